This is an optimization exercise on Yosys and OpenROAD, whose aim is small area, not a production implementation. Where RTL was checked, it was by simulation tests only, not by an equivalence proof against the original. The runs stand in the order in which they began. Some may have run side by side, so a run need not build on the results above it, and the first need not be the original design. Not every run is shown, and edits may drop behaviour that the tests do not exercise. The RTL of run 4 was laid out without a check of its function. Power figures rest on the tool's default switching activity, not on a simulated workload.

==> flow/design.v <==
`timescale 1ns / 1ps
module encoder16 (
    input   wire [15:0]  in,
    output  reg  [3 :0]  out
);
    always @(*) begin
        case (in)
        16'b0000_0000_0000_0000: out = 4'd0; 
        16'b0000_0000_0000_0010: out = 4'd1; 
        16'b0000_0000_0000_0100: out = 4'd2; 
        16'b0000_0000_0000_1000: out = 4'd3; 
        16'b0000_0000_0001_0000: out = 4'd4; 
        16'b0000_0000_0010_0000: out = 4'd5; 
        16'b0000_0000_0100_0000: out = 4'd6; 
        16'b0000_0000_1000_0000: out = 4'd7; 
        16'b0000_0001_0000_0000: out = 4'd8; 
        16'b0000_0010_0000_0000: out = 4'd9; 
        16'b0000_0100_0000_0000: out = 4'd10; 
        16'b0000_1000_0000_0000: out = 4'd11; 
        16'b0001_0000_0000_0000: out = 4'd12; 
        16'b0010_0000_0000_0000: out = 4'd13; 
        16'b0100_0000_0000_0000: out = 4'd14; 
        16'b1000_0000_0000_0000: out = 4'd15; 
        default: out = 4'd0;     
        endcase
    end
endmodule
`timescale 1ns / 1ps
module tlb #(
    parameter TLBNUM = 16
    ) (
    input   wire                        clk,
    input   wire [              18:0]   s_vpn_1,
    input   wire                        s_odd_1,
    input   wire [              7 :0]   s_asid_1,
    output  wire                        s_found_1,
    output  wire [$clog2(TLBNUM)-1:0]   s_index_1,
    output  wire [              19:0]   s_pfn_1,
    output  wire [              2 :0]   s_c_1,
    output  wire                        s_d_1,
    output  wire                        s_v_1,
    input   wire [              18:0]   s_vpn_2,
    input   wire                        s_odd_2,
    input   wire [              7 :0]   s_asid_2,
    output  wire                        s_found_2,
    output  wire [$clog2(TLBNUM)-1:0]   s_index_2,
    output  wire [              19:0]   s_pfn_2,
    output  wire [              2 :0]   s_c_2,
    output  wire                        s_d_2,
    output  wire                        s_v_2,
    input   wire                        we,
    input   wire [$clog2(TLBNUM)-1:0]   w_index,
    input   wire [              18:0]   w_vpn,
    input   wire [              7 :0]   w_asid,
    input   wire                        w_g,
    input   wire [              19:0]   w_pfn0,
    input   wire [              2 :0]   w_c0,
    input   wire                        w_d0,
    input   wire                        w_v0,
    input   wire [              19:0]   w_pfn1,
    input   wire [              2 :0]   w_c1,
    input   wire                        w_d1,
    input   wire                        w_v1,
    input   wire [$clog2(TLBNUM)-1:0]   r_index,
    output  wire [              18:0]   r_vpn,
    output  wire [              7 :0]   r_asid,
    output  wire                        r_g,
    output  wire [              19:0]   r_pfn0,
    output  wire [              2 :0]   r_c0,
    output  wire                        r_d0,
    output  wire                        r_v0,
    output  wire [              19:0]   r_pfn1,
    output  wire [              2 :0]   r_c1,
    output  wire                        r_d1,
    output  wire                        r_v1
);
    reg     [               18:0]   tlb_vpn     [TLBNUM-1:0];
    reg     [               7 :0]   tlb_asid    [TLBNUM-1:0];
    reg                             tlb_g       [TLBNUM-1:0];
    reg     [               19:0]   tlb_pfn0    [TLBNUM-1:0];
    reg     [               2 :0]   tlb_c0      [TLBNUM-1:0];
    reg                             tlb_d0      [TLBNUM-1:0];
    reg                             tlb_v0      [TLBNUM-1:0];
    reg     [               19:0]   tlb_pfn1    [TLBNUM-1:0];
    reg     [               2 :0]   tlb_c1      [TLBNUM-1:0];
    reg                             tlb_d1      [TLBNUM-1:0];
    reg                             tlb_v1      [TLBNUM-1:0];
    always @(posedge clk) begin
        if (we) begin
            tlb_vpn  [w_index]  <= w_vpn;
            tlb_asid [w_index]  <= w_asid;    
            tlb_g    [w_index]  <= w_g;
            tlb_pfn0 [w_index]  <= w_pfn0;    
            tlb_c0   [w_index]  <= w_c0;
            tlb_d0   [w_index]  <= w_d0;
            tlb_v0   [w_index]  <= w_v0;
            tlb_pfn1 [w_index]  <= w_pfn1;    
            tlb_c1   [w_index]  <= w_c1;
            tlb_d1   [w_index]  <= w_d1;
            tlb_v1   [w_index]  <= w_v1;
        end
    end
    assign r_vpn  = tlb_vpn  [r_index];
    assign r_asid = tlb_asid [r_index];
    assign r_g    = tlb_g    [r_index];
    assign r_pfn0 = tlb_pfn0 [r_index];
    assign r_c0   = tlb_c0   [r_index];
    assign r_d0   = tlb_d0   [r_index];
    assign r_v0   = tlb_v0   [r_index];
    assign r_pfn1 = tlb_pfn1 [r_index];
    assign r_c1   = tlb_c1   [r_index];
    assign r_d1   = tlb_d1   [r_index];
    assign r_v1   = tlb_v1   [r_index];
    wire    [TLBNUM-1:0]   tlb_match_1;
    assign tlb_match_1[ 0] = (s_vpn_1 == tlb_vpn[ 0]) && ((s_asid_1 == tlb_asid[ 0]) || tlb_g[ 0]);
    assign tlb_match_1[ 1] = (s_vpn_1 == tlb_vpn[ 1]) && ((s_asid_1 == tlb_asid[ 1]) || tlb_g[ 1]);
    assign tlb_match_1[ 2] = (s_vpn_1 == tlb_vpn[ 2]) && ((s_asid_1 == tlb_asid[ 2]) || tlb_g[ 2]);
    assign tlb_match_1[ 3] = (s_vpn_1 == tlb_vpn[ 3]) && ((s_asid_1 == tlb_asid[ 3]) || tlb_g[ 3]);
    assign tlb_match_1[ 4] = (s_vpn_1 == tlb_vpn[ 4]) && ((s_asid_1 == tlb_asid[ 4]) || tlb_g[ 4]);
    assign tlb_match_1[ 5] = (s_vpn_1 == tlb_vpn[ 5]) && ((s_asid_1 == tlb_asid[ 5]) || tlb_g[ 5]);
    assign tlb_match_1[ 6] = (s_vpn_1 == tlb_vpn[ 6]) && ((s_asid_1 == tlb_asid[ 6]) || tlb_g[ 6]);
    assign tlb_match_1[ 7] = (s_vpn_1 == tlb_vpn[ 7]) && ((s_asid_1 == tlb_asid[ 7]) || tlb_g[ 7]);
    assign tlb_match_1[ 8] = (s_vpn_1 == tlb_vpn[ 8]) && ((s_asid_1 == tlb_asid[ 8]) || tlb_g[ 8]);
    assign tlb_match_1[ 9] = (s_vpn_1 == tlb_vpn[ 9]) && ((s_asid_1 == tlb_asid[ 9]) || tlb_g[ 9]);
    assign tlb_match_1[10] = (s_vpn_1 == tlb_vpn[10]) && ((s_asid_1 == tlb_asid[10]) || tlb_g[10]);
    assign tlb_match_1[11] = (s_vpn_1 == tlb_vpn[11]) && ((s_asid_1 == tlb_asid[11]) || tlb_g[11]);
    assign tlb_match_1[12] = (s_vpn_1 == tlb_vpn[12]) && ((s_asid_1 == tlb_asid[12]) || tlb_g[12]);
    assign tlb_match_1[13] = (s_vpn_1 == tlb_vpn[13]) && ((s_asid_1 == tlb_asid[13]) || tlb_g[13]);
    assign tlb_match_1[14] = (s_vpn_1 == tlb_vpn[14]) && ((s_asid_1 == tlb_asid[14]) || tlb_g[14]);
    assign tlb_match_1[15] = (s_vpn_1 == tlb_vpn[15]) && ((s_asid_1 == tlb_asid[15]) || tlb_g[15]);
    assign s_found_1     = |tlb_match_1;
    encoder16 en0 (
        .in     (tlb_match_1),
        .out    (s_index_1)
    );
    assign s_pfn_1       = 
        {20{tlb_match_1[ 0] & ~s_odd_1}} & tlb_pfn0[ 0] |
        {20{tlb_match_1[ 0] &  s_odd_1}} & tlb_pfn1[ 0] |
        {20{tlb_match_1[ 1] & ~s_odd_1}} & tlb_pfn0[ 1] |
        {20{tlb_match_1[ 1] &  s_odd_1}} & tlb_pfn1[ 1] |
        {20{tlb_match_1[ 2] & ~s_odd_1}} & tlb_pfn0[ 2] |
        {20{tlb_match_1[ 2] &  s_odd_1}} & tlb_pfn1[ 2] |
        {20{tlb_match_1[ 3] & ~s_odd_1}} & tlb_pfn0[ 3] |
        {20{tlb_match_1[ 3] &  s_odd_1}} & tlb_pfn1[ 3] |
        {20{tlb_match_1[ 4] & ~s_odd_1}} & tlb_pfn0[ 4] |
        {20{tlb_match_1[ 4] &  s_odd_1}} & tlb_pfn1[ 4] |
        {20{tlb_match_1[ 5] & ~s_odd_1}} & tlb_pfn0[ 5] |
        {20{tlb_match_1[ 5] &  s_odd_1}} & tlb_pfn1[ 5] |
        {20{tlb_match_1[ 6] & ~s_odd_1}} & tlb_pfn0[ 6] |
        {20{tlb_match_1[ 6] &  s_odd_1}} & tlb_pfn1[ 6] |
        {20{tlb_match_1[ 7] & ~s_odd_1}} & tlb_pfn0[ 7] |
        {20{tlb_match_1[ 7] &  s_odd_1}} & tlb_pfn1[ 7] |
        {20{tlb_match_1[ 8] & ~s_odd_1}} & tlb_pfn0[ 8] |
        {20{tlb_match_1[ 8] &  s_odd_1}} & tlb_pfn1[ 8] |
        {20{tlb_match_1[ 9] & ~s_odd_1}} & tlb_pfn0[ 9] |
        {20{tlb_match_1[ 9] &  s_odd_1}} & tlb_pfn1[ 9] |
        {20{tlb_match_1[10] & ~s_odd_1}} & tlb_pfn0[10] |
        {20{tlb_match_1[10] &  s_odd_1}} & tlb_pfn1[10] |
        {20{tlb_match_1[11] & ~s_odd_1}} & tlb_pfn0[11] |
        {20{tlb_match_1[11] &  s_odd_1}} & tlb_pfn1[11] |
        {20{tlb_match_1[12] & ~s_odd_1}} & tlb_pfn0[12] |
        {20{tlb_match_1[12] &  s_odd_1}} & tlb_pfn1[12] |
        {20{tlb_match_1[13] & ~s_odd_1}} & tlb_pfn0[13] |
        {20{tlb_match_1[13] &  s_odd_1}} & tlb_pfn1[13] |
        {20{tlb_match_1[14] & ~s_odd_1}} & tlb_pfn0[14] |
        {20{tlb_match_1[14] &  s_odd_1}} & tlb_pfn1[14] |
        {20{tlb_match_1[15] & ~s_odd_1}} & tlb_pfn0[15] |
        {20{tlb_match_1[15] &  s_odd_1}} & tlb_pfn1[15] ;
    assign s_c_1         =
        {20{tlb_match_1[ 0] & ~s_odd_1}} & tlb_c0[ 0]   |
        {20{tlb_match_1[ 0] &  s_odd_1}} & tlb_c1[ 0]   |
        {20{tlb_match_1[ 1] & ~s_odd_1}} & tlb_c0[ 1]   |
        {20{tlb_match_1[ 1] &  s_odd_1}} & tlb_c1[ 1]   |
        {20{tlb_match_1[ 2] & ~s_odd_1}} & tlb_c0[ 2]   |
        {20{tlb_match_1[ 2] &  s_odd_1}} & tlb_c1[ 2]   |
        {20{tlb_match_1[ 3] & ~s_odd_1}} & tlb_c0[ 3]   |
        {20{tlb_match_1[ 3] &  s_odd_1}} & tlb_c1[ 3]   |
        {20{tlb_match_1[ 4] & ~s_odd_1}} & tlb_c0[ 4]   |
        {20{tlb_match_1[ 4] &  s_odd_1}} & tlb_c1[ 4]   |
        {20{tlb_match_1[ 5] & ~s_odd_1}} & tlb_c0[ 5]   |
        {20{tlb_match_1[ 5] &  s_odd_1}} & tlb_c1[ 5]   |
        {20{tlb_match_1[ 6] & ~s_odd_1}} & tlb_c0[ 6]   |
        {20{tlb_match_1[ 6] &  s_odd_1}} & tlb_c1[ 6]   |
        {20{tlb_match_1[ 7] & ~s_odd_1}} & tlb_c0[ 7]   |
        {20{tlb_match_1[ 7] &  s_odd_1}} & tlb_c1[ 7]   |
        {20{tlb_match_1[ 8] & ~s_odd_1}} & tlb_c0[ 8]   |
        {20{tlb_match_1[ 8] &  s_odd_1}} & tlb_c1[ 8]   |
        {20{tlb_match_1[ 9] & ~s_odd_1}} & tlb_c0[ 9]   |
        {20{tlb_match_1[ 9] &  s_odd_1}} & tlb_c1[ 9]   |
        {20{tlb_match_1[10] & ~s_odd_1}} & tlb_c0[10]   |
        {20{tlb_match_1[10] &  s_odd_1}} & tlb_c1[10]   |
        {20{tlb_match_1[11] & ~s_odd_1}} & tlb_c0[11]   |
        {20{tlb_match_1[11] &  s_odd_1}} & tlb_c1[11]   |
        {20{tlb_match_1[12] & ~s_odd_1}} & tlb_c0[12]   |
        {20{tlb_match_1[12] &  s_odd_1}} & tlb_c1[12]   |
        {20{tlb_match_1[13] & ~s_odd_1}} & tlb_c0[13]   |
        {20{tlb_match_1[13] &  s_odd_1}} & tlb_c1[13]   |
        {20{tlb_match_1[14] & ~s_odd_1}} & tlb_c0[14]   |
        {20{tlb_match_1[14] &  s_odd_1}} & tlb_c1[14]   |
        {20{tlb_match_1[15] & ~s_odd_1}} & tlb_c0[15]   |
        {20{tlb_match_1[15] &  s_odd_1}} & tlb_c1[15]   ;
    assign s_d_1         =
        {20{tlb_match_1[ 0] & ~s_odd_1}} & tlb_d0[ 0]   |
        {20{tlb_match_1[ 0] &  s_odd_1}} & tlb_d1[ 0]   |
        {20{tlb_match_1[ 1] & ~s_odd_1}} & tlb_d0[ 1]   |
        {20{tlb_match_1[ 1] &  s_odd_1}} & tlb_d1[ 1]   |
        {20{tlb_match_1[ 2] & ~s_odd_1}} & tlb_d0[ 2]   |
        {20{tlb_match_1[ 2] &  s_odd_1}} & tlb_d1[ 2]   |
        {20{tlb_match_1[ 3] & ~s_odd_1}} & tlb_d0[ 3]   |
        {20{tlb_match_1[ 3] &  s_odd_1}} & tlb_d1[ 3]   |
        {20{tlb_match_1[ 4] & ~s_odd_1}} & tlb_d0[ 4]   |
        {20{tlb_match_1[ 4] &  s_odd_1}} & tlb_d1[ 4]   |
        {20{tlb_match_1[ 5] & ~s_odd_1}} & tlb_d0[ 5]   |
        {20{tlb_match_1[ 5] &  s_odd_1}} & tlb_d1[ 5]   |
        {20{tlb_match_1[ 6] & ~s_odd_1}} & tlb_d0[ 6]   |
        {20{tlb_match_1[ 6] &  s_odd_1}} & tlb_d1[ 6]   |
        {20{tlb_match_1[ 7] & ~s_odd_1}} & tlb_d0[ 7]   |
        {20{tlb_match_1[ 7] &  s_odd_1}} & tlb_d1[ 7]   |
        {20{tlb_match_1[ 8] & ~s_odd_1}} & tlb_d0[ 8]   |
        {20{tlb_match_1[ 8] &  s_odd_1}} & tlb_d1[ 8]   |
        {20{tlb_match_1[ 9] & ~s_odd_1}} & tlb_d0[ 9]   |
        {20{tlb_match_1[ 9] &  s_odd_1}} & tlb_d1[ 9]   |
        {20{tlb_match_1[10] & ~s_odd_1}} & tlb_d0[10]   |
        {20{tlb_match_1[10] &  s_odd_1}} & tlb_d1[10]   |
        {20{tlb_match_1[11] & ~s_odd_1}} & tlb_d0[11]   |
        {20{tlb_match_1[11] &  s_odd_1}} & tlb_d1[11]   |
        {20{tlb_match_1[12] & ~s_odd_1}} & tlb_d0[12]   |
        {20{tlb_match_1[12] &  s_odd_1}} & tlb_d1[12]   |
        {20{tlb_match_1[13] & ~s_odd_1}} & tlb_d0[13]   |
        {20{tlb_match_1[13] &  s_odd_1}} & tlb_d1[13]   |
        {20{tlb_match_1[14] & ~s_odd_1}} & tlb_d0[14]   |
        {20{tlb_match_1[14] &  s_odd_1}} & tlb_d1[14]   |
        {20{tlb_match_1[15] & ~s_odd_1}} & tlb_d0[15]   |
        {20{tlb_match_1[15] &  s_odd_1}} & tlb_d1[15]   ;
    assign s_v_1         =
        {20{tlb_match_1[ 0] & ~s_odd_1}} & tlb_v0[ 0]   |
        {20{tlb_match_1[ 0] &  s_odd_1}} & tlb_v1[ 0]   |
        {20{tlb_match_1[ 1] & ~s_odd_1}} & tlb_v0[ 1]   |
        {20{tlb_match_1[ 1] &  s_odd_1}} & tlb_v1[ 1]   |
        {20{tlb_match_1[ 2] & ~s_odd_1}} & tlb_v0[ 2]   |
        {20{tlb_match_1[ 2] &  s_odd_1}} & tlb_v1[ 2]   |
        {20{tlb_match_1[ 3] & ~s_odd_1}} & tlb_v0[ 3]   |
        {20{tlb_match_1[ 3] &  s_odd_1}} & tlb_v1[ 3]   |
        {20{tlb_match_1[ 4] & ~s_odd_1}} & tlb_v0[ 4]   |
        {20{tlb_match_1[ 4] &  s_odd_1}} & tlb_v1[ 4]   |
        {20{tlb_match_1[ 5] & ~s_odd_1}} & tlb_v0[ 5]   |
        {20{tlb_match_1[ 5] &  s_odd_1}} & tlb_v1[ 5]   |
        {20{tlb_match_1[ 6] & ~s_odd_1}} & tlb_v0[ 6]   |
        {20{tlb_match_1[ 6] &  s_odd_1}} & tlb_v1[ 6]   |
        {20{tlb_match_1[ 7] & ~s_odd_1}} & tlb_v0[ 7]   |
        {20{tlb_match_1[ 7] &  s_odd_1}} & tlb_v1[ 7]   |
        {20{tlb_match_1[ 8] & ~s_odd_1}} & tlb_v0[ 8]   |
        {20{tlb_match_1[ 8] &  s_odd_1}} & tlb_v1[ 8]   |
        {20{tlb_match_1[ 9] & ~s_odd_1}} & tlb_v0[ 9]   |
        {20{tlb_match_1[ 9] &  s_odd_1}} & tlb_v1[ 9]   |
        {20{tlb_match_1[10] & ~s_odd_1}} & tlb_v0[10]   |
        {20{tlb_match_1[10] &  s_odd_1}} & tlb_v1[10]   |
        {20{tlb_match_1[11] & ~s_odd_1}} & tlb_v0[11]   |
        {20{tlb_match_1[11] &  s_odd_1}} & tlb_v1[11]   |
        {20{tlb_match_1[12] & ~s_odd_1}} & tlb_v0[12]   |
        {20{tlb_match_1[12] &  s_odd_1}} & tlb_v1[12]   |
        {20{tlb_match_1[13] & ~s_odd_1}} & tlb_v0[13]   |
        {20{tlb_match_1[13] &  s_odd_1}} & tlb_v1[13]   |
        {20{tlb_match_1[14] & ~s_odd_1}} & tlb_v0[14]   |
        {20{tlb_match_1[14] &  s_odd_1}} & tlb_v1[14]   |
        {20{tlb_match_1[15] & ~s_odd_1}} & tlb_v0[15]   |
        {20{tlb_match_1[15] &  s_odd_1}} & tlb_v1[15]   ;
    wire    [TLBNUM-1:0]   tlb_match_2;
    assign tlb_match_2[ 0] = (s_vpn_2 == tlb_vpn[ 0]) && ((s_asid_2 == tlb_asid[ 0]) || tlb_g[ 0]);
    assign tlb_match_2[ 1] = (s_vpn_2 == tlb_vpn[ 1]) && ((s_asid_2 == tlb_asid[ 1]) || tlb_g[ 1]);
    assign tlb_match_2[ 2] = (s_vpn_2 == tlb_vpn[ 2]) && ((s_asid_2 == tlb_asid[ 2]) || tlb_g[ 2]);
    assign tlb_match_2[ 3] = (s_vpn_2 == tlb_vpn[ 3]) && ((s_asid_2 == tlb_asid[ 3]) || tlb_g[ 3]);
    assign tlb_match_2[ 4] = (s_vpn_2 == tlb_vpn[ 4]) && ((s_asid_2 == tlb_asid[ 4]) || tlb_g[ 4]);
    assign tlb_match_2[ 5] = (s_vpn_2 == tlb_vpn[ 5]) && ((s_asid_2 == tlb_asid[ 5]) || tlb_g[ 5]);
    assign tlb_match_2[ 6] = (s_vpn_2 == tlb_vpn[ 6]) && ((s_asid_2 == tlb_asid[ 6]) || tlb_g[ 6]);
    assign tlb_match_2[ 7] = (s_vpn_2 == tlb_vpn[ 7]) && ((s_asid_2 == tlb_asid[ 7]) || tlb_g[ 7]);
    assign tlb_match_2[ 8] = (s_vpn_2 == tlb_vpn[ 8]) && ((s_asid_2 == tlb_asid[ 8]) || tlb_g[ 8]);
    assign tlb_match_2[ 9] = (s_vpn_2 == tlb_vpn[ 9]) && ((s_asid_2 == tlb_asid[ 9]) || tlb_g[ 9]);
    assign tlb_match_2[10] = (s_vpn_2 == tlb_vpn[10]) && ((s_asid_2 == tlb_asid[10]) || tlb_g[10]);
    assign tlb_match_2[11] = (s_vpn_2 == tlb_vpn[11]) && ((s_asid_2 == tlb_asid[11]) || tlb_g[11]);
    assign tlb_match_2[12] = (s_vpn_2 == tlb_vpn[12]) && ((s_asid_2 == tlb_asid[12]) || tlb_g[12]);
    assign tlb_match_2[13] = (s_vpn_2 == tlb_vpn[13]) && ((s_asid_2 == tlb_asid[13]) || tlb_g[13]);
    assign tlb_match_2[14] = (s_vpn_2 == tlb_vpn[14]) && ((s_asid_2 == tlb_asid[14]) || tlb_g[14]);
    assign tlb_match_2[15] = (s_vpn_2 == tlb_vpn[15]) && ((s_asid_2 == tlb_asid[15]) || tlb_g[15]);
    assign s_found_2     = |tlb_match_2;
    encoder16 en1 (
        .in     (tlb_match_2),
        .out    (s_index_2)
    );
    assign s_pfn_2       = 
        {20{tlb_match_2[ 0] & ~s_odd_2}} & tlb_pfn0[ 0] |
        {20{tlb_match_2[ 0] &  s_odd_2}} & tlb_pfn1[ 0] |
        {20{tlb_match_2[ 1] & ~s_odd_2}} & tlb_pfn0[ 1] |
        {20{tlb_match_2[ 1] &  s_odd_2}} & tlb_pfn1[ 1] |
        {20{tlb_match_2[ 2] & ~s_odd_2}} & tlb_pfn0[ 2] |
        {20{tlb_match_2[ 2] &  s_odd_2}} & tlb_pfn1[ 2] |
        {20{tlb_match_2[ 3] & ~s_odd_2}} & tlb_pfn0[ 3] |
        {20{tlb_match_2[ 3] &  s_odd_2}} & tlb_pfn1[ 3] |
        {20{tlb_match_2[ 4] & ~s_odd_2}} & tlb_pfn0[ 4] |
        {20{tlb_match_2[ 4] &  s_odd_2}} & tlb_pfn1[ 4] |
        {20{tlb_match_2[ 5] & ~s_odd_2}} & tlb_pfn0[ 5] |
        {20{tlb_match_2[ 5] &  s_odd_2}} & tlb_pfn1[ 5] |
        {20{tlb_match_2[ 6] & ~s_odd_2}} & tlb_pfn0[ 6] |
        {20{tlb_match_2[ 6] &  s_odd_2}} & tlb_pfn1[ 6] |
        {20{tlb_match_2[ 7] & ~s_odd_2}} & tlb_pfn0[ 7] |
        {20{tlb_match_2[ 7] &  s_odd_2}} & tlb_pfn1[ 7] |
        {20{tlb_match_2[ 8] & ~s_odd_2}} & tlb_pfn0[ 8] |
        {20{tlb_match_2[ 8] &  s_odd_2}} & tlb_pfn1[ 8] |
        {20{tlb_match_2[ 9] & ~s_odd_2}} & tlb_pfn0[ 9] |
        {20{tlb_match_2[ 9] &  s_odd_2}} & tlb_pfn1[ 9] |
        {20{tlb_match_2[10] & ~s_odd_2}} & tlb_pfn0[10] |
        {20{tlb_match_2[10] &  s_odd_2}} & tlb_pfn1[10] |
        {20{tlb_match_2[11] & ~s_odd_2}} & tlb_pfn0[11] |
        {20{tlb_match_2[11] &  s_odd_2}} & tlb_pfn1[11] |
        {20{tlb_match_2[12] & ~s_odd_2}} & tlb_pfn0[12] |
        {20{tlb_match_2[12] &  s_odd_2}} & tlb_pfn1[12] |
        {20{tlb_match_2[13] & ~s_odd_2}} & tlb_pfn0[13] |
        {20{tlb_match_2[13] &  s_odd_2}} & tlb_pfn1[13] |
        {20{tlb_match_2[14] & ~s_odd_2}} & tlb_pfn0[14] |
        {20{tlb_match_2[14] &  s_odd_2}} & tlb_pfn1[14] |
        {20{tlb_match_2[15] & ~s_odd_2}} & tlb_pfn0[15] |
        {20{tlb_match_2[15] &  s_odd_2}} & tlb_pfn1[15] ;
    assign s_c_2         =
        {20{tlb_match_2[ 0] & ~s_odd_2}} & tlb_c0[ 0]   |
        {20{tlb_match_2[ 0] &  s_odd_2}} & tlb_c1[ 0]   |
        {20{tlb_match_2[ 1] & ~s_odd_2}} & tlb_c0[ 1]   |
        {20{tlb_match_2[ 1] &  s_odd_2}} & tlb_c1[ 1]   |
        {20{tlb_match_2[ 2] & ~s_odd_2}} & tlb_c0[ 2]   |
        {20{tlb_match_2[ 2] &  s_odd_2}} & tlb_c1[ 2]   |
        {20{tlb_match_2[ 3] & ~s_odd_2}} & tlb_c0[ 3]   |
        {20{tlb_match_2[ 3] &  s_odd_2}} & tlb_c1[ 3]   |
        {20{tlb_match_2[ 4] & ~s_odd_2}} & tlb_c0[ 4]   |
        {20{tlb_match_2[ 4] &  s_odd_2}} & tlb_c1[ 4]   |
        {20{tlb_match_2[ 5] & ~s_odd_2}} & tlb_c0[ 5]   |
        {20{tlb_match_2[ 5] &  s_odd_2}} & tlb_c1[ 5]   |
        {20{tlb_match_2[ 6] & ~s_odd_2}} & tlb_c0[ 6]   |
        {20{tlb_match_2[ 6] &  s_odd_2}} & tlb_c1[ 6]   |
        {20{tlb_match_2[ 7] & ~s_odd_2}} & tlb_c0[ 7]   |
        {20{tlb_match_2[ 7] &  s_odd_2}} & tlb_c1[ 7]   |
        {20{tlb_match_2[ 8] & ~s_odd_2}} & tlb_c0[ 8]   |
        {20{tlb_match_2[ 8] &  s_odd_2}} & tlb_c1[ 8]   |
        {20{tlb_match_2[ 9] & ~s_odd_2}} & tlb_c0[ 9]   |
        {20{tlb_match_2[ 9] &  s_odd_2}} & tlb_c1[ 9]   |
        {20{tlb_match_2[10] & ~s_odd_2}} & tlb_c0[10]   |
        {20{tlb_match_2[10] &  s_odd_2}} & tlb_c1[10]   |
        {20{tlb_match_2[11] & ~s_odd_2}} & tlb_c0[11]   |
        {20{tlb_match_2[11] &  s_odd_2}} & tlb_c1[11]   |
        {20{tlb_match_2[12] & ~s_odd_2}} & tlb_c0[12]   |
        {20{tlb_match_2[12] &  s_odd_2}} & tlb_c1[12]   |
        {20{tlb_match_2[13] & ~s_odd_2}} & tlb_c0[13]   |
        {20{tlb_match_2[13] &  s_odd_2}} & tlb_c1[13]   |
        {20{tlb_match_2[14] & ~s_odd_2}} & tlb_c0[14]   |
        {20{tlb_match_2[14] &  s_odd_2}} & tlb_c1[14]   |
        {20{tlb_match_2[15] & ~s_odd_2}} & tlb_c0[15]   |
        {20{tlb_match_2[15] &  s_odd_2}} & tlb_c1[15]   ;
    assign s_d_2         =
        {20{tlb_match_2[ 0] & ~s_odd_2}} & tlb_d0[ 0]   |
        {20{tlb_match_2[ 0] &  s_odd_2}} & tlb_d1[ 0]   |
        {20{tlb_match_2[ 1] & ~s_odd_2}} & tlb_d0[ 1]   |
        {20{tlb_match_2[ 1] &  s_odd_2}} & tlb_d1[ 1]   |
        {20{tlb_match_2[ 2] & ~s_odd_2}} & tlb_d0[ 2]   |
        {20{tlb_match_2[ 2] &  s_odd_2}} & tlb_d1[ 2]   |
        {20{tlb_match_2[ 3] & ~s_odd_2}} & tlb_d0[ 3]   |
        {20{tlb_match_2[ 3] &  s_odd_2}} & tlb_d1[ 3]   |
        {20{tlb_match_2[ 4] & ~s_odd_2}} & tlb_d0[ 4]   |
        {20{tlb_match_2[ 4] &  s_odd_2}} & tlb_d1[ 4]   |
        {20{tlb_match_2[ 5] & ~s_odd_2}} & tlb_d0[ 5]   |
        {20{tlb_match_2[ 5] &  s_odd_2}} & tlb_d1[ 5]   |
        {20{tlb_match_2[ 6] & ~s_odd_2}} & tlb_d0[ 6]   |
        {20{tlb_match_2[ 6] &  s_odd_2}} & tlb_d1[ 6]   |
        {20{tlb_match_2[ 7] & ~s_odd_2}} & tlb_d0[ 7]   |
        {20{tlb_match_2[ 7] &  s_odd_2}} & tlb_d1[ 7]   |
        {20{tlb_match_2[ 8] & ~s_odd_2}} & tlb_d0[ 8]   |
        {20{tlb_match_2[ 8] &  s_odd_2}} & tlb_d1[ 8]   |
        {20{tlb_match_2[ 9] & ~s_odd_2}} & tlb_d0[ 9]   |
        {20{tlb_match_2[ 9] &  s_odd_2}} & tlb_d1[ 9]   |
        {20{tlb_match_2[10] & ~s_odd_2}} & tlb_d0[10]   |
        {20{tlb_match_2[10] &  s_odd_2}} & tlb_d1[10]   |
        {20{tlb_match_2[11] & ~s_odd_2}} & tlb_d0[11]   |
        {20{tlb_match_2[11] &  s_odd_2}} & tlb_d1[11]   |
        {20{tlb_match_2[12] & ~s_odd_2}} & tlb_d0[12]   |
        {20{tlb_match_2[12] &  s_odd_2}} & tlb_d1[12]   |
        {20{tlb_match_2[13] & ~s_odd_2}} & tlb_d0[13]   |
        {20{tlb_match_2[13] &  s_odd_2}} & tlb_d1[13]   |
        {20{tlb_match_2[14] & ~s_odd_2}} & tlb_d0[14]   |
        {20{tlb_match_2[14] &  s_odd_2}} & tlb_d1[14]   |
        {20{tlb_match_2[15] & ~s_odd_2}} & tlb_d0[15]   |
        {20{tlb_match_2[15] &  s_odd_2}} & tlb_d1[15]   ;
    assign s_v_2         =
        {20{tlb_match_2[ 0] & ~s_odd_2}} & tlb_v0[ 0]   |
        {20{tlb_match_2[ 0] &  s_odd_2}} & tlb_v1[ 0]   |
        {20{tlb_match_2[ 1] & ~s_odd_2}} & tlb_v0[ 1]   |
        {20{tlb_match_2[ 1] &  s_odd_2}} & tlb_v1[ 1]   |
        {20{tlb_match_2[ 2] & ~s_odd_2}} & tlb_v0[ 2]   |
        {20{tlb_match_2[ 2] &  s_odd_2}} & tlb_v1[ 2]   |
        {20{tlb_match_2[ 3] & ~s_odd_2}} & tlb_v0[ 3]   |
        {20{tlb_match_2[ 3] &  s_odd_2}} & tlb_v1[ 3]   |
        {20{tlb_match_2[ 4] & ~s_odd_2}} & tlb_v0[ 4]   |
        {20{tlb_match_2[ 4] &  s_odd_2}} & tlb_v1[ 4]   |
        {20{tlb_match_2[ 5] & ~s_odd_2}} & tlb_v0[ 5]   |
        {20{tlb_match_2[ 5] &  s_odd_2}} & tlb_v1[ 5]   |
        {20{tlb_match_2[ 6] & ~s_odd_2}} & tlb_v0[ 6]   |
        {20{tlb_match_2[ 6] &  s_odd_2}} & tlb_v1[ 6]   |
        {20{tlb_match_2[ 7] & ~s_odd_2}} & tlb_v0[ 7]   |
        {20{tlb_match_2[ 7] &  s_odd_2}} & tlb_v1[ 7]   |
        {20{tlb_match_2[ 8] & ~s_odd_2}} & tlb_v0[ 8]   |
        {20{tlb_match_2[ 8] &  s_odd_2}} & tlb_v1[ 8]   |
        {20{tlb_match_2[ 9] & ~s_odd_2}} & tlb_v0[ 9]   |
        {20{tlb_match_2[ 9] &  s_odd_2}} & tlb_v1[ 9]   |
        {20{tlb_match_2[10] & ~s_odd_2}} & tlb_v0[10]   |
        {20{tlb_match_2[10] &  s_odd_2}} & tlb_v1[10]   |
        {20{tlb_match_2[11] & ~s_odd_2}} & tlb_v0[11]   |
        {20{tlb_match_2[11] &  s_odd_2}} & tlb_v1[11]   |
        {20{tlb_match_2[12] & ~s_odd_2}} & tlb_v0[12]   |
        {20{tlb_match_2[12] &  s_odd_2}} & tlb_v1[12]   |
        {20{tlb_match_2[13] & ~s_odd_2}} & tlb_v0[13]   |
        {20{tlb_match_2[13] &  s_odd_2}} & tlb_v1[13]   |
        {20{tlb_match_2[14] & ~s_odd_2}} & tlb_v0[14]   |
        {20{tlb_match_2[14] &  s_odd_2}} & tlb_v1[14]   |
        {20{tlb_match_2[15] & ~s_odd_2}} & tlb_v0[15]   |
        {20{tlb_match_2[15] &  s_odd_2}} & tlb_v1[15]   ;
endmodule
==> flow/run.sh <==
#!/bin/bash
# synth_recipe.tcl (not shown) runs the flow's synth.tcl, then flattens the netlist and writes it again
# the make line also repeats each setting of config.mk as NAME=value (left out here)
make -C /OpenROAD-flow-scripts/flow DESIGN_CONFIG=/design/flow/config.mk WORK_HOME=/design/flow/orfs CLKGATE_MAP_FILE= SYNTH_SCRIPT=/design/flow/synth_recipe.tcl finish
==> flow/config.mk <==
export PLATFORM = sky130hd
export DESIGN_NAME = tlb
export DESIGN_NICKNAME = tlb
export VERILOG_FILES = /design/flow/design.v
export SDC_FILE = /design/flow/constraint.sdc
export NUM_CORES = 8
export LEC_CHECK = 0
export CAP_MARGIN = 20
export CORE_MARGIN = 2
export CORE_UTILIZATION = 35
export PLACE_DENSITY = 0.5
export SETUP_SLACK_MARGIN = 0.3
export SLEW_MARGIN = 20
==> flow/constraint.sdc <==
create_clock -name core_clock -period 10.0 [get_ports {clk}]
set_input_delay 2.0000 -clock core_clock [delete_from_list [all_inputs] [get_ports {clk}]]
set_output_delay 2.0000 -clock core_clock [all_outputs]
set_load 0.01 [all_outputs]
==> metrics.md, run 1 <==
| Metric | Value |
|---|---|
| Post-Synthesis Cells | roughly 5300 |
| Overall Global Routing Usage | about two fifths |
| CP most frequent cell | nand4_1 |
| Die Wd | 456 um |
| Clk root buf | clkbuf_16 |
| Worst setup SP type | input port |
| Initial DRC Count | about 14000 |
| Syn Area/Cell | 13.5 um2 |
| FF+latch count, synth | around 1200 |
| Area share of the largest cell type after synthesis | between 50% and 60% |
| Worst path required time | 8.00 ns |
| Rows | between 150 and 200 |
| DP Area | roughly 80000 um2 |
| Post-CTS Repair Setup Buffers | 0 |
| Die height | between 400 and 500 um |
| Clock slew at reported path FFs | approximately 0.06 ns |
| Initial antenna violation count | 60 |
| PwrDens | between 150 and 200 nW/um2 |
| Ranking of synthesized cells by area | edfxtp_1 52%, mux4_2 12%, xor2_1 9.1% |
| Core outline area | approximately 200000 um2 |
| Final setup viols | 0 |
| Vias in the first global route | approximately 59000 |
| Slowest stage delay, CP | just over 1 ns |
| Final wirelength | between 400000 and 500000 um |
| Crit Path Max Fanout | 11 |
| Clk sinks | ~1200 |
| Overflow after GRT | 0 |
| Cts repair resizes | 0 |
| Max_slew headroom | a little under a fifth |
| Final Slew Violations | 0 |
| Max cap viols | 0 |
| Mapped Area | between 70000 and 80000 um2 |
| Non-Filler Instances | roughly 8500 |
| Period minus WS final | ~9.4 ns |
| IO Pins | roughly 280 |
| Detail Route Antenna Nets | 0 |
| DR WL/cell | around 53 um |
| # H-tree levels | 4 |
| Via-per-instance ratio | around 7.6 |
| Area leader, netlist | edfxtp_1 |
| Clk buf depth | 3 |
| Yosys warning total | 2 |
| Leakage | ~27 nW |
| Library cells used by synthesis | 84 |
| Crit path capture type | output pin |
| Synth-to-layout area growth | 17.7% |
| DP HPWL | 294000 um |
| CP arrival | around 7.4 ns |
| CP Class | input port to output pin |
| Syn nets | between 5000 and 6000 |
| Ys flop type | edfxtp_1 |
| Layout fillers | about 18000 |
| Final Cycle Share | around 94% |
| CP bufs+invs | 4 |
| TritonRoute pass-1 iters | 12 |
| Ys async rst share | 0% |
| Final Hold Fails | 0 |
| Crit-path cells | clkdlybuf4s50_1, buf_4, xor2_1, nor4_1, nand3_1, nor2_4, buf_4, nand4_1, nand4_1, nor4_1, nand4_1, clkdlybuf4s50_1 |
| GPL Wtd Cong | between 1 and 1.5 |
| Fmax | roughly 0.11 GHz |
| Actual slew at the worst max-slew pin | roughly 1.2 ns |
| Status | no timing/DRC/antenna violations |
| Layout cells sized above 1 | between 20% and 30% |
| Pin count of the biggest net entering global routing | approximately 120 |
| Sequential fraction of the synthesis area | between 50 and 60% |
| CTS tree | done |
| Initial Util | 35.3% |
| Design area | approximately 84000 um2 |
| Number of synthesized flops with an enable pin | around 1200 |
| Hold Path Class | input port to register |
| I/O Buffers | ~280 |
| CTS buffer count | roughly 150 |
| First-pass GRT wire length | slightly below 600000 um |
| RSZ-0062 raised after global routing | false |
| Dpl cells | 8123 |
| Maximum vdd drop | approximately 200 uV |
| Fin nets | roughly 5700 |
| Total negative slack | 0 ns |
| Top Family by Delay on Critical Path | simple AND/OR/NAND/NOR gates |
| Pwr Total | 0.0129 W |
| Via Count | 64500 |
| Slowest cell on the critical path | clkdlybuf4s50_1 |
| Hold buffers post-CTS | 0 |
| Die footprint | slightly above 200000 um2 |
| DRC errors left | 0 |
## worst paths after layout
path	startpoint	to	slack, ns	depth (start not counted)
max	s_vpn_2[13]	s_pfn_2[4]	0.56	12
min	w_vpn[8]	tlb_vpn[11][8]	2.09	1
## sequential cells by signal, indices dropped and copies added, names as in the netlist
register,count
tlb_d1,16
tlb_c1,48
tlb_g,16
tlb_vpn,304
tlb_d0,16
tlb_asid,128
tlb_pfn1,320
tlb_v1,16
tlb_pfn0,320
tlb_c0,48
tlb_v0,16
## per-layer routing
layer / up-vias / global-route usage (%) / wire length (um)
met4: 36 / 25.6 / 36200
li1: 22400 / - / -
met1: 32800 / 54.2 / 166000
met2: 7225 / 56.3 / 176000
met5: - / 1.08 / 553
met3: 2043 / 17.8 / 67100
## cell families after synthesis
| kind of cell | after synthesis | synth area share (%) |
|---|---|---|
| simple gates | 1669 | 13.7 |
| flops | 1248 | 52.5 |
| xor+xnor | 881 | 10.8 |
| compound gates | 538 | 6.26 |
| buf+inv | 505 | 3.34 |
| mux | 464 | 13.4 |
## layout by cell type, fill, tap and decap left out, types with 135 or more instances in the layout
cell,instances
nand2_1,159
edfxtp_1,1248
xor2_1,746
clkbuf_16,150
nor4_1,192
mux4_2,390
buf_4,326
clkdlybuf4s50_1,274
nand4_1,636
xnor2_1,135
nand3_1,218
## area by class of cell
type | count | area, um2 | area share, %
flip-flops and latches | 1248 | 37500 | 44.6
multi-input cells | 3552 | 32300 | 38.4
repair buffers | 642 | 5980 | 7.11
clock buffers | 177 | 3850 | 4.58
well taps | 2672 | 3340 | 3.98
clock inverters | 87 | 937 | 1.11
diodes | 74 | 185 | 0.220
inverters | 9 | 43.8 | 0.0521
## synthesized netlist by cell type (all sizes together), types with 12 or more instances
master / count
a2111oi: 18
a211oi: 12
a21oi: 46
a221o: 12
a221oi: 61
a222oi: 37
a22o: 42
a22oi: 63
a31oi: 13
a32o: 40
a32oi: 65
a41o: 14
and2: 36
and3: 98
and4: 33
buf: 243
clkbuf: 253
edfxtp: 1248
mux2: 39
mux2i: 35
mux4: 390
nand2: 161
nand3: 218
nand4: 636
nor2: 104
nor2b: 34
nor3: 58
nor3b: 29
nor4: 202
nor4b: 14
o2111ai: 12
o211ai: 15
o21ai: 17
or4: 22
xnor2: 135
xor2: 746
## power breakdown
group	internal, W	leakage (nW)	switching [W]	total, W
sequential	0.00588	11.3	0.000139	0.00602
combinational	0.000496	13.7	0.000839	0.00133
clock	0.00317	2.33	0.00235	0.00552
## metrics by stage
step	worst slack, ns	utilization (%)	hold WS (ns)
after CTS	0.692	41.4	2.07
after global routing	0.744	41.4	2.13
after floorplan	1.59	-	2.10
after detailed placement	0.711	39.1	2.94
final	0.555	41.5	2.09
after global placement	0.696	39.1	2.93
==> run 2, diff against run 1 <==
==> flow/design.v (replaced) <==
`timescale 1ns / 1ps
module encoder16 (
    input   wire [15:0]  in,
    output  wire [3 :0]  out
);
    assign out[0] = |(in & 16'b1010_1010_1010_1010);
    assign out[1] = |(in & 16'b1100_1100_1100_1100);
    assign out[2] = |(in & 16'b1111_0000_1111_0000);
    assign out[3] = |(in & 16'b1111_1111_0000_0000);
endmodule
`timescale 1ns / 1ps
module tlb #(
    parameter TLBNUM = 16
    ) (
    input   wire                        clk,
    input   wire [              18:0]   s_vpn_1,
    input   wire                        s_odd_1,
    input   wire [              7 :0]   s_asid_1,
    output  wire                        s_found_1,
    output  wire [$clog2(TLBNUM)-1:0]   s_index_1,
    output  wire [              19:0]   s_pfn_1,
    output  wire [              2 :0]   s_c_1,
    output  wire                        s_d_1,
    output  wire                        s_v_1,
    input   wire [              18:0]   s_vpn_2,
    input   wire                        s_odd_2,
    input   wire [              7 :0]   s_asid_2,
    output  wire                        s_found_2,
    output  wire [$clog2(TLBNUM)-1:0]   s_index_2,
    output  wire [              19:0]   s_pfn_2,
    output  wire [              2 :0]   s_c_2,
    output  wire                        s_d_2,
    output  wire                        s_v_2,
    input   wire                        we,
    input   wire [$clog2(TLBNUM)-1:0]   w_index,
    input   wire [              18:0]   w_vpn,
    input   wire [              7 :0]   w_asid,
    input   wire                        w_g,
    input   wire [              19:0]   w_pfn0,
    input   wire [              2 :0]   w_c0,
    input   wire                        w_d0,
    input   wire                        w_v0,
    input   wire [              19:0]   w_pfn1,
    input   wire [              2 :0]   w_c1,
    input   wire                        w_d1,
    input   wire                        w_v1,
    input   wire [$clog2(TLBNUM)-1:0]   r_index,
    output  wire [              18:0]   r_vpn,
    output  wire [              7 :0]   r_asid,
    output  wire                        r_g,
    output  wire [              19:0]   r_pfn0,
    output  wire [              2 :0]   r_c0,
    output  wire                        r_d0,
    output  wire                        r_v0,
    output  wire [              19:0]   r_pfn1,
    output  wire [              2 :0]   r_c1,
    output  wire                        r_d1,
    output  wire                        r_v1
);
    localparam W = 78;
    reg     [W-1:0]     ent [TLBNUM-1:0];
    always @(posedge clk) begin
        if (we)
            ent[w_index] <= {w_vpn, w_asid, w_g, w_pfn0, w_c0, w_d0, w_v0,
                             w_pfn1, w_c1, w_d1, w_v1};
    end
    wire    [TLBNUM-1:0]    rsel;
    wire    [W-1:0]         rd;
    genvar i, b;
    generate
        for (i = 0; i < TLBNUM; i = i + 1) begin : g_rsel
            assign rsel[i] = (r_index == i);
        end
        for (b = 0; b < W; b = b + 1) begin : g_rd
            sel16 u_rd (
                .s(rsel),
                .d({ent[15][b], ent[14][b], ent[13][b], ent[12][b],
                    ent[11][b], ent[10][b], ent[9][b],  ent[8][b],
                    ent[7][b],  ent[6][b],  ent[5][b],  ent[4][b],
                    ent[3][b],  ent[2][b],  ent[1][b],  ent[0][b]}),
                .y(rd[b])
            );
        end
    endgenerate
    assign {r_vpn, r_asid, r_g, r_pfn0, r_c0, r_d0, r_v0,
            r_pfn1, r_c1, r_d1, r_v1} = rd;
    wire    [TLBNUM-1:0]    m1, m2;
    wire    [2*TLBNUM-1:0]  q1, q2;      
    wire    [24:0]          o1, o2;
    generate
        for (i = 0; i < TLBNUM; i = i + 1) begin : g_match
            wire [18:0] vpn  = ent[i][77:59];
            wire [7:0]  asid = ent[i][58:51];
            wire        g    = ent[i][50];
            assign m1[i] = (s_vpn_1 == vpn) && (g || (s_asid_1 == asid));
            assign m2[i] = (s_vpn_2 == vpn) && (g || (s_asid_2 == asid));
            assign q1[i]          = m1[i] & ~s_odd_1;
            assign q1[TLBNUM + i] = m1[i] &  s_odd_1;
            assign q2[i]          = m2[i] & ~s_odd_2;
            assign q2[TLBNUM + i] = m2[i] &  s_odd_2;
        end
        for (b = 0; b < 25; b = b + 1) begin : g_so
            wire [2*TLBNUM-1:0] d = {
                ent[15][b], ent[14][b], ent[13][b], ent[12][b],
                ent[11][b], ent[10][b], ent[9][b],  ent[8][b],
                ent[7][b],  ent[6][b],  ent[5][b],  ent[4][b],
                ent[3][b],  ent[2][b],  ent[1][b],  ent[0][b],
                ent[15][25+b], ent[14][25+b], ent[13][25+b], ent[12][25+b],
                ent[11][25+b], ent[10][25+b], ent[9][25+b],  ent[8][25+b],
                ent[7][25+b],  ent[6][25+b],  ent[5][25+b],  ent[4][25+b],
                ent[3][25+b],  ent[2][25+b],  ent[1][25+b],  ent[0][25+b]};
            sel32 u_o1 (.s(q1), .d(d), .y(o1[b]));
            sel32 u_o2 (.s(q2), .d(d), .y(o2[b]));
        end
    endgenerate
    assign s_found_1 = |m1;
    assign s_found_2 = |m2;
    assign {s_pfn_1, s_c_1, s_d_1, s_v_1} = o1;
    assign {s_pfn_2, s_c_2, s_d_2, s_v_2} = o2;
    encoder16 en0 (.in(m1), .out(s_index_1));
    encoder16 en1 (.in(m2), .out(s_index_2));
endmodule
module sel16 (
    input   wire [15:0] s,
    input   wire [15:0] d,
    output  wire        y
);
    wire [5:0] x;
    aoi222 a0 (.a(s[2:0]),   .b(d[2:0]),   .y(x[0]));
    aoi222 a1 (.a(s[5:3]),   .b(d[5:3]),   .y(x[1]));
    aoi222 a2 (.a(s[8:6]),   .b(d[8:6]),   .y(x[2]));
    aoi222 a3 (.a(s[11:9]),  .b(d[11:9]),  .y(x[3]));
    aoi222 a4 (.a(s[14:12]), .b(d[14:12]), .y(x[4]));
    nand2g n5 (.a(s[15]), .b(d[15]), .y(x[5]));
    wire t;
    and4g  g0 (.a(x[0]), .b(x[1]), .c(x[2]), .d(x[3]), .y(t));
    nand3g g1 (.a(t), .b(x[4]), .c(x[5]), .y(y));
endmodule
module sel32 (
    input   wire [31:0] s,
    input   wire [31:0] d,
    output  wire        y
);
    wire [11:0] x;
    genvar k;
    generate
        for (k = 0; k < 10; k = k + 1) begin : g_a
            aoi222 a (.a(s[3*k+2:3*k]), .b(d[3*k+2:3*k]), .y(x[k]));
        end
    endgenerate
    nand2g n10 (.a(s[30]), .b(d[30]), .y(x[10]));
    nand2g n11 (.a(s[31]), .b(d[31]), .y(x[11]));
    wire [2:0] t;
    nand4g n0 (.a(x[0]), .b(x[1]), .c(x[2]),  .d(x[3]),  .y(t[0]));
    nand4g n1 (.a(x[4]), .b(x[5]), .c(x[6]),  .d(x[7]),  .y(t[1]));
    nand4g n2 (.a(x[8]), .b(x[9]), .c(x[10]), .d(x[11]), .y(t[2]));
    assign y = |t;
endmodule
module aoi222 (
    input   wire [2:0]  a,
    input   wire [2:0]  b,
    output  wire        y
);
    assign y = ~|(a & b);
endmodule
module nand2g (input wire a, input wire b, output wire y);
    assign y = ~(a & b);
endmodule
module nand3g (input wire a, input wire b, input wire c, output wire y);
    assign y = ~(a & b & c);
endmodule
module nand4g (input wire a, input wire b, input wire c, input wire d, output wire y);
    assign y = ~(a & b & c & d);
endmodule
module and4g (input wire a, input wire b, input wire c, input wire d, output wire y);
    assign y = a & b & c & d;
endmodule
--- a/flow/config.mk
+++ b/flow/config.mk
@@ -11,3 +11,4 @@
 export PLACE_DENSITY = 0.5
 export SETUP_SLACK_MARGIN = 0.3
 export SLEW_MARGIN = 20
+export SYNTH_HIERARCHICAL = 1
==> run 2 against run 1 <==
Net effect:
- synthesized cell count decreased by 23%
- die area decreased by 14%
- largest cell class unchanged
- clock-buffer cell count decreased by 7
- sequential share of layout area increased by 6.7 points
- cell area decreased by 13%
- total power decreased by 3.0%
- largest power group unchanged
- area after synthesis decreased by 15%
- highest routed layer unchanged
- routed wire length decreased by 28%
==> metrics.md, run 2 <==
| Metric | Value |
|---|---|
| Slowest cell on the critical path | clkdlybuf4s50_1 |
| Clk buf depth | 3 |
| GR Layer Usage met1 | a little under half |
| Most common cell in the netlist | edfxtp_1 |
| M3 GR Usage | under 10% |
| Initial antenna violation count | 22 |
| Hold buffers post-CTS | 0 |
| Post-Synthesis Cells | a little over 4000 |
| Top Family by Delay on Critical Path | simple AND/OR/NAND/NOR gates |
| CTS buffer count | ~140 |
| Via-per-instance ratio | a little over 7 |
| Actual slew at the worst max-slew pin | 1.27 ns |
| Die footprint | 178000 um2 |
| Worst setup SP type | input port |
| Max cap viols | 0 |
| Ys flop type | edfxtp_1 |
| Worst path required time | around 8 ns |
| I/O Buffers | ~280 |
| Non-Filler Instances | 7108 |
| Util after Layout | ~42% |
| Area share of the largest cell type after synthesis | between 60% and 70% |
| Fin nets | around 4800 |
| Sequential fraction of the synthesis area | between 60 and 70% |
| Vias in the first global route | between 40000 and 50000 |
| Overflow after GRT | 0 |
| Clock slew at reported path FFs | ~0.06 ns |
| PwrDens | about 170 nW/um2 |
| Crit path capture type | output pin |
| Ranking of synthesized cells by area | edfxtp_1 61%, a222oi_1 15%, xor2_1 11% |
| IO Pins | between 200 and 300 |
| GPL Wtd Cong | between 1 and 1.5 |
| Top flop regs | ent (1248) |
| Via Count | just over 50000 |
| Final Slew Violations | 0 |
| CP bufs+invs | 2 |
| Commonest cells after routing, fill and taps aside | 1248 x edfxtp_1, 890 x a222oi_1, 768 x xor2_1 |
| Period minus WS final | 9.34 ns |
| Yosys warning total | 7 |
| Sw Pwr | 0.00313 W |
| CP Class | input port to output pin |
| Hold Path Class | input port to register |
| Die Wd | about 420 um |
| Syn nets | around 4300 |
| Overall Global Routing Usage | around a third |
| Crit-path cells | clkdlybuf4s50_1, xor2_1, nor4_1, nand4_1, nor3_2, and2_2, a222oi_1, nand4_1, or3_1, clkdlybuf4s50_1 |
| Layout cells sized above 1 | between 10% and 20% |
| Status | no timing/DRC/antenna violations |
| Leakage | approximately 23 nW |
| Library cells used by synthesis | 26 |
| # H-tree levels | 4 |
| DRC errors left | 0 |
| First-pass GRT wire length | ~430000 um |
| Synth-to-layout area growth | 19.7% |
| Initial Util | a little over a third |
| CTS tree | done |
| Syn Area/Cell | roughly 15 um2 |
| Initial DRC Count | 14500 |
| Combinational power share | 8.2% |
| Mapped Area | 61100 um2 |
| Final setup viols | 0 |
| Area leader, netlist | edfxtp_1 |
| Clk sinks | ~1200 |
| Max_slew headroom | 15.2% |
| Fmax | around 0.11 GHz |
| Dpl cells | 6832 |
| Post-CTS Repair Setup Buffers | 0 |
| Rows | 153 |
| Final wirelength | around 320000 um |
| Commonest non-fill, non-tap cell in the layout | edfxtp_1 |
| Final Hold Fails | 0 |
| Reg power frac | 47.9% |
| Maximum vdd drop | roughly 160 uV |
| Pin count of the biggest net entering global routing | 79 |
| Number of synthesized flops with an enable pin | around 1200 |
| RSZ-0062 raised after global routing | false |
| Clock Power Share | between 40% and 50% |
| Detail Route Antenna Nets | 0 |
| Clk root buf | clkbuf_16 |
| Final Cycle Share | about 93% |
| DR WL/cell | approximately 45 um |
| Most Used Layer, Global Route | met2 |
| Top cells by count, synth | 1248 x edfxtp_1, 890 x a222oi_1, 768 x xor2_1, 242 x nor4_1, 189 x nand2_1 |
| Internal Power | between 0.009 and 0.01 W |
| Cts repair resizes | 0 |
| Ys async rst share | 0% |
| GR Util met2 | ~53% |
| TritonRoute pass-1 iters | 15 |
| Total negative slack | 0 ns |
| Die height | approximately 420 um |
| DP HPWL | approximately 200000 um |
| Crit Path Max Fanout | 21 |
| Top reg by flops | ent |
| Net Sw Frac | 25.1% |
| FF+latch count, synth | ~1200 |
| Core outline area | 174000 um2 |
| CP arrival | 7.34 ns |
| Slowest stage delay, CP | 1.02 ns |
| Max reg flops | 1248 |
==> run 2: path summary, 6_finish.rpt <==
check,startpoint,endpoint,cells past startpoint
worst min-delay path,w_pfn1[6],ent[14][11],1
worst max-delay path,s_vpn_2[14],s_pfn_2[1],10
==> run 2: routing by layer <==
layer | routed length [um] | up-vias
li1 | - | 19600
met2 | 142000 | 5012
met3 | 43400 | 969
met1 | 115000 | 25900
met5 | 161 | -
met4 | 21500 | 13
==> run 2: Yosys stat by module, one instance, submodules excluded, excerpt <==
module / copies in the design / cells inside / area (um2)
tlb: 1 / 2665 / 49100
encoder16: 2 / 11 / 65.1
aoi222: 890 / 1 / 10.0
and4g: 78 / 1 / 8.76
nand4g: 150 / 1 / 6.26
sel32: 50 / 1 / 6.26
nand3g: 78 / 1 / 5.00
nand2g: 178 / 1 / 3.75
==> run 2: cells by family after synthesis <==
logic type             synth area share, %
flip-flops                            61.4
AND/OR/NAND/NOR                       9.33
AO/OA/AOI/OAI                         14.9
XOR/XNOR                              12.4
buffers and inverters                 2.08
==> run 2: metrics by stage <==
step	power [W]	instance area [um2]	worst slack (ns)	hold slack (ns)
3_5_place_dp	0.00708	68300	0.835	2.93
5_1_grt	0.0127	73100	0.730	2.15
2_1_floorplan	0.00652	61100	1.06	2.10
6_report	0.0125	73100	0.660	2.12
4_1_cts	0.0125	73100	0.830	2.08
3_3_place_gp	0.00708	68300	0.847	2.94
==> run 2: layout make-up <==
cell class	count	area [um2]
Fill cell	15900	101000
Sequential cell	1248	37500
Multi-Input combinational cell	2749	22800
Timing Repair Buffer	510	5070
Clock buffer	170	3720
Tap cell	2325	2910
Clock inverter	93	1070
Antenna cell	13	32.5
==> run 2: power groups by stage <==
stage / Sequential (W) / Combinational, W / Clock, W
after floorplan: 0.00605 / 0.000466 / 0
after CTS: 0.00597 / 0.00100 / 0.00549
after detailed placement: 0.00608 / 0.000996 / 0
after global placement: 0.00608 / 0.00100 / 0
final: 0.00598 / 0.00103 / 0.00548
after global routing: 0.00598 / 0.00104 / 0.00570
==> run 3, diff against run 2 <==
==> flow/flow/run.sh (new file) <==
#!/bin/bash
# Standard ORFS layout with three changes after the standard synthesis: port buffers use the
# smallest buffer, buffering and repair may not use the large buffers and inverters, and the
# clock tree uses small buffers and no dummy loads. Each tool's log stays under orfs/logs/;
# make's own output goes to synth_make.log and flow_make.log in the work folder.
set -euo pipefail
cd "$(dirname "$0")/.."
bash standard.sh synth > synth_make.log 2>&1
P=sky130_fd_sc_hd__
DU="${P}probe_p_8 ${P}probec_p_8 ${P}lpflow_bleeder_1 ${P}lpflow_clkbufkapwr_1 ${P}lpflow_clkbufkapwr_16 ${P}lpflow_clkbufkapwr_2 ${P}lpflow_clkbufkapwr_4 ${P}lpflow_clkbufkapwr_8 ${P}lpflow_clkinvkapwr_1 ${P}lpflow_clkinvkapwr_16 ${P}lpflow_clkinvkapwr_2 ${P}lpflow_clkinvkapwr_4 ${P}lpflow_clkinvkapwr_8 ${P}lpflow_decapkapwr_12 ${P}lpflow_decapkapwr_3 ${P}lpflow_decapkapwr_4 ${P}lpflow_decapkapwr_6 ${P}lpflow_decapkapwr_8 ${P}lpflow_inputiso0n_1 ${P}lpflow_inputiso0p_1 ${P}lpflow_inputiso1n_1 ${P}lpflow_inputiso1p_1 ${P}lpflow_inputisolatch_1 ${P}lpflow_isobufsrc_1 ${P}lpflow_isobufsrc_16 ${P}lpflow_isobufsrc_2 ${P}lpflow_isobufsrc_4 ${P}lpflow_isobufsrc_8 ${P}lpflow_isobufsrckapwr_16 ${P}lpflow_lsbuf_lh_hl_isowell_tap_1 ${P}lpflow_lsbuf_lh_hl_isowell_tap_2 ${P}lpflow_lsbuf_lh_hl_isowell_tap_4 ${P}lpflow_lsbuf_lh_isowell_4 ${P}lpflow_lsbuf_lh_isowell_tap_1 ${P}lpflow_lsbuf_lh_isowell_tap_2 ${P}lpflow_lsbuf_lh_isowell_tap_4"
BIG="${P}buf_4 ${P}buf_6 ${P}buf_8 ${P}buf_12 ${P}buf_16 ${P}bufbuf_8 ${P}bufbuf_16 ${P}bufinv_8 ${P}bufinv_16 ${P}inv_6 ${P}inv_8 ${P}inv_12 ${P}inv_16 ${P}clkinv_8 ${P}clkinv_16"
CTS="-sink_clustering_enable -repair_clock_nets -dont_use_dummy_load -buf_list ${P}clkbuf_4 -sink_clustering_size 8 -sink_clustering_max_diameter 40"
bash standard.sh \
  "DONT_USE_CELLS=$DU $BIG" \
  "BUFFER_PORTS_ARGS=-buffer_cell ${P}buf_1" \
  "CTS_ARGS=$CTS" \
  finish > flow_make.log 2>&1
==> flow/standard.sh (new file) <==
#!/bin/bash
# synth_recipe.tcl (not shown) runs the flow's synth.tcl, then flattens the netlist and writes it again
# the make line also repeats each setting of config.mk as NAME=value (left out here)
make -C /OpenROAD-flow-scripts/flow DESIGN_CONFIG=/design/flow/config.mk WORK_HOME=/design/flow/orfs CLKGATE_MAP_FILE= SYNTH_SCRIPT=/design/flow/synth_recipe.tcl "${@:-finish}"
--- a/flow/config.mk
+++ b/flow/config.mk
@@ -7,8 +7,8 @@
 export LEC_CHECK = 0
 export CAP_MARGIN = 20
 export CORE_MARGIN = 2
-export CORE_UTILIZATION = 35
-export PLACE_DENSITY = 0.5
-export SETUP_SLACK_MARGIN = 0.3
+export CORE_UTILIZATION = 45
+export PLACE_DENSITY = 0.6
+export SETUP_SLACK_MARGIN = 0.0
 export SLEW_MARGIN = 20
 export SYNTH_HIERARCHICAL = 1
removed: flow/run.sh
==> run 3 against run 2 <==
Net effect:
- still clean on timing, DRC and antenna
- utilization grew 7.2 points
- maximum frequency grew 1.3%
- flip-flop and latch count unchanged
- clock power is 51% lower
- combinational power decreased by 11%
- die area fell by 22%
- global-route usage rose by 8.0 points
- total power is 23% lower
- routed wire length decreased by 5.4%
- worst setup slack improved by 0.12 ns
- final cell count is 7.3% lower
- critical endpoint is now s_pfn_1[14]
==> metrics.md, run 3 <==
| Metric | Value |
|---|---|
| Status | no timing/DRC/antenna violations |
| Period minus WS final | about 9.2 ns |
| Via-per-instance ratio | a little over 8 |
| Area share of the largest cell type after synthesis | about three fifths |
| FF/Latch Area | 37500 um2 |
| Ys async rst share | 0% |
| Commonest non-fill, non-tap cell in the layout | edfxtp_1 |
| PwrDens | 144 nW/um2 |
| Clock Power Share | ~28% |
| Sequential fraction of the synthesis area | roughly three fifths |
| RSZ-0062 raised after global routing | false |
| Synth-to-layout area growth | 9.11% |
| Hold wc startpoint | w_pfn1[19] |
| CP most frequent cell | buf_1 |
| Initial antenna violation count | 24 |
| Final Slew Violations | 0 |
| Final Hold Fails | 0 |
| Crit path capture type | output pin |
| Overall Global Routing Usage | between 40% and 50% |
| Syn Area/Cell | between 10 and 15 um2 |
| Net Sw Frac | a little over a quarter |
| Final Cycle Share | between 90% and 100% |
| Commonest cells after routing, fill and taps aside | 1248 x edfxtp_1, 890 x a222oi_1, 768 x xor2_1 |
| Layout fillers | about 12000 |
| Final setup viols | 0 |
| Reg power frac | between 60 and 70% |
| Max cap viols | 0 |
| Design area | 66600 um2 |
| Vias in the first global route | 49000 |
| Internal Power | between 0.007 and 0.008 W |
| Fmax | approximately 0.11 GHz |
| Worst setup SP type | input port |
| Yosys warning total | 7 |
| # H-tree levels | 4 |
| Worst path required time | roughly 8 ns |
| Setup crit start | s_vpn_1[13] |
| CP arrival | ~7.2 ns |
| Sw Pwr | roughly 0.0026 W |
| Clk buf depth | 3 |
| Actual slew at the worst max-slew pin | 1.37 ns |
| Top Family by Delay on Critical Path | simple AND/OR/NAND/NOR gates |
| Die height | 372 um |
| Cts repair resizes | 0 |
| Number of synthesized flops with an enable pin | about 1200 |
| Ys flop type | edfxtp_1 |
| Die footprint | 139000 um2 |
| Leakage | approximately 21 nW |
| Max reg flops | 1248 |
| Area occupied by multi-input gates | around 23000 um2 |
| Core outline area | 135000 um2 |
| Pin count of the biggest net entering global routing | 33 |
| Top reg by flops | ent |
| IO Pins | approximately 280 |
| I/O Buffers | 281 |
| Clk sinks | approximately 1200 |
| Slowest stage delay, CP | around 1.1 ns |
| First-pass GRT wire length | a little over 400000 um |
| Hold Path Class | input port to register |
| Clk root buf | clkbuf_4 |
| Top flop regs | ent (1248) |
| DR WL/cell | 46.3 um |
| Total negative slack | 0 ns |
| Detail Route Antenna Nets | 0 |
| Post-CTS Repair Setup Buffers | 0 |
| Initial DRC Count | approximately 16000 |
| Overflow after GRT | 0 |
| Mapped Area | 61100 um2 |
| Final wirelength | just over 300000 um |
| Max_slew headroom | 8.92% |
| CP Class | input port to output pin |
| Maximum vdd drop | roughly 110 uV |
| Combinational power share | 9.5% |
| CP bufs+invs | 3 |
| GPL Wtd Cong | ~1.2 |
| Die Wd | about 370 um |
| Pwr Total | between 0.009 and 0.01 W |
| Ranking of synthesized cells by area | edfxtp_1 61%, a222oi_1 15%, xor2_1 11% |
| Library cells used by synthesis | 26 |
| Layout cells sized above 1 | between 10% and 20% |
| Area leader, netlist | edfxtp_1 |
| CTS buffer count | between 200 and 250 |
| Initial Util | between 40% and 50% |
| FF+latch count, synth | 1248 |
| Top cells by count, synth | 1248 x edfxtp_1, 890 x a222oi_1, 768 x xor2_1, 242 x nor4_1, 189 x nand2_1 |
| Hold buffers post-CTS | 0 |
| Most common cell in the netlist | edfxtp_1 |
| DP HPWL | between 200000 and 250000 um |
| Via Count | approximately 53000 |
| DRC errors left | 0 |
| CTS tree | done |
| Stages on worst setup path | 10 |
| Rows | roughly 140 |
| Post-Synthesis Cells | ~4000 |
| Crit Path Max Fanout | 11 |
| Clock slew at reported path FFs | approximately 0.09 ns |
| Syn nets | about 4300 |
| DP Area | 65000 um2 |
| Crit-path cells | buf_1, xor2_1, nor4_1, nand4_1, nor4_2, buf_1, a222oi_1, nand4_1, or3_1, buf_1 |
| Slowest cell on the critical path | nor4_1 |
| TritonRoute pass-1 iters | 17 |
| Hold Path Depth | 1 |
| Fin nets | ~4900 |
run 3: kinds of logic (layout without fill, tap and decap cells):
family          Yosys count  in the layout  share of synthesized area (%)
flops                  1248           1248                           61.4
simple gates            963            963                           9.33
compound gates          922            922                           14.9
xor+xnor                864            864                           12.4
buf+inv                 114            787                           2.08
other cells               0             26                              0
run 3: area by class of cell:
class / instances / share of cell area (%)
diodes: 26 / 0.0976
clock buffers: 204 / 2.30
multi-input cells: 2749 / 34.4
flip-flops and latches: 1248 / 56.2
well taps: 1781 / 3.34
repair buffers: 583 / 3.66
run 3: final timing paths:
check / end / slack [ns]
max: s_pfn_1[14] / 0.78
min: ent[1][24] / 1.13
run 3: power by group through the flow:
stage               Clock (W)  Sequential (W)  Combinational, W
global route          0.00291         0.00597          0.000927
global placement            0         0.00608          0.000870
CTS                   0.00271         0.00596          0.000873
detailed placement          0         0.00608          0.000868
finish                0.00271         0.00597          0.000915
floorplan                   0         0.00605          0.000466
run 3: through the flow:
step	hold slack [ns]	worst slack, ns	std cells	utilization, %
final	1.13	0.777	6591	49.3
after global routing	1.14	1.09	6576	49.3
after CTS	1.11	1.22	6564	49.2
after detailed placement	2.51	1.25	6360	48.1
after global placement	2.50	0.916	6356	48.0
after floorplan	2.10	1.06	4111	-
run 3: routing by layer:
layer,up-vias,GRT usage (%),wire length (um)
met1,25800,54.2,102000
li1,19800,-,-
met5,-,0,167
met2,6037,61.6,126000
met3,1427,15.2,50600
met4,18,28.5,26400
run 3: modules after synthesis (local to each module, per instance), a selection:
| module | times used | flops+latches |
|---|---|---|
| nand4g | 150 | 0 |
| sel32 | 50 | 0 |
| tlb | 1 | 1248 |
| aoi222 | 890 | 0 |
| encoder16 | 2 | 0 |
| and4g | 78 | 0 |
| nand2g | 178 | 0 |
| nand3g | 78 | 0 |
==> run 4, diff against run 3 <==
--- a/flow/design.v
+++ b/flow/design.v
@@ -92,12 +92,12 @@
             wire [18:0] vpn  = ent[i][77:59];
             wire [7:0]  asid = ent[i][58:51];
             wire        g    = ent[i][50];
-            assign m1[i] = (s_vpn_1 == vpn) && (g || (s_asid_1 == asid));
-            assign m2[i] = (s_vpn_2 == vpn) && (g || (s_asid_2 == asid));
-            assign q1[i]          = m1[i] & ~s_odd_1;
-            assign q1[TLBNUM + i] = m1[i] &  s_odd_1;
-            assign q2[i]          = m2[i] & ~s_odd_2;
-            assign q2[TLBNUM + i] = m2[i] &  s_odd_2;
+            match_ent u_m1 (.kv(s_vpn_1), .ka(s_asid_1), .odd(s_odd_1),
+                            .ev(vpn), .ea(asid), .g(g),
+                            .m(m1[i]), .me(q1[i]), .mo(q1[TLBNUM + i]));
+            match_ent u_m2 (.kv(s_vpn_2), .ka(s_asid_2), .odd(s_odd_2),
+                            .ev(vpn), .ea(asid), .g(g),
+                            .m(m2[i]), .me(q2[i]), .mo(q2[TLBNUM + i]));
         end
         for (b = 0; b < 25; b = b + 1) begin : g_so
             wire [2*TLBNUM-1:0] d = {
@@ -120,6 +120,36 @@
     encoder16 en0 (.in(m1), .out(s_index_1));
     encoder16 en1 (.in(m2), .out(s_index_2));
 endmodule
+module match_ent (
+    input   wire [18:0] kv,
+    input   wire [7:0]  ka,
+    input   wire        odd,
+    input   wire [18:0] ev,
+    input   wire [7:0]  ea,
+    input   wire        g,
+    output  wire        m,
+    output  wire        me,
+    output  wire        mo
+);
+    wire [18:0] xv = kv ^ ev;        
+    wire [7:0]  xa = ka ^ ea;        
+    wire [3:0]  pv;                  
+    wire        pvn;                 
+    wire [1:0]  pa;                  
+    wire        abad, nv;
+    assign pv[0] = ~|xv[3:0];
+    assign pv[1] = ~|xv[7:4];
+    assign pv[2] = ~|xv[11:8];
+    assign pv[3] = ~|xv[15:12];
+    assign pvn   = |xv[18:16];
+    assign pa[0] = ~|xa[3:0];
+    assign pa[1] = ~|xa[7:4];
+    assign abad  = ~((pa[0] & pa[1]) | g);
+    assign nv    = ~&pv;
+    assign m     = ~(nv | pvn | abad);
+    assign me    = ~(nv | pvn | abad | odd);
+    assign mo    = ~(nv | pvn | abad | ~odd);
+endmodule
 module sel16 (
     input   wire [15:0] s,
     input   wire [15:0] d,
@@ -172,6 +202,18 @@
 module nand4g (input wire a, input wire b, input wire c, input wire d, output wire y);
     assign y = ~(a & b & c & d);
 endmodule
+module nor4g (input wire a, input wire b, input wire c, input wire d, output wire y);
+    assign y = ~(a | b | c | d);
+endmodule
+module nor3g (input wire a, input wire b, input wire c, output wire y);
+    assign y = ~(a | b | c);
+endmodule
+module or3g (input wire a, input wire b, input wire c, output wire y);
+    assign y = a | b | c;
+endmodule
+module a21oig (input wire a1, input wire a2, input wire b, output wire y);
+    assign y = ~((a1 & a2) | b);
+endmodule
 module and4g (input wire a, input wire b, input wire c, input wire d, output wire y);
     assign y = a & b & c & d;
 endmodule
==> flow/flow/run.sh (replaced) <==
#!/bin/bash
# Standard ORFS layout, with two changes: port buffers use the smallest buffer, and the clock
# tree uses small buffers and no dummy loads. Each tool's log stays under orfs/logs/; make's
# own output goes to flow_make.log in the work folder.
set -euo pipefail
cd "$(dirname "$0")/.."
CTS="-sink_clustering_enable -repair_clock_nets -dont_use_dummy_load -buf_list sky130_fd_sc_hd__clkbuf_4 -sink_clustering_size 8 -sink_clustering_max_diameter 40"
bash standard.sh \
  "BUFFER_PORTS_ARGS=-buffer_cell sky130_fd_sc_hd__buf_1" \
  "CTS_ARGS=$CTS" \
  finish > flow_make.log 2>&1
==> run 4 against run 3 <==
Net effect:
- die area shrank 1.8%
- critical path depth increased by 1
- total power shrank 1.1%
- critical path type unchanged
- critical endpoint is now s_pfn_2[15]
- largest power group unchanged
==> metrics.md, run 4 <==
| Metric | Value |
|---|---|
| Status | no timing/DRC/antenna violations |
| Fmax | around 0.13 GHz |
| Post-Synthesis Cells | 4093 |
| CP bufs+invs | 4 |
| Crit-path cells | buf_1, buf_4, xor2_1, nor4_1, a21oi_1, nor4_2, buf_4, a222oi_1, nand4_1, or3_1, buf_1 |
| Area leader, netlist | edfxtp_1 |
| Ranking of synthesized cells by area | edfxtp_1 63%, a222oi_1 15%, xor2_1 13% |
| Hold wc startpoint | w_pfn1[18] |
| Final worst slack | approximately 2.3 ns |
| Library cells used by synthesis | 17 |
| Initial Util | a little under half |
| M3 GR Usage | 12.7% |
| Final Cycle Share | 77.4% |
| TritonRoute pass-1 iters | 22 |
| Final Slew Violations | 0 |
| Overflow after GRT | 0 |
| Fin nets | between 4000 and 5000 |
| Top reg by flops | ent |
| Total negative slack | 0 ns |
| Top flop regs | ent (1248) |
| Layout fillers | 11300 |
| Core outline area | around 130000 um2 |
| Ys flop type | edfxtp_1 |
| Layout cells sized above 1 | 10.4% |
| Clock slew at reported path FFs | approximately 0.090 ns |
| Detail Route Antenna Nets | 0 |
| DP HPWL | 161000 um |
| Clk sinks | roughly 1200 |
| Hold path endpoint | ent[11][23] |
| Crit path capture type | output pin |
| Pin count of the biggest net entering global routing | 79 |
| Maximum vdd drop | between 100 and 150 uV |
| FF/Latch Area | roughly 37000 um2 |
| Worst slack, placed | 2.53 ns |
| CP arrival | about 5.7 ns |
| CTS buffer count | slightly above 200 |
| Overall Global Routing Usage | between 30% and 40% |
| Sequential fraction of the synthesis area | roughly 63% |
| FF+latch count, synth | around 1200 |
| Via-per-instance ratio | slightly below 8 |
| CTS tree | done |
| IO Pins | ~280 |
| Final Hold Fails | 0 |
| RSZ-0062 raised after global routing | false |
| Via Count | ~51000 |
| Final wirelength | 274000 um |
| Syn nets | between 4000 and 5000 |
| Vias in the first global route | 48900 |
| GR Util met2 | between 50% and 60% |
| Slowest stage delay, CP | 0.88 ns |
| Most Used Layer, Global Route | met2 |
| Worst path required time | 8.00 ns |
| Yosys warning total | 7 |
| Initial DRC Count | 14600 |
| Actual slew at the worst max-slew pin | about 1.2 ns |
| Ys async rst share | 0% |
| Clk root buf | clkbuf_4 |
| Final setup viols | 0 |
| First-pass GRT wire length | around 370000 um |
| Slowest cell on the critical path | nor4_1 |
| Top Family by Delay on Critical Path | simple AND/OR/NAND/NOR gates |
| Hold Path Depth | 1 |
| Leakage | slightly above 20 nW |
| CP Class | input port to output pin |
| Commonest non-fill, non-tap cell in the layout | edfxtp_1 |
| Worst setup SP type | input port |
| PwrDens | between 100 and 150 nW/um2 |
| Clk buf depth | 3 |
| Die height | between 300 and 400 um |
| Rows | between 100 and 150 |
| Area occupied by multi-input gates | 23100 um2 |
| Hold buffers post-CTS | 0 |
| Number of synthesized flops with an enable pin | 1248 |
| Top cells by count, synth | 1248 x edfxtp_1, 890 x a222oi_1, 864 x xor2_1, 285 x nand2_1, 277 x nor4_1 |
| Syn Area/Cell | roughly 15 um2 |
| Area share of the largest cell type after synthesis | between 60% and 70% |
| DR WL/cell | 41.9 um |
| Commonest cells after routing, fill and taps aside | 1248 x edfxtp_1, 890 x a222oi_1, 864 x xor2_1 |
| Die footprint | around 140000 um2 |
| Synth-to-layout area growth | 11.7% |
| Max_slew headroom | around a fifth |
| Mapped Area | between 50000 and 60000 um2 |
| Die Wd | roughly 370 um |
| Period minus WS final | about 7.7 ns |
| # H-tree levels | 4 |
| Cts repair resizes | 0 |
| Initial antenna violation count | 27 |
| DRC errors left | 0 |
| I/O Buffers | 281 |
| Max cap viols | 0 |
| Hold Path Class | input port to register |
| Post-CTS Repair Setup Buffers | 0 |
| Max reg flops | ~1200 |
| Most common cell in the netlist | edfxtp_1 |
| GR Layer Usage met1 | approximately 51% |
| Crit Path Max Fanout | 25 |
| GPL Wtd Cong | approximately 1 |
-- run 4: changes by cell type after synthesis, moves of 6 or more --
| cell | before | now |
|---|---|---|
| xnor2_1 | 96 | 0 |
| nand4_1 | 184 | 152 |
| nor4_1 | 242 | 277 |
| nor3_2 | 32 | 1 |
| and2_1 | 32 | 0 |
| buf_12 | 6 | 0 |
| nand2_1 | 189 | 285 |
| nor3_1 | 10 | 73 |
| clkbuf_1 | 6 | 0 |
| xor2_1 | 768 | 864 |
| buf_6 | 91 | 0 |
-- run 4: kinds of logic (layout without fill, tap and decap cells) --
kind of cell	after synthesis	after routing	share of synthesized area, %
flip-flops	1248	1248	62.5
AND/OR/NAND/NOR	1059	1059	9.75
AO/OA/AOI/OAI	922	922	15.1
XOR/XNOR	864	864	12.6
other	0	25	0
buffers and inverters	0	669	0
-- run 4: worst max-delay path by stage --
stage                     cells past startpoint     endpoint  slack [ns]   startpoint
after floorplan                               5    r_asid[0]        1.06   r_index[2]
after global placement                       11     s_c_1[2]        2.49   s_vpn_1[1]
after detailed placement                     11  s_pfn_2[15]        2.53  s_asid_2[6]
after CTS                                    11     s_c_1[2]        2.51  s_asid_1[6]
after global routing                         11  s_pfn_2[15]        2.34  s_asid_2[6]
final                                        11  s_pfn_2[15]        2.26  s_asid_2[6]
-- run 4: layer usage --
| metal | wire length (um) | vias to the layer above |
|---|---|---|
| li1 | - | 19900 |
| met1 | 93300 | 25000 |
| met2 | 115000 | 5398 |
| met3 | 45300 | 1111 |
| met4 | 20200 | 18 |
| met5 | 121 | - |
-- run 4: final cells by class --
type	instances	share of cell area (%)
Multi-Input combinational cell	2845	34.5
Tap cell	1755	3.28
Antenna cell	25	0.0934
Timing Repair Buffer	465	3.86
Clock buffer	204	2.29
Sequential cell	1248	55.9
-- run 4: power breakdown --
group          switching, W  internal (W)
clock network       0.00177      0.000924
logic              0.000599      0.000235
registers         0.0000879       0.00587
total               0.00246       0.00703
-- run 4: Yosys stat by module, one instance, submodules excluded, a selection --
module     flops+latches  cell area [um2]  cells  copies in the design
match_ent              0              318     42                    32
and4g                  0             8.76      1                    78
encoder16              0             65.1     11                     2
sel32                  0             6.26      1                    50
aoi222                 0             10.0      1                   890
nand2g                 0             3.75      1                   178
tlb                 1248            37800   1303                     1
nand3g                 0             5.00      1                    78
nand4g                 0             6.26      1                   150
-- run 4: stage by stage --
step / cell area [um2] / power, W / hold slack, ns / util, % / instances
floorplan: 60000 / 0.00640 / 2.10 / - / 4093
global placement: 65400 / 0.00686 / 2.48 / 49.6 / 6312
detailed placement: 65400 / 0.00688 / 2.49 / 49.6 / 6313
CTS: 66900 / 0.00947 / 1.08 / 50.8 / 6517
global route: 67000 / 0.00975 / 1.10 / 50.8 / 6533
finish: 67000 / 0.00949 / 1.14 / 50.8 / 6542
==> run 5, diff against run 4 <==
==> flow/design.v: back to that of run 2 <==
==> run 5 against run 4 <==
Net effect:
- total power is 0.57% higher
- die area is 1.9% higher
- sequential share of layout area is 0.43 points higher
- worst setup slack worse by 1.2 ns
- clock power hardly changed
- routed wire length is 8.9% higher
- utilization is 1.6 points lower
- via count is 1.1% higher
- non-clock buffer count is 28 lower
- critical path type unchanged
- largest power group unchanged
==> metrics.md, run 5 <==
| Metric | Value |
|---|---|
| Status | no timing/DRC/antenna violations |
| Number of synthesized flops with an enable pin | about 1200 |
| Core outline area | 135000 um2 |
| Top cells by count, synth | 1248 x edfxtp_1, 890 x a222oi_1, 768 x xor2_1, 242 x nor4_1, 189 x nand2_1 |
| Clk root buf | clkbuf_4 |
| DR WL/cell | around 46 um |
| Fin nets | roughly 4800 |
| CP arrival | 6.90 ns |
| Layout cells sized above 1 | 10.6% |
| Die Wd | approximately 370 um |
| Max cap viols | 0 |
| Clk sinks | 1248 |
| Clk buf depth | 3 |
| RSZ-0062 raised after global routing | false |
| Hold buffers post-CTS | 0 |
| Internal Power | approximately 0.0070 W |
| Synth-to-layout area growth | 8.85% |
| Clock Power Share | ~28% |
| Clock slew at reported path FFs | about 0.090 ns |
| Ys async rst share | 0% |
| CTS buffer count | 204 |
| Initial DRC Count | around 15000 |
| Worst setup SP type | input port |
| Die footprint | approximately 140000 um2 |
| DRC errors left | 0 |
| Worst path required time | 8.00 ns |
| Syn nets | between 4000 and 5000 |
| Max reg flops | about 1200 |
| First-pass GRT wire length | between 300000 and 400000 um |
| Rows | roughly 140 |
| Yosys warning total | 7 |
| Crit-path cells | buf_1, xor2_1, nor4_1, nand4_1, nor3_2, and2_2, buf_4, nand2_1, nand4_1, or3_1, buf_1 |
| Top reg by flops | ent |
| Maximum vdd drop | about 110 uV |
| # H-tree levels | 4 |
| CP Class | input port to output pin |
| Hold path endpoint | ent[3][2] |
| Hold wc startpoint | w_c1[0] |
| Hold_ws | around 1.2 ns |
| Library cells used by synthesis | 26 |
| Via Count | 51900 |
| Leakage | between 20 and 25 nW |
| IO Pins | 282 |
| Final setup viols | 0 |
| Ranking of synthesized cells by area | edfxtp_1 61%, a222oi_1 15%, xor2_1 11% |
| Area leader, netlist | edfxtp_1 |
| Syn Area/Cell | 14.9 um2 |
| Overflow after GRT | 0 |
| Total negative slack | 0 ns |
| Ys flop type | edfxtp_1 |
| Fmax | about 0.11 GHz |
| Sw Pwr | about 0.0025 W |
| Mapped Area | around 60000 um2 |
| Area share of the largest cell type after synthesis | between 60% and 70% |
| Top flop regs | ent (1248) |
| Hold Path Depth | 1 |
| Via-per-instance ratio | 8.06 |
| Combinational power share | under 10% |
| I/O Buffers | 281 |
| Crit Path Max Fanout | 16 |
| Sequential fraction of the synthesis area | between 60% and 70% |
| Die height | roughly 370 um |
| Most common cell in the netlist | edfxtp_1 |
| Crit path capture type | output pin |
| Final Slew Violations | 0 |
| Max_slew headroom | 9.52% |
| Detail Route Antenna Nets | 0 |
| Post-CTS Repair Setup Buffers | 0 |
| Slowest stage delay, CP | between 0.8 and 0.9 ns |
| CTS tree | done |
| Reg power frac | about 63% |
| Final Hold Fails | 0 |
| TritonRoute pass-1 iters | 17 |
| DP HPWL | about 180000 um |
| Actual slew at the worst max-slew pin | about 1.4 ns |
| Final wirelength | approximately 300000 um |
| Initial Util | 45.2% |
| Net Sw Frac | 26.3% |
| Slowest cell on the critical path | buf_1 |
| Pin count of the biggest net entering global routing | a little under 80 |
| Cts repair resizes | 0 |
| Overall Global Routing Usage | 41.8% |
| GPL Wtd Cong | 1.08 |
| Period minus WS final | just under 9 ns |
| Vias in the first global route | around 49000 |
| Post-Synthesis Cells | just over 4000 |
| Commonest cells after routing, fill and taps aside | 1248 x edfxtp_1, 890 x a222oi_1, 768 x xor2_1 |
| Hold Path Class | input port to register |
| Commonest non-fill, non-tap cell in the layout | edfxtp_1 |
| Final Cycle Share | around 89% |
| FF+latch count, synth | ~1200 |
| PwrDens | about 140 nW/um2 |
| Initial antenna violation count | 30 |
run 5: cell count changes in the layout (fill, tap and decap cells not counted), moves of 2 or more:
cell,previous run,this run
nor3_1,64,0
nor4_1,207,209
xor2_1,864,768
nor4_2,71,37
and2_2,0,28
buf_4,171,143
nor3_4,2,0
nor3_2,8,42
nand4_1,152,184
xnor2_1,0,96
nand2_1,285,189
and2_1,0,4
run 5: area by class of cell:
cell class                      instances  area (um2)
Antenna cell                           26        65.1
Clock buffer                          204        1530
Fill cell                           11800       68600
Multi-Input combinational cell       2749       22800
Sequential cell                      1248       37500
Tap cell                             1781        2230
Timing Repair Buffer                  437        2390
run 5: metal layers:
layer | up-vias | share of wire [%] | track usage [%]
met4 | 10 | 7.6 | 25.0
met2 | 5927 | 41 | 59.3
met3 | 1219 | 17 | 15.7
met5 | - | 0.031 | 0.175
met1 | 25200 | 34 | 54.3
li1 | 19500 | - | -
run 5: Yosys stat by module (local to each module, per instance), a selection:
| module | flip-flops and latches | cells inside | copies in the design | area, um2 |
|---|---|---|---|---|
| nand4g | 0 | 1 | 150 | 6.26 |
| encoder16 | 0 | 11 | 2 | 65.1 |
| aoi222 | 0 | 1 | 890 | 10.0 |
| nand2g | 0 | 1 | 178 | 3.75 |
| tlb | 1248 | 2665 | 1 | 49100 |
| sel32 | 0 | 1 | 50 | 6.26 |
| and4g | 0 | 1 | 78 | 8.76 |
| nand3g | 0 | 1 | 78 | 5.00 |
run 5: worst max-delay path by stage:
stage	startpoint	end	slack, ns	cells past startpoint
after floorplan	r_index[2]	r_asid[0]	1.06	5
after global placement	s_vpn_2[18]	s_pfn_2[9]	1.42	11
after detailed placement	s_vpn_2[18]	s_pfn_2[9]	1.49	11
after CTS	s_vpn_2[18]	s_pfn_2[9]	1.47	11
after global routing	s_vpn_2[18]	s_pfn_2[9]	1.29	11
final	s_vpn_2[18]	s_pfn_2[9]	1.10	11
run 5: per-stage QoR:
stage	instances	total power, W	cell area, um2	utilization, %	setup slack, ns
floorplan	4111	0.00652	61100	-	1.06
global placement	6214	0.00693	64900	48.0	1.42
detailed placement	6215	0.00693	64900	48.0	1.49
CTS	6419	0.00950	66400	49.2	1.47
global route	6434	0.00978	66500	49.2	1.29
finish	6445	0.00954	66500	49.2	1.10
run 5: cell families (layout without fill, tap and decap cells):
logic type             after synthesis  in the layout  synth area share [%]
flip-flops                        1248           1248                  61.4
XOR/XNOR                           864            864                  12.4
AO/OA/AOI/OAI                      922            922                  14.9
other                                0             26                     0
AND/OR/NAND/NOR                    963            963                  9.33
buffers and inverters              114            641                  2.08
run 5: power groups by stage:
stage	clock, W	sequential [W]	combinational (W)
6_report	0.00269	0.00597	0.000888
3_5_place_dp	0	0.00608	0.000854
3_3_place_gp	0	0.00608	0.000854
4_1_cts	0.00268	0.00596	0.000858
5_1_grt	0.00289	0.00597	0.000909
2_1_floorplan	0	0.00605	0.000466
run 5: critical path: cells and delay by family:
kind / cells / cell delay, ns
XOR/XNOR: 1 / 0.14
AND/OR/NAND/NOR: 7 / 3.30
buffers and inverters: 3 / 1.40
==> run 6, diff against run 5 <==
==> flow/flow/run.sh (replaced) <==
#!/bin/bash
# Standard ORFS layout with three changes: port buffers use the smallest buffer; before the
# resize step's repair_design, flow/mybuf.tcl gives each high-fanout net one buffer sized to
# its load; and the clock tree uses small buffers and no dummy loads. Each tool's log stays
# under orfs/logs/; make's own output goes to flow_make.log in the work folder.
set -euo pipefail
cd "$(dirname "$0")/.."
P=sky130_fd_sc_hd__
CTS="-sink_clustering_enable -repair_clock_nets -dont_use_dummy_load -buf_list ${P}clkbuf_4 -sink_clustering_size 8 -sink_clustering_max_diameter 40"
bash standard.sh \
  "BUFFER_PORTS_ARGS=-buffer_cell ${P}buf_1" \
  "PRE_RESIZE_TCL=$PWD/flow/mybuf.tcl" \
  "CTS_ARGS=$CTS" \
  finish > flow_make.log 2>&1
==> flow/flow/mybuf.tcl (new file) <==
# Runs before repair_design in the resize step (PRE_RESIZE_TCL). Replaces the buffers that
# timing-driven global placement left with one buffer per high-fanout net, sized to the net.
# custom high-fanout buffering: one buffer per net, sized to the load
set block [ord::get_db_block]
set dbu [$block getDefUnits]
# 1. remove buffers that repair inserted (keep port buffers)
set nrm 0
foreach inst [$block getInsts] {
  set m [[$inst getMaster] getName]
  if {![regexp {__(buf|clkbuf)_[0-9]+$} $m]} continue
  set in ""; set out ""
  foreach it [$inst getITerms] {
    if {[$it isInputSignal]} {set in $it}
    if {[$it isOutputSignal]} {set out $it}
  }
  if {$in eq "" || $out eq ""} continue
  set nin [$in getNet]; set nout [$out getNet]
  if {$nin eq "NULL" || $nout eq "NULL"} continue
  if {[llength [$nin getBTerms]] > 0 || [llength [$nout getBTerms]] > 0} continue
  set its {}
  foreach it [$nout getITerms] { if {$it ne $out} { lappend its $it } }
  $in disconnect
  $out disconnect
  foreach it $its { $it disconnect; $it connect $nin }
  odb::dbInst_destroy $inst
  odb::dbNet_destroy $nout
  incr nrm
}
puts "MYBUF removed $nrm buffers"
# 2. downsize combinational gates to their _1 variant (same footprint family)
set nres 0
foreach inst [$block getInsts] {
  set m [[$inst getMaster] getName]
  if {[regexp {^(sky130_fd_sc_hd__(nor|nand|and|or|a21oi|a22oi|o21ai|xor|xnor|inv)[0-9a-z]*)_([2-9]|1[0-9])$} $m -> base]} {
    set new ${base}_1
    if {[llength [get_lib_cells $new]]} { replace_cell [get_cells [$inst getName]] $new; incr nres }
  }
}
puts "MYBUF downsized $nres"
estimate_parasitics -placement
# 3. one buffer per heavy net, next to its driver; a port buffer is resized instead
set caps {sky130_fd_sc_hd__buf_1 0.130 sky130_fd_sc_hd__buf_2 0.316 sky130_fd_sc_hd__buf_4 0.561 sky130_fd_sc_hd__buf_6 0.785 sky130_fd_sc_hd__buf_8 1.0 sky130_fd_sc_hd__buf_12 1.5 sky130_fd_sc_hd__buf_16 2.0}
set factor 1.5
set nins 0; set nup 0
foreach net [get_nets *] {
  set dnet [sta::sta_to_db_net $net]
  if {[$dnet getSigType] ne "SIGNAL"} continue
  set loads [get_pins -of_objects $net -filter "direction==input"]
  if {[llength $loads] < 8} continue
  set drv [get_pins -of_objects $net -filter "direction==output"]
  if {[llength $drv] != 1} continue
  set dcell [get_cells -of_objects $drv]
  set dref [get_property $dcell ref_name]
  set cap [$net capacitance [sta::cmd_scene] max]
  set want [expr {$cap * 1e12 * $factor}]
  set pick ""
  foreach {c mc} $caps { if {$mc >= $want} { set pick $c; break } }
  if {$pick eq ""} { set pick sky130_fd_sc_hd__buf_16 }
  if {[regexp {__buf_[0-9]+$} $dref]} {
    if {$pick ne $dref} { replace_cell $dcell $pick; incr nup }
    continue
  }
  set it [sta::sta_to_db_pin $drv]; lassign [$it getAvgXY] ok x y
  insert_buffer -buffer_cell $pick -net [get_full_name $net] -location [list [expr {$x/double($dbu)}] [expr {$y/double($dbu)}]]
  incr nins
}
puts "MYBUF inserted $nins resized $nup"
==> run 6 against run 5 <==
Net effect:
- critical path type unchanged
- synthesized cell count did not move
- largest cell class unchanged
- final cell count fell by 1.2%
- first-iteration DRC count grew 4.5%
- sequential share of layout area up 1.0 points
- clock power about the same
- combinational power decreased by 3.6%
- critical path depth stayed put
- die area is the same
- flip-flop and latch count stayed put
- global-route usage fell by 0.51 points
- cell area shrank 1.8%
- highest routed layer unchanged
- utilization is 0.86 points lower
==> metrics.md, run 6 <==
| Metric | Value |
|---|---|
| Actual slew at the worst max-slew pin | 1.30 ns |
| Clk root buf | clkbuf_4 |
| Layout fillers | approximately 12000 |
| DP HPWL | 170000 um |
| Top reg by flops | ent |
| Final worst slack | approximately 0.74 ns |
| IO Pins | 282 |
| Post-CTS Repair Setup Buffers | 0 |
| Max reg flops | roughly 1200 |
| # H-tree levels | 4 |
| PwrDens | between 100 and 150 nW/um2 |
| Yosys warning total | 7 |
| Commonest cells after routing, fill and taps aside | 1248 x edfxtp_1, 890 x a222oi_1, 768 x xor2_1 |
| Slowest stage delay, CP | 0.89 ns |
| CTS buffer count | around 200 |
| Top flop regs | ent (1248) |
| Commonest non-fill, non-tap cell in the layout | edfxtp_1 |
| Crit-path cells | buf_2, xor2_1, nor4_1, nand4_1, nor3_1, and2_1, buf_2, nand2_1, nand4_1, or3_1, buf_1 |
| Core outline area | 135000 um2 |
| Leakage | approximately 20 nW |
| Most common cell in the netlist | edfxtp_1 |
| Hold Path Class | input port to register |
| Area share of the largest cell type after synthesis | slightly above 60% |
| Final Cycle Share | between 90% and 100% |
| I/O Buffers | 281 |
| Die Wd | approximately 370 um |
| DR WL/cell | about 46 um |
| GPL Wtd Cong | approximately 1.1 |
| Final Hold Fails | 0 |
| Initial antenna violation count | 27 |
| Syn Area/Cell | roughly 15 um2 |
| CP arrival | between 7 and 8 ns |
| Hold buffers post-CTS | 0 |
| Slowest cell on the critical path | nor3_1 |
| Initial Util | between 40% and 50% |
| Overflow after GRT | 0 |
| Top cells by count, synth | 1248 x edfxtp_1, 890 x a222oi_1, 768 x xor2_1, 242 x nor4_1, 189 x nand2_1 |
| Period minus WS final | 9.26 ns |
| Area leader, netlist | edfxtp_1 |
| Final wirelength | 295000 um |
| Number of synthesized flops with an enable pin | between 1000 and 1500 |
| DRC errors left | 0 |
| Via Count | just over 50000 |
| Layout cells sized above 1 | under 10% |
| Post-Synthesis Cells | 4111 |
| Worst setup SP type | input port |
| Die height | roughly 370 um |
| Ranking of synthesized cells by area | edfxtp_1 61%, a222oi_1 15%, xor2_1 11% |
| Initial DRC Count | 15700 |
| TritonRoute pass-1 iters | 15 |
| Clk sinks | ~1200 |
| FF+latch count, synth | about 1200 |
| Util after Layout | 48.3% |
| Status | no timing/DRC/antenna violations |
| Ys async rst share | 0% |
| Final setup viols | 0 |
| Ys flop type | edfxtp_1 |
| RSZ-0062 raised after global routing | false |
| Syn nets | 4255 |
| Die footprint | ~140000 um2 |
| Top Family by Delay on Critical Path | simple AND/OR/NAND/NOR gates |
| First-pass GRT wire length | roughly 390000 um |
| Crit Path Max Fanout | 25 |
| Detail Route Antenna Nets | 0 |
| Final Slew Violations | 0 |
| Maximum vdd drop | roughly 130 uV |
| Total negative slack | 0 ns |
| Pwr Total | 0.00948 W |
| Sequential fraction of the synthesis area | 61.4% |
| Via-per-instance ratio | about 8 |
| Max_slew headroom | 13.5% |
| Max cap viols | 0 |
| Fmax | about 0.11 GHz |
| CTS tree | done |
| Cts repair resizes | 0 |
| Worst slack, placed | 1.21 ns |
| Clk buf depth | 3 |
| Crit path capture type | output pin |
| Fin nets | 4718 |
| Vias in the first global route | roughly 48000 |
| Clock slew at reported path FFs | approximately 0.10 ns |
| Overall Global Routing Usage | 41.3% |
| Rows | between 100 and 150 |
| Worst path required time | about 8.0 ns |
| Mapped Area | a little over 60000 um2 |
| Synth-to-layout area growth | 6.94% |
| CP Class | input port to output pin |
| Library cells used by synthesis | 26 |
| CP bufs+invs | 3 |
| Pin count of the biggest net entering global routing | slightly below 80 |
[run 6: cell counts after synthesis]
No cell type changed its count.
[run 6: per-stage QoR]
stage | std cells | area (um2) | hold slack (ns)
after detailed placement | 6156 | 63800 | 2.49
after floorplan | 4111 | 61100 | 2.10
after global routing | 6367 | 65300 | 1.16
final | 6370 | 65300 | 1.15
after global placement | 6214 | 64900 | 2.48
after CTS | 6353 | 65300 | 1.09
[run 6: final timing paths]
| check | startpoint | endpoint | slack, ns | cells after the start |
|---|---|---|---|---|
| setup / recovery | s_vpn_1[2] | s_pfn_1[14] | 0.74 | 11 |
| hold / removal | w_pfn0[14] | ent[3][44] | 1.15 | 1 |
[run 6: layout make-up]
cell class	count	area [um2]	share of cell area (%)
diodes	17	42.5	0.0651
well taps	1781	2230	3.41
flip-flops and latches	1248	37500	57.4
repair buffers	378	1950	2.99
multi-input cells	2749	22100	33.9
clock buffers	197	1480	2.26
[run 6: layer usage]
metal / vias up / part of all wire, % / global-route usage, %
met5: - / 0.035 / 0
li1: 19400 / - / -
met2: 5706 / 41 / 58.4
met1: 24700 / 35 / 54.6
met3: 1147 / 17 / 14.5
met4: 18 / 7.5 / 24.4
[run 6: where the power goes]
part           switching, W  leakage (nW)  internal, W
logic              0.000630          8.00     0.000227
registers          0.000101          11.3      0.00587
clock network       0.00176         0.906     0.000894
total               0.00249          20.2      0.00699
[run 6: kinds of logic after synthesis]
logic type / share of synthesized area (%)
AND/OR/NAND/NOR: 9.33
buffers and inverters: 2.08
flip-flops: 61.4
XOR/XNOR: 12.4
AO/OA/AOI/OAI: 14.9
[run 6: per-module statistics from Yosys, one instance, submodules excluded, a selection]
| module | cells inside | area [um2] | flip-flops and latches | copies in the design |
|---|---|---|---|---|
| tlb | 2665 | 49100 | 1248 | 1 |
| encoder16 | 11 | 65.1 | 0 | 2 |
| aoi222 | 1 | 10.0 | 0 | 890 |
| and4g | 1 | 8.76 | 0 | 78 |
| nand4g | 1 | 6.26 | 0 | 150 |
| sel32 | 1 | 6.26 | 0 | 50 |
| nand3g | 1 | 5.00 | 0 | 78 |
| nand2g | 1 | 3.75 | 0 | 178 |
==> run 7, diff against run 6 <==
--- a/flow/design.v
+++ b/flow/design.v
@@ -141,24 +141,30 @@
     input   wire [31:0] d,
     output  wire        y
 );
-    wire [11:0] x;
+    wire [10:0] x;
     genvar k;
     generate
         for (k = 0; k < 10; k = k + 1) begin : g_a
             aoi222 a (.a(s[3*k+2:3*k]), .b(d[3*k+2:3*k]), .y(x[k]));
         end
     endgenerate
-    nand2g n10 (.a(s[30]), .b(d[30]), .y(x[10]));
-    nand2g n11 (.a(s[31]), .b(d[31]), .y(x[11]));
+    aoi22  a10 (.a(s[31:30]), .b(d[31:30]), .y(x[10]));
     wire [2:0] t;
-    nand4g n0 (.a(x[0]), .b(x[1]), .c(x[2]),  .d(x[3]),  .y(t[0]));
-    nand4g n1 (.a(x[4]), .b(x[5]), .c(x[6]),  .d(x[7]),  .y(t[1]));
-    nand4g n2 (.a(x[8]), .b(x[9]), .c(x[10]), .d(x[11]), .y(t[2]));
+    nand4g n0 (.a(x[0]), .b(x[1]), .c(x[2]), .d(x[3]),  .y(t[0]));
+    nand4g n1 (.a(x[4]), .b(x[5]), .c(x[6]), .d(x[7]),  .y(t[1]));
+    nand3g n2 (.a(x[8]), .b(x[9]), .c(x[10]),           .y(t[2]));
     assign y = |t;
 endmodule
 module aoi222 (
     input   wire [2:0]  a,
     input   wire [2:0]  b,
+    output  wire        y
+);
+    assign y = ~|(a & b);
+endmodule
+module aoi22 (
+    input   wire [1:0]  a,
+    input   wire [1:0]  b,
     output  wire        y
 );
     assign y = ~|(a & b);
--- a/flow/flow/run.sh
+++ b/flow/flow/run.sh
@@ -6,7 +6,7 @@
 set -euo pipefail
 cd "$(dirname "$0")/.."
 P=sky130_fd_sc_hd__
-CTS="-sink_clustering_enable -repair_clock_nets -dont_use_dummy_load -buf_list ${P}clkbuf_4 -sink_clustering_size 8 -sink_clustering_max_diameter 40"
+CTS="-sink_clustering_enable -repair_clock_nets -dont_use_dummy_load -buf_list ${P}clkbuf_4 -sink_clustering_size 8 -sink_clustering_max_diameter 60"
 bash standard.sh \
   "BUFFER_PORTS_ARGS=-buffer_cell ${P}buf_1" \
   "PRE_RESIZE_TCL=$PWD/flow/mybuf.tcl" \
--- a/flow/flow/mybuf.tcl
+++ b/flow/flow/mybuf.tcl
@@ -40,7 +40,7 @@
 estimate_parasitics -placement
 # 3. one buffer per heavy net, next to its driver; a port buffer is resized instead
 set caps {sky130_fd_sc_hd__buf_1 0.130 sky130_fd_sc_hd__buf_2 0.316 sky130_fd_sc_hd__buf_4 0.561 sky130_fd_sc_hd__buf_6 0.785 sky130_fd_sc_hd__buf_8 1.0 sky130_fd_sc_hd__buf_12 1.5 sky130_fd_sc_hd__buf_16 2.0}
-set factor 1.5
+set factor 1.35
 set nins 0; set nup 0
 foreach net [get_nets *] {
   set dnet [sta::sta_to_db_net $net]
==> run 7 against run 6 <==
Net effect:
- still clean
- first-iteration DRC count fell by 11%
- die area rose by 0.30%
- area after synthesis rose by 0.31%
- worst hold slack improved by 0.056 ns
- critical path depth did not move
- cell area fell by 0.38%
- synthesized cell count fell by 1.2%
- final cell count fell by 0.96%
- routed wire length rose by 0.81%
- utilization fell by 0.24 points
- worst setup slack improved by 0.30 ns
- via count rose by 0.78%
- largest cell class unchanged
- largest power group unchanged
==> metrics.md, run 7 <==
| Metric | Value |
|---|---|
| I/O Buffers | between 200 and 300 |
| Die height | roughly 370 um |
| Max_slew headroom | roughly 8.5% |
| Pin count of the biggest net entering global routing | 79 |
| Crit path capture type | output pin |
| Combinational power share | just over 9% |
| Commonest cells after routing, fill and taps aside | 1248 x edfxtp_1, 890 x a222oi_1, 768 x xor2_1 |
| Max cap viols | 0 |
| CP most frequent cell | buf_2 |
| DP Area | about 64000 um2 |
| Actual slew at the worst max-slew pin | around 1.4 ns |
| Final Hold Fails | 0 |
| IO Pins | between 200 and 300 |
| Worst slack, placed | 1.54 ns |
| Initial Util | a little under half |
| Vias in the first global route | 47500 |
| # H-tree levels | 4 |
| CP Capture Point | s_pfn_1[7] |
| Non-Filler Instances | ~6300 |
| Top cells by count, synth | 1248 x edfxtp_1, 890 x a222oi_1, 768 x xor2_1, 242 x nor4_1, 161 x nand3_1 |
| Die Wd | between 300 and 400 um |
| DRC errors left | 0 |
| Crit-path cells | buf_2, xor2_1, nor4_1, nand4_1, nor3_1, and2_1, buf_2, a22oi_1, nand3_1, or3_1, buf_1 |
| Post-Synthesis Cells | 4061 |
| Stages on worst setup path | 11 |
| Via-per-instance ratio | slightly above 8 |
| CP bufs+invs | 3 |
| First-pass GRT wire length | between 300000 and 400000 um |
| Total negative slack | 0 ns |
| Maximum vdd drop | roughly 130 uV |
| RSZ-0062 raised after global routing | false |
| CTS tree | done |
| TritonRoute pass-1 iters | 17 |
| Period minus WS final | ~9 ns |
| Design area | 65100 um2 |
| Via Count | slightly above 50000 |
| Area share of the largest cell type after synthesis | between 60% and 70% |
| Hold Path Class | input port to register |
| Reg power frac | between 60% and 70% |
| Crit Path Max Fanout | 25 |
| GPL Wtd Cong | roughly 1.1 |
| Synth-to-layout area growth | 6.21% |
| Sequential fraction of the synthesis area | about three fifths |
| Library cells used by synthesis | 27 |
| Slowest stage delay, CP | 1.02 ns |
| Clock Power Share | 27.6% |
| Initial antenna violation count | 27 |
| Final wirelength | around 300000 um |
| Top reg by flops | ent |
| Post-CTS Repair Setup Buffers | 0 |
| Clk buf depth | 3 |
| Dpl cells | roughly 6000 |
| Yosys warning total | 7 |
| Number of synthesized flops with an enable pin | between 1000 and 1500 |
| Syn Area/Cell | ~15 um2 |
| Commonest non-fill, non-tap cell in the layout | edfxtp_1 |
| Mapped Area | around 61000 um2 |
| Slowest cell on the critical path | nor3_1 |
| Max reg flops | about 1200 |
| Status | no timing/DRC/antenna violations |
| Clk sinks | about 1200 |
| Worst path required time | ~8 ns |
| Syn nets | approximately 4200 |
| Hold wc startpoint | w_pfn0[10] |
| DR WL/cell | between 40 and 50 um |
| Rows | about 140 |
| Ys async rst share | 0% |
| Core outline area | between 100000 and 150000 um2 |
| Cts repair resizes | 0 |
| Overall Global Routing Usage | between 40 and 50% |
| Final Cycle Share | 89.6% |
| PwrDens | roughly 140 nW/um2 |
| Overflow after GRT | 0 |
| Worst setup SP type | input port |
| Top flop regs | ent (1248) |
| FF+latch count, synth | between 1000 and 1500 |
| CP Class | input port to output pin |
| Sw Pwr | ~0.0025 W |
| Fin nets | approximately 4700 |
| Ranking of synthesized cells by area | edfxtp_1 61%, a222oi_1 15%, xor2_1 11% |
| Clock slew at reported path FFs | ~0.10 ns |
| Area leader, netlist | edfxtp_1 |
| Die footprint | 139000 um2 |
| Leakage | 20.1 nW |
| Detail Route Antenna Nets | 0 |
| Final worst slack | approximately 1.0 ns |
| Initial DRC Count | 14000 |
| Top Family by Delay on Critical Path | simple AND/OR/NAND/NOR gates |
| Final setup viols | 0 |
| Final Slew Violations | 0 |
| Fmax | 0.112 GHz |
| Clk root buf | clkbuf_4 |
| Ys flop type | edfxtp_1 |
| Most common cell in the netlist | edfxtp_1 |
| Net Sw Frac | between 20% and 30% |
| Internal Power | 0.00691 W |
| CTS buffer count | around 180 |
| Hold buffers post-CTS | 0 |
| CP arrival | approximately 7.0 ns |
| Setup crit start | s_vpn_1[2] |
| Layout cells sized above 1 | 7.48% |
| DP HPWL | around 170000 um |
==> run 7: power by group through the flow <==
stage	logic, W	registers, W	clock network, W
floorplan	0.000466	0.00605	0
global placement	0.000859	0.00608	0
detailed placement	0.000825	0.00608	0
CTS	0.000829	0.00596	0.00259
global route	0.000871	0.00597	0.00278
finish	0.000857	0.00597	0.00261
==> run 7: modules after synthesis, one instance, submodules excluded, excerpt <==
| module | cells | flops+latches |
|---|---|---|
| tlb | 2665 | 1248 |
| encoder16 | 11 | 0 |
| aoi222 | 1 | 0 |
| and4g | 1 | 0 |
| nand4g | 1 | 0 |
| sel32 | 1 | 0 |
| nand3g | 1 | 0 |
==> run 7: worst min path at each step <==
| stage | end | slack (ns) | cells past startpoint |
|---|---|---|---|
| 6_report | ent[7][40] | 1.21 | 1 |
| 5_1_grt | ent[14][35] | 1.20 | 1 |
| 4_1_cts | ent[6][3] | 1.14 | 1 |
| 3_5_place_dp | ent[14][3] | 2.49 | 1 |
| 3_3_place_gp | ent[15][3] | 2.49 | 1 |
| 2_1_floorplan | ent[0][0] | 2.10 | 0 |
==> run 7: layout make-up <==
cell class / instances / area (um2)
Antenna cell: 21 / 52.6
Clock buffer: 179 / 1340
Fill cell: 11900 / 70200
Multi-Input combinational cell: 2699 / 22100
Sequential cell: 1248 / 37500
Tap cell: 1781 / 2230
Timing Repair Buffer: 381 / 1890
==> run 7: cell families (layout without fill, tap and decap cells) <==
family                 Yosys count  after routing  share of synthesized area (%)
AO/OA/AOI/OAI                  972            972                           15.8
XOR/XNOR                       864            864                           12.4
buffers and inverters          114            560                           2.07
flip-flops                    1248           1248                           61.2
other                            0             21                              0
AND/OR/NAND/NOR                863            863                           8.59
==> run 7: per-layer routing <==
layer | GRT usage, % | part of all wire, % | up-vias
met5 | 0.454 | 0.065 | -
met4 | 24.4 | 7.4 | 16
met3 | 13.7 | 17 | 1222
met2 | 58.6 | 41 | 5859
met1 | 54.0 | 34 | 25000
li1 | - | - | 19200
==> run 7: per-stage QoR <==
step	total power (W)	hold slack [ns]	util [%]
after floorplan	0.00652	2.10	-
after global placement	0.00694	2.49	48.1
after detailed placement	0.00690	2.49	47.1
after CTS	0.00938	1.14	48.1
after global routing	0.00963	1.20	48.1
final	0.00943	1.21	48.1

-- what the ideal ports hide --
In the flow no input, the clock included, has a driving cell. The finished layouts below were timed again as built, in two steps. Step 1 sets driving cells, clkbuf_16 on the clock port and buf_2 on the other inputs (assumed; they add their load-dependent delay and slew). Step 2 moves the port delays by t, midway between the first and last clock arrival at a register: inputs arrive t later, outputs are due t later. That takes back most of the time a late clock gives input paths. Three values: ideal ports, drivers, drivers and shift; two values: the first two.
| run | shift t [ns] | slack for setup (ns) | cell pins on the clock port's net |
|---|---|---|---|
| run 1 | 0.921 | 0.555 / 0.526 / 0.526 | 1 |
| run 2 | 0.893 | 0.660 / 0.636 / 0.636 | 1 |
| run 3 | 1.406 | 0.777 / 0.750 / 0.750 | 1 |
| run 4 | 1.344 | 2.257 / 2.233 / 2.233 | 1 |
| run 5 | 1.307 | 1.100 / 1.072 / 1.072 | 1 |
| run 6 | 1.316 | 0.735 / 0.708 / 0.708 | 1 |
| run 7 | 1.290 | 1.039 / 1.009 / 1.009 | 1 |
After both steps every run listed still meets setup and hold. The setup slack of run 7, which loses most, moves by -0.030 ns with the drivers and by -0.030 ns with both steps.
